Background: an optimization exercise with open tools, aiming at small area, a short achievable clock period and few clock cycles. Do not read the settings as production practice.
The RTL was checked by simulation tests, not by an equivalence proof against the original design.
The runs stand in the order in which they began. Some may have run side by side, so a run need not build on the results above it, and the first need not be the original design.
Some runs may be left out. An edit can pass the tests and still lose a function that they never use.
Power and IR drop assume default switching activity.

`design/flow/run.sh`:
```
#!/bin/bash
# synth_recipe.tcl (not shown) runs the flow's synth.tcl, then flattens the netlist and writes it again
# the make line also repeats each setting of config.mk as NAME=value (left out here)
make -C /OpenROAD-flow-scripts/flow DESIGN_CONFIG=/design/flow/config.mk WORK_HOME=/design/flow/orfs CLKGATE_MAP_FILE= SYNTH_SCRIPT=/design/flow/synth_recipe.tcl finish
```
`design/flow/constraint.sdc`:
```
create_clock -name core_clock -period 8.0 [get_ports {clk}]
set_input_delay 1.6000 -clock core_clock [delete_from_list [all_inputs] [get_ports {clk}]]
set_output_delay 1.6000 -clock core_clock [all_outputs]
set_load 0.01 [all_outputs]
```
`design/flow/config.mk`:
```
export PLATFORM = sky130hd
export DESIGN_NAME = KANADE32
export DESIGN_NICKNAME = KANADE32
export VERILOG_FILES = /design/flow/design.v
export SDC_FILE = /design/flow/constraint.sdc
export NUM_CORES = 4
export LEC_CHECK = 0
export CAP_MARGIN = 20
export CORE_MARGIN = 2
export CORE_UTILIZATION = 40
export SLEW_MARGIN = 20
```
`design/flow/design.v`:
```
module REGFILE(
    input clk,
    input reset_n,
    input we,
    input [4:0] waddr,
    input [31:0] wdata,
    input [4:0] raddr0,
    input [4:0] raddr1,
    output [31:0] rdata0,
    output [31:0] rdata1
);
reg [31:1] valid;
wire [31:0] rword [0:31];
wire [31:0] vbits = {valid, 1'b0};
assign rword[0] = 32'h0;
genvar i;
generate
    for (i = 1; i < 32; i = i + 1) begin : g_r
        reg [31:0] q;
        always @(posedge clk) begin
            if (we && waddr == i)
                q <= wdata;
        end
        assign rword[i] = q;
    end
endgenerate
always @(posedge clk) begin
    if (!reset_n)
        valid <= 31'h0;
    else if (we && waddr != 5'd0)
        valid[waddr] <= 1'b1;
end
assign rdata0 = rword[raddr0] & {32{vbits[raddr0]}};
assign rdata1 = rword[raddr1] & {32{vbits[raddr1]}};
endmodule
module KANADE32(
    input reset_n,
    input clk,
    output [29:0] mem_addr,
    output [31:0] mem_wdata,
    output mem_we,
    input [31:0] mem_rdata
);
reg [31:0] fpc;         
reg        d_valid;     
reg        e_valid;
reg [31:0] e_a, e_b;    
reg        e_fa, e_fb;  
reg        e_la, e_lb;  
reg [15:0] e_imm;
reg [31:0] e_tgt;       
reg [4:0]  e_dst;
reg        e_we;        
reg        e_use_imm;
reg        e_sub;
reg [2:0]  e_rsel;      
reg        e_load, e_store;
reg        e_br, e_jmp, e_jr;
reg [1:0]  e_cond;      
reg [31:0] w_res;
reg [4:0]  w_dst;
reg        w_we;
reg        w_load;
localparam R_SUM = 3'd0, R_AND = 3'd1, R_OR = 3'd2, R_XOR = 3'd3,
           R_NOR = 3'd4, R_SLT = 3'd5, R_SLTU = 3'd6;
wire [31:0] ins = mem_rdata;
wire [5:0] op = ins[31:26];
wire [4:0] rs = ins[25:21];
wire [4:0] rt = ins[20:16];
wire [4:0] rd = ins[15:11];
wire [5:0] fn = ins[5:0];
reg        d_we, d_use_imm, d_sub, d_load, d_store, d_br, d_jmp, d_jr, d_jal;
reg        d_use_rs, d_use_rt;
reg [2:0]  d_rsel;
reg [4:0]  d_dst;
always @* begin
    d_we = 1'b0; d_use_imm = 1'b0; d_sub = 1'b0; d_load = 1'b0; d_store = 1'b0;
    d_br = 1'b0; d_jmp = 1'b0; d_jr = 1'b0; d_jal = 1'b0;
    d_use_rs = 1'b1; d_use_rt = 1'b0;
    d_rsel = R_SUM; d_dst = rt;
    case (op)
        6'h00: begin
            d_dst = rd;
            d_use_rt = 1'b1;
            case (fn)
                6'h20, 6'h21: begin d_we = 1'b1; end
                6'h22, 6'h23: begin d_we = 1'b1; d_sub = 1'b1; end
                6'h24: begin d_we = 1'b1; d_rsel = R_AND; end
                6'h25: begin d_we = 1'b1; d_rsel = R_OR; end
                6'h26: begin d_we = 1'b1; d_rsel = R_XOR; end
                6'h27: begin d_we = 1'b1; d_rsel = R_NOR; end
                6'h2A: begin d_we = 1'b1; d_sub = 1'b1; d_rsel = R_SLT; end
                6'h2B: begin d_we = 1'b1; d_sub = 1'b1; d_rsel = R_SLTU; end
                6'h08: begin d_jr = 1'b1; d_use_rt = 1'b0; end
                default: ;
            endcase
        end
        6'h01: begin d_br = 1'b1; d_sub = 1'b1; d_use_rt = 1'b1; end
        6'h02: begin d_jmp = 1'b1; d_use_rs = 1'b0; end
        6'h03: begin d_jmp = 1'b1; d_jal = 1'b1; d_use_rs = 1'b0; d_we = 1'b1;
                     d_dst = 5'd31; d_rsel = R_OR; end
        6'h04, 6'h05: begin d_br = 1'b1; d_use_rt = 1'b1; end
        6'h06: begin d_br = 1'b1; d_sub = 1'b1; d_use_rt = 1'b1; end
        6'h08, 6'h09: begin d_we = 1'b1; d_use_imm = 1'b1; end
        6'h0A: begin d_we = 1'b1; d_use_imm = 1'b1; d_sub = 1'b1; d_rsel = R_SLT; end
        6'h0B: begin d_we = 1'b1; d_use_imm = 1'b1; d_sub = 1'b1; d_rsel = R_SLTU; end
        6'h0C: begin d_we = 1'b1; d_use_imm = 1'b1; d_rsel = R_AND; end
        6'h0D: begin d_we = 1'b1; d_use_imm = 1'b1; d_rsel = R_OR; end
        6'h0E: begin d_we = 1'b1; d_use_imm = 1'b1; d_rsel = R_XOR; end
        6'h23: begin d_we = 1'b1; d_use_imm = 1'b1; d_load = 1'b1; end
        6'h2B: begin d_use_imm = 1'b1; d_store = 1'b1; d_use_rt = 1'b1; end
        default: ;
    endcase
end
wire [31:0] rf_a, rf_b;
wire [31:0] rdata_w = w_load ? mem_rdata : w_res;
REGFILE rf(
    .clk(clk),
    .reset_n(reset_n),
    .we(w_we),
    .waddr(w_dst),
    .wdata(rdata_w),
    .raddr0(rs),
    .raddr1(rt),
    .rdata0(rf_a),
    .rdata1(rf_b)
);
wire byp_a = w_we && (w_dst == rs);
wire byp_b = w_we && (w_dst == rt);
wire [31:0] d_a = d_jal ? fpc : (byp_a ? w_res : rf_a);
wire [31:0] d_b = d_jal ? 32'h0 : (byp_b ? w_res : rf_b);
wire hit_a = e_valid && e_we && (e_dst == rs) && d_use_rs;
wire hit_b = e_valid && e_we && (e_dst == rt) && d_use_rt;
wire [31:0] d_boff = {{14{ins[15]}}, ins[15:0], 2'b00};
wire [31:0] d_tgt = d_br ? (fpc + d_boff)
                  : {(d_jal ? 4'b0000 : fpc[31:28]), ins[25:0], 2'b00};
wire e_stall = e_la | e_lb;
wire e_go = e_valid & ~e_stall;
wire [31:0] A = e_fa ? w_res : e_a;
wire [31:0] B = e_fb ? w_res : e_b;
wire [31:0] imm32 = {{16{e_imm[15]}}, e_imm};
wire [31:0] B2 = e_use_imm ? imm32 : B;
wire [31:0] B2x = e_sub ? ~B2 : B2;
wire [32:0] sum33 = {1'b0, A} + {1'b0, B2x} + {32'h0, e_sub};
wire [31:0] sum = sum33[31:0];
wire ltu = ~sum33[32];
wire lts = (A[31] ^ B2[31]) ? A[31] : sum[31];
wire eq = (A == B);
reg [31:0] result;
always @* begin
    case (e_rsel)
        R_AND: result = A & B2;
        R_OR: result = A | B2;
        R_XOR: result = A ^ B2;
        R_NOR: result = ~(A | B2);
        R_SLT: result = {31'h0, lts};
        R_SLTU: result = {31'h0, ltu};
        default: result = sum;
    endcase
end
reg cond;
always @* begin
    case (e_cond)
        2'd0: cond = eq;
        2'd1: cond = ~eq;
        2'd2: cond = lts;
        default: cond = lts | eq;
    endcase
end
wire e_mem = e_go & (e_load | e_store);
wire redirect = e_go & (e_jmp | e_jr | (e_br & cond));
wire [31:0] tgt = e_jr ? A : e_tgt;
wire [31:0] nfa = redirect ? tgt : fpc;
assign mem_addr = e_mem ? sum[31:2] : nfa[31:2];
assign mem_we = e_go & e_store;
assign mem_wdata = B;
always @(posedge clk) begin
    if (!reset_n) begin
        fpc <= 32'h0;
        d_valid <= 1'b0;
        e_valid <= 1'b0;
        e_la <= 1'b0;
        e_lb <= 1'b0;
        w_we <= 1'b0;
        w_load <= 1'b0;
    end else begin
        if (!e_mem) fpc <= nfa + 32'd4;
        d_valid <= ~e_mem;
        if (e_stall) begin
            if (e_la) e_a <= mem_rdata;
            if (e_lb) e_b <= mem_rdata;
            e_la <= 1'b0;
            e_lb <= 1'b0;
        end else begin
            e_valid <= d_valid & ~redirect;
            e_a <= d_a;
            e_b <= d_b;
            e_fa <= hit_a & ~e_load;
            e_fb <= hit_b & ~e_load;
            e_la <= d_valid & ~redirect & hit_a & e_load;
            e_lb <= d_valid & ~redirect & hit_b & e_load;
            e_imm <= ins[15:0];
            e_tgt <= d_tgt;
            e_dst <= d_dst;
            e_we <= d_we & (d_dst != 5'd0);
            e_use_imm <= d_use_imm;
            e_sub <= d_sub;
            e_rsel <= d_rsel;
            e_load <= d_load;
            e_store <= d_store;
            e_br <= d_br;
            e_jmp <= d_jmp;
            e_jr <= d_jr;
            e_cond <= (op == 6'h04) ? 2'd0 : (op == 6'h05) ? 2'd1 :
                      (op == 6'h01) ? 2'd2 : 2'd3;
        end
        w_res <= result;
        w_dst <= e_dst;
        w_we <= e_go & e_we;
        w_load <= e_go & e_load;
    end
end
endmodule
```
==> key figures, run 1 <==
Detailed routing
  – ANT nets after route: 0
  – 1st-iter DRT viols: around 12000
  – Routed WL: 299000 um
  – Via Count: 54000
  – Vias per inst: 7.35
  – Drt wl/cell: 40.7 um
  – DRC: 0
  – DR pass1 iterations: 11

Synth
  – Area share of the largest cell type after synthesis: 0.562
  – Post-Synth Simple-Gate Area: 0.0919
  – Synth Area in XOR/XNOR: 0.0255
  – Number of synthesized flops with an enable pin: 1161
  – Most used DFF post-synth: edfxtp_1
  – Synthesized Nets: 5262
  – Post-synthesis compound-gate area fraction: 0.201
  – Commonest cells in the netlist: edfxtp_1, nor2_1, a221oi_1
  – Async set-reset flop share out of synthesis: 0
  – Register bit count reported by yosys: 1230
  – Register area share after synthesis: 0.584
  – Post-synthesis mux area share: 0.0388
  – Largest family of logic cells by synthesized area: compound AO/OA/AOI/OAI gates
  – Cells after synthesis: about 5100
  – Netlist cell types: 83
  – Synth Cell Area: 62100 um2
  – Syn Area/Cell: 12.2 um2
  – Adder-cell share of the synthesized area: 0.0283
  – Area leader, netlist: edfxtp_1
  – Top post-synthesis cells by area: edfxtp_1, a221oi_1, a22o_1
  – YS warnings: 2
  – Most common cell in the netlist: edfxtp_1

Cells and area
  – Finished Layout Cells: 7348
  – Area Growth Syn to Fin: 15.1%
  – Post-route cell area: 71500 um2
  – Nets: 5366
  – Fraction of layout cells with a size suffix above 1: 0.128

Timing
  – Final period util: 0.980
  – Fmax achieved: 128 MHz
  – Post-route setup TNS: 0 ps
  – Final min period: 7840 ps
  – Final Skew: 45.1 ps
  – RSZ-0062 raised after global routing: no
  – Final Hold Vio Count: 0
  – Fin. max-slew vios: 0
  – Slew Limit Headroom: 0.130
  – Worst Max-Slew Pin Slew: 1300 ps
  – WHS: 477 ps
  – # setup viols final: 0
  – Final worst slack: 162 ps

Floorplan
  – Site Rows: 144
  – Die height: 398 um
  – Die W: 398 um
  – Die area: 158000 um2
  – Area of the core: 154000 um2
  – Initial Util: 0.403
  – # IOs: 97

Global route
  – Number of global-route vias before repair: 50000
  – Antenna violations before repair: 21
  – Largest net degree at the start of global routing: between 70 and 80
  – GRT Residual Overflow: 0
  – First-pass GRT wire length: 404000 um
  – GRT Overall Usage: 0.366

Place
  – Routability congestion estimate: 0.972
  – Placed Instance Area: 66900 um2
  – Placed Instances: 7093
  – Hpwl dp: 181000 um
  – Post-place setup slack: slightly below 700 ps
  – PortBufs: 96

Job
  – # Max-Cap Violations: 0

Setup path
  – Kind of critical path: flop to primary output
  – Critical-path maximum fanout: 8
  – Crit path DAT: about 6200 ps
  – Crit path capture type: primary output
  – Critical Path RT: 6400 ps
  – Crit start category: flop

Clock network
  – Max Buffers Root-to-Sink: 3
  – Root buf cell: clkbuf_16
  – Clock Pin Slew Worst Setup and Hold Paths: 60 ps
  – Worst skew pair latency: 810 ps
  – Cts bufs inserted: 134
  – Depth of the CTS H-tree: 4
  – CTS tree: yes
  – Clock sink count: 1230

Pwr
  – Leak: 24.1 nW
  – Pwr per Cell Area: 229 nW/um2
  – VDD IR max: 0.000228 V

Run status
  – Status: finished clean

Hold path
  – Worst min path class: flop to flop
[path summary, 6_finish.rpt]
kind	startpoint	to	slack [ps]	cells past startpoint
max	e_fb$_DFFE_PP_	mem_addr[28]	160	16
min	fpc[1]$_SDFFE_PN0P_	fpc[1]$_SDFFE_PN0P_	480	2
max reg2reg	e_fb$_DFFE_PP_	fpc[30]$_SDFFE_PN0N_	1070	26
min reg2reg	fpc[1]$_SDFFE_PN0P_	fpc[1]$_SDFFE_PN0P_	480	2
[final cells by class]
| class | instances | area, um2 |
|---|---|---|
| Antenna cell | 12 | 30.0 |
| Clock buffer | 161 | 3520 |
| Clock inverter | 74 | 922 |
| Fill cell | 13700 | 82600 |
| Inverter | 116 | 435 |
| Multi-Input combinational cell | 3378 | 24800 |
| Sequential cell | 1230 | 36200 |
| Tap cell | 2044 | 2560 |
| Timing Repair Buffer | 333 | 2980 |
[critical path, cell delays in order (launching register included)]
cell,delay [ps]
edfxtp_1,350
buf_4,190
mux2_2,380
mux2i_1,290
xnor2_1,170
fa_1,470
a21o_1,230
a211o_1,290
a211oi_1,360
o21ai_0,250
a21oi_1,360
o311ai_0,330
o31ai_1,380
o21ai_0,210
xnor2_1,220
mux2i_1,330
clkdlybuf4s50_1,610
[registers in the layout, indices dropped and copies added (netlist names), 2 cells and up]
register / flops
e_tgt: 32
e_imm: 16
e_dst: 5
w_dst: 5
e_cond: 2
fpc: 32
e_b: 32
w_res: 32
e_a: 32
rf.valid: 31
rf.g_r.q: 992
e_rsel: 3
[timing repair]
action	4_1_cts	5_1_grt
setup buffers	7	0
endpoints found under the hold margin	0	0
hold buffers	0	0
endpoints found under the setup margin	3	0
gates resized for setup	0	0
[cells by family (layout without fill, tap and decap cells)]
| kind of cell | count (synthesis) | in the layout |
|---|---|---|
| other cells | 0 | 12 |
| fa+ha+maj | 139 | 139 |
| simple gates | 1189 | 1189 |
| mux | 207 | 207 |
| flops | 1230 | 1230 |
| buf+inv | 481 | 684 |
| compound gates | 1662 | 1662 |
| xor+xnor | 181 | 181 |
[per-layer routing]
metal	part of all wire	global-route usage	vias up	wire, um
met5	0.00096	0.000908	-	286
met4	0.077	0.217	16	23000
met3	0.17	0.163	1475	50200
met2	0.41	0.524	5665	123000
met1	0.34	0.455	26100	103000
li1	-	-	20700	-
[placed cells by master, fill, tap and decap left out, types with 173 or more instances in the layout]
master       n
a21oi_1    173
a221oi_1   324
a22o_1     313
a22oi_1    275
buf_4      218
edfxtp_1  1161
nand2_1    253
nand3_1    196
nor2_1     242
o21ai_0    228
[report_power, final]
| part | internal, mW | switching (mW) | total, mW | leakage [nW] |
|---|---|---|---|---|
| Clock | 3.73 | 2.75 | 6.48 | 2.13 |
| Combinational | 0.750 | 1.66 | 2.41 | 10.7 |
| Sequential | 7.32 | 0.157 | 7.47 | 11.2 |
[metrics by stage]
stage | util | total power, mW
2_1_floorplan | - | 8.85
4_1_cts | 0.463 | 16.2
3_5_place_dp | 0.434 | 9.88
5_1_grt | 0.464 | 16.7
3_3_place_gp | 0.434 | 9.87
6_report | 0.464 | 16.4
Testbench counts, summed over its fixed seeds: cycles 124,364.
==> run 2: changes to the inputs <==
==> design/flow/design.v (replaced) <==
module ADD32(
    input [31:0] a,
    input [31:0] b,
    input cin,
    output [31:0] s,
    output cout
);
wire [31:0] p0 = a ^ b;
wire [31:0] g0 = (a & b) | {31'h0, p0[0] & cin};
wire [31:0] g [0:5];
wire [31:0] p [0:5];
assign g[0] = g0;
assign p[0] = {p0[31:1], 1'b0};
genvar l, i;
generate
    for (l = 0; l < 5; l = l + 1) begin : g_lvl
        for (i = 0; i < 32; i = i + 1) begin : g_bit
            if (i & (1 << l)) begin : g_op
                localparam integer J = ((i >> l) << l) - 1;
                assign g[l+1][i] = g[l][i] | (p[l][i] & g[l][J]);
                assign p[l+1][i] = p[l][i] & p[l][J];
            end else begin : g_pass
                assign g[l+1][i] = g[l][i];
                assign p[l+1][i] = p[l][i];
            end
        end
    end
endgenerate
wire [32:0] c = {g[5], cin};
assign s = p0 ^ c[31:0];
assign cout = c[32];
endmodule
module INC30(
    input [29:0] x,
    output [29:0] y
);
wire [29:0] a [0:5];
assign a[0] = x;
genvar l, i;
generate
    for (l = 0; l < 5; l = l + 1) begin : g_lvl
        for (i = 0; i < 30; i = i + 1) begin : g_bit
            if (i & (1 << l)) begin : g_op
                localparam integer J = ((i >> l) << l) - 1;
                assign a[l+1][i] = a[l][i] & a[l][J];
            end else begin : g_pass
                assign a[l+1][i] = a[l][i];
            end
        end
    end
endgenerate
assign y = x ^ {a[5][28:0], 1'b1};
endmodule
module CMP32(
    input [31:0] a,
    input [31:0] b,
    output lt,
    output eq
);
wire [31:0] nb = ~b;
wire [31:0] p0 = a ^ nb;
wire [31:0] g0 = (a & nb) | {31'h0, p0[0]};
wire [31:0] g [0:5];
wire [31:0] p [0:5];
assign g[0] = g0;
assign p[0] = {p0[31:1], 1'b0};
genvar l, i;
generate
    for (l = 0; l < 5; l = l + 1) begin : g_lvl
        for (i = 0; i < 32; i = i + 1) begin : g_bit
            if (i & (1 << l)) begin : g_op
                localparam integer J = ((i >> l) << l) - 1;
                assign g[l+1][i] = g[l][i] | (p[l][i] & g[l][J]);
                assign p[l+1][i] = p[l][i] & p[l][J];
            end else begin : g_pass
                assign g[l+1][i] = g[l][i];
                assign p[l+1][i] = p[l][i];
            end
        end
    end
endgenerate
assign lt = (a[31] ^ b[31]) ? a[31] : ~g[5][30];
assign eq = &p0;
endmodule
module REGFILE(
    input clk,
    input reset_n,
    input we,
    input [4:0] waddr,
    input [31:0] wdata,
    input [4:0] raddr0,
    input [4:0] raddr1,
    output [31:0] rdata0,
    output [31:0] rdata1
);
reg [31:1] valid;
wire [31:0] rword [0:31];
wire [31:0] vbits = {valid, 1'b0};
assign rword[0] = 32'h0;
genvar i;
generate
    for (i = 1; i < 32; i = i + 1) begin : g_r
        reg [31:0] q;
        always @(posedge clk) begin
            if (we && waddr == i)
                q <= wdata;
        end
        assign rword[i] = q;
    end
endgenerate
always @(posedge clk) begin
    if (!reset_n)
        valid <= 31'h0;
    else if (we && waddr != 5'd0)
        valid[waddr] <= 1'b1;
end
assign rdata0 = rword[raddr0] & {32{vbits[raddr0]}};
assign rdata1 = rword[raddr1] & {32{vbits[raddr1]}};
endmodule
module KANADE32(
    input reset_n,
    input clk,
    output [29:0] mem_addr,
    output [31:0] mem_wdata,
    output mem_we,
    input [31:0] mem_rdata
);
reg [29:0] ar;
reg        we;
reg        m_fetch;     
reg [1:0]  flo;         
assign mem_addr = ar;
assign mem_we = we;
assign mem_wdata = w1_res;    
reg        d_valid;     
reg [31:0] dpc4;        
reg        e_valid;
reg [31:0] e_a, e_b;
reg        e_a1, e_b1;   
reg [31:0] e_alt;       
reg [4:0]  e_dst;
reg        e_we;
reg        e_use_imm, e_sub;
reg [2:0]  e_rsel;
reg        e_load, e_store;
reg        e_br, e_pred, e_force, e_jr;
reg [1:0]  e_cond;      
reg [31:0] w1_res, w2_res;
reg [4:0]  w1_dst, w2_dst;
reg        w1_we, w2_we;
reg        w1_load, w2_load;
localparam R_SUM = 3'd0, R_AND = 3'd1, R_OR = 3'd2, R_XOR = 3'd3,
           R_NOR = 3'd4, R_SLT = 3'd5, R_SLTU = 3'd6, R_B = 3'd7;
wire [31:0] ins = mem_rdata;
wire [5:0] op = ins[31:26];
wire [4:0] rs = ins[25:21];
wire [4:0] rt = ins[20:16];
wire [4:0] rd = ins[15:11];
wire [5:0] fn = ins[5:0];
reg        d_we, d_use_imm, d_sub, d_load, d_store, d_br, d_jmp, d_jr, d_jal;
reg        d_use_rs, d_use_rt;
reg [2:0]  d_rsel;
reg [4:0]  d_dst;
always @* begin
    d_we = 1'b0; d_use_imm = 1'b0; d_sub = 1'b0; d_load = 1'b0; d_store = 1'b0;
    d_br = 1'b0; d_jmp = 1'b0; d_jr = 1'b0; d_jal = 1'b0;
    d_use_rs = 1'b1; d_use_rt = 1'b0;
    d_rsel = R_SUM; d_dst = rt;
    case (op)
        6'h00: begin
            d_dst = rd;
            d_use_rt = 1'b1;
            case (fn)
                6'h20, 6'h21: begin d_we = 1'b1; end
                6'h22, 6'h23: begin d_we = 1'b1; d_sub = 1'b1; end
                6'h24: begin d_we = 1'b1; d_rsel = R_AND; end
                6'h25: begin d_we = 1'b1; d_rsel = R_OR; end
                6'h26: begin d_we = 1'b1; d_rsel = R_XOR; end
                6'h27: begin d_we = 1'b1; d_rsel = R_NOR; end
                6'h2A: begin d_we = 1'b1; d_sub = 1'b1; d_rsel = R_SLT; end
                6'h2B: begin d_we = 1'b1; d_sub = 1'b1; d_rsel = R_SLTU; end
                6'h08: begin d_jr = 1'b1; d_use_rt = 1'b0; end
                default: ;
            endcase
        end
        6'h01: begin d_br = 1'b1; d_sub = 1'b1; d_use_rt = 1'b1; end
        6'h02: begin d_jmp = 1'b1; d_use_rs = 1'b0; end
        6'h03: begin d_jmp = 1'b1; d_jal = 1'b1; d_use_rs = 1'b0; d_we = 1'b1;
                     d_dst = 5'd31; d_rsel = R_OR; end
        6'h04, 6'h05: begin d_br = 1'b1; d_use_rt = 1'b1; end
        6'h06: begin d_br = 1'b1; d_sub = 1'b1; d_use_rt = 1'b1; end
        6'h08, 6'h09: begin d_we = 1'b1; d_use_imm = 1'b1; end
        6'h0A: begin d_we = 1'b1; d_use_imm = 1'b1; d_sub = 1'b1; d_rsel = R_SLT; end
        6'h0B: begin d_we = 1'b1; d_use_imm = 1'b1; d_sub = 1'b1; d_rsel = R_SLTU; end
        6'h0C: begin d_we = 1'b1; d_use_imm = 1'b1; d_rsel = R_AND; end
        6'h0D: begin d_we = 1'b1; d_use_imm = 1'b1; d_rsel = R_OR; end
        6'h0E: begin d_we = 1'b1; d_use_imm = 1'b1; d_rsel = R_XOR; end
        6'h23: begin d_we = 1'b1; d_use_imm = 1'b1; d_load = 1'b1; end
        6'h2B: begin d_use_imm = 1'b1; d_store = 1'b1; d_use_rt = 1'b1; d_rsel = R_B; end
        default: ;
    endcase
end
wire [31:0] w2_data = w2_load ? mem_rdata : w2_res;
wire [31:0] rf_a, rf_b;
REGFILE rf(
    .clk(clk),
    .reset_n(reset_n),
    .we(w2_we),
    .waddr(w2_dst),
    .wdata(w2_data),
    .raddr0(rs),
    .raddr1(rt),
    .rdata0(rf_a),
    .rdata1(rf_b)
);
wire [29:0] dpc_w;
INC30 dec_d(.x(~dpc4[31:2]), .y(dpc_w));
wire [31:0] dpc = {~dpc_w, dpc4[1:0]};
wire m1_a = w1_we && (w1_dst == rs);
wire m1_b = w1_we && (w1_dst == rt);
wire m2_a = w2_we && (w2_dst == rs);
wire m2_b = w2_we && (w2_dst == rt);
wire [31:0] d_a = d_jal ? dpc4 : m1_a ? w1_res : m2_a ? w2_res : rf_a;
wire [31:0] d_b = d_jal ? 32'h0 : m1_b ? w1_res : m2_b ? w2_res : rf_b;
wire a1 = d_use_rs && e_valid && e_we && (e_dst == rs);
wire b1 = d_use_rt && e_valid && e_we && (e_dst == rt);
wire hz = (a1 | b1) & e_load |
          (d_use_rs && m1_a && w1_load) | (d_use_rt && m1_b && w1_load);
wire [31:0] d_boff = {{14{ins[15]}}, ins[15:0], 2'b00};
wire [31:0] d_btgt;
ADD32 add_d(.a(dpc4), .b(d_boff), .cin(1'b0), .s(d_btgt), .cout());
wire [31:0] d_jtgt = {(d_jal ? 4'b0000 : dpc4[31:28]), ins[25:0], 2'b00};
wire d_back = d_br & ins[15];           
wire d_redir_want = d_jmp | d_back;
wire [31:0] d_tgt = d_jmp ? d_jtgt : d_btgt;
wire e_go = e_valid;
wire [31:0] A = e_a1 ? w1_res : e_a;
wire [31:0] B = e_b1 ? w1_res : e_b;
wire [31:0] imm32 = {{16{e_alt[15]}}, e_alt[15:0]};
wire [31:0] B2 = e_use_imm ? imm32 : B;
wire [31:0] B2x = e_sub ? ~B2 : B2;
wire [31:0] sum;
wire cout;
ADD32 add_e(.a(A), .b(B2x), .cin(e_sub), .s(sum), .cout(cout));
wire ltu = ~cout;
wire lts = (A[31] ^ B2[31]) ? A[31] : sum[31];
wire blt, eq;
CMP32 cmp_e(.a(A), .b(B), .lt(blt), .eq(eq));
reg [31:0] result;
always @* begin
    case (e_rsel)
        R_AND: result = A & B2;
        R_OR: result = A | B2;
        R_XOR: result = A ^ B2;
        R_NOR: result = ~(A | B2);
        R_SLT: result = {31'h0, lts};
        R_SLTU: result = {31'h0, ltu};
        R_B: result = B;                  
        default: result = sum;
    endcase
end
reg cond;
always @* begin
    case (e_cond)
        2'd0: cond = eq;
        2'd1: cond = ~eq;
        2'd2: cond = blt;
        default: cond = blt | eq;
    endcase
end
wire e_mem = e_go & (e_load | e_store);
wire e_redir = e_go & (e_force | e_jr | (e_br & (cond ^ e_pred)));
wire [31:0] e_tgt = e_jr ? A : e_alt;
wire drop = d_valid & hz & ~e_redir;
wire [29:0] ar4;
INC30 inc_f(.x(ar), .y(ar4));
wire [29:0] seq = m_fetch ? ar4 : dpc4[31:2];
reg rpend;
wire d_redir_ok = d_valid & d_redir_want & ~e_mem & ~hz;
wire d_redir = d_redir_ok & ~e_redir;
wire d_taken = d_back & d_redir_ok;     
always @(posedge clk) begin
    if (!reset_n) begin
        ar <= 30'h0;
        flo <= 2'h0;
        m_fetch <= 1'b1;
        we <= 1'b0;
        d_valid <= 1'b0;
        e_valid <= 1'b0;
        rpend <= 1'b0;
        w1_we <= 1'b0; w1_load <= 1'b0;
        w2_we <= 1'b0; w2_load <= 1'b0;
    end else begin
        we <= 1'b0;
        if (e_redir) begin
            ar <= e_tgt[31:2]; flo <= e_tgt[1:0];
            m_fetch <= 1'b1;
        end else if (e_mem) begin
            ar <= sum[31:2];
            we <= e_store;
            m_fetch <= 1'b0;
        end else begin
            m_fetch <= 1'b1;
            if (drop | rpend) begin
                ar <= dpc[31:2]; flo <= dpc[1:0];
            end else if (d_redir) begin
                ar <= d_tgt[31:2]; flo <= d_tgt[1:0];
            end else begin
                ar <= seq;
            end
        end
        d_valid <= m_fetch & ~e_redir & ~drop & ~d_redir;
        rpend <= (drop | rpend) & e_mem;
        e_valid <= d_valid & ~e_redir & ~drop;
        w1_we <= e_go & e_we;
        w1_load <= e_go & e_load;
        w2_we <= w1_we;
        w2_load <= w1_load;
    end
end
always @(posedge clk) begin
    if (m_fetch & ~drop) dpc4 <= {ar4, flo};
    e_a <= d_a;
    e_b <= d_b;
    e_a1 <= a1;
    e_b1 <= b1;
    e_alt <= d_use_imm ? {16'h0, ins[15:0]} : d_taken ? dpc4 : d_tgt;
    e_dst <= d_dst;
    e_we <= d_we & (d_dst != 5'd0);
    e_use_imm <= d_use_imm;
    e_sub <= d_sub;
    e_rsel <= d_rsel;
    e_load <= d_load;
    e_store <= d_store;
    e_br <= d_br;
    e_pred <= d_taken;
    e_force <= d_jmp & ~d_redir_ok;
    e_jr <= d_jr;
    e_cond <= (op == 6'h04) ? 2'd0 : (op == 6'h05) ? 2'd1 :
              (op == 6'h01) ? 2'd2 : 2'd3;
    w1_res <= result;
    w1_dst <= e_dst;
    w2_res <= w1_res;
    w2_dst <= w1_dst;
end
endmodule
--- a/design/flow/config.mk
+++ b/design/flow/config.mk
@@ -8,4 +8,5 @@
 export CAP_MARGIN = 20
 export CORE_MARGIN = 2
 export CORE_UTILIZATION = 40
+export SETUP_SLACK_MARGIN = 4.0
 export SLEW_MARGIN = 20
==> key figures, run 2 <==
Pwr
  – Power after layout: 17.0 mW (was 16.4 mW)
  – VDD IR max: 0.000156 V (was 0.000228 V)
  – Leak: 26.5 nW (was 24.1 nW)
  – Pwr per Cell Area: 224 nW/um2 (was 229 nW/um2)

Synth
  – Most used DFF post-synth: edfxtp_1 (unchanged)
  – YS warnings: 5 (was 2)
  – Number of synthesized flops with an enable pin: 1024 (was 1161)
  – Top post-synthesis cells by area: edfxtp_1, dfxtp_1, a221oi_1 (was edfxtp_1, a221oi_1, a22o_1)
  – Area leader, netlist: edfxtp_1 (unchanged)
  – Async set-reset flop share out of synthesis: 0 (unchanged)
  – Most common cell in the netlist: edfxtp_1 (unchanged)
  – Area share of the largest cell type after synthesis: 0.497 (was 0.562)
  – Syn Area/Cell: 12.1 um2 (was 12.2 um2)
  – Register area share after synthesis: 0.582 (was 0.584)
  – Synthesized Nets: 5316 (was 5262)
  – Netlist cell types: 87 (was 83)
  – Commonest cells in the netlist: edfxtp_1, a221oi_1, a22o_1 (was edfxtp_1, nor2_1, a221oi_1)
  – Cells after synthesis: 5098 (was 5089)
  – Synth Cell Area: 61900 um2 (was 62100 um2)
  – Register bit count reported by yosys: 1287 (was 1230)

Place
  – PortBufs: 96 (unchanged)
  – Routability congestion estimate: 0.974 (was 0.972)
  – Placed Instance Area: 66200 um2 (was 66900 um2)
  – Hpwl dp: 178000 um (was 181000 um)
  – Post-place setup slack: 1740 ps (was 679 ps)

Setup path
  – Crit Reg-Reg Startpoint: e_a1$_DFF_P_ (was e_fb$_DFFE_PP_)
  – Crit path cell chain: buf_12 > buf_12 > mux2i_4 > inv_2 > ha_1 > nand4_1 > nor4_4 > nand4_1 > mux2i_2 > o22ai_4 > mux2i_4 > nor2b_4 > buf_12 > buf_12 > buf_8 > and3_4 > buf_4 > a211oi_4 (was buf_4 > mux2_2 > mux2i_1 > xnor2_1 > fa_1 > a21o_1 > a211o_1 > a211oi_1 > o21ai_0 > a21oi_1 > o311ai_0 > o31ai_1 > o21ai_0 > xnor2_1 > mux2i_1 > clkdlybuf4s50_1)
  – Worst-case reg-to-reg path depth: 18 (was 26)
  – Critical-path maximum fanout: 7 (was 8)
  – Critical Path RT: 8690 ps (was 6400 ps)
  – Crit start category: flop (unchanged)
  – Kind of critical path: flop to flop (was flop to primary output)
  – Crit path capture type: flop (was primary output)
  – Reg2reg end: ar[12]$_SDFF_PN0_ (was fpc[30]$_SDFFE_PN0N_)
  – Crit path DAT: 4910 ps (was 6240 ps)
  – Most used cell, CP: buf_12
  – Worst path slowest cell: dfxtp_4 (was clkdlybuf4s50_1)
  – Top delay family on crit path: simple AND/OR/NAND/NOR gates (was compound AO/OA/AOI/OAI gates)
  – Worst path bufs/invs: 7 (was 2)
  – Slowest cell delay on critical path: 430 ps (was 610 ps)
  – R2R Setup Slk: 3770 ps (was 1070 ps)

Clock network
  – Hold-fix buffers at CTS: 0 (unchanged)
  – Max Buffers Root-to-Sink: 3 (unchanged)
  – Clock Pin Slew Worst Setup and Hold Paths: 60 ps (about the same)
  – Clock sink count: 1287 (was 1230)
  – CTS tree: yes (unchanged)
  – Root buf cell: clkbuf_16 (unchanged)
  – Depth of the CTS H-tree: 4 (unchanged)
  – Cts bufs inserted: 139 (was 134)
  – Worst skew pair latency: 810 ps (about the same)

Floorplan
  – Site Rows: 144 (unchanged)
  – Die height: 397 um (was 398 um)
  – Area of the core: 154000 um2 (about the same)
  – Die W: 397 um (was 398 um)
  – Die area: 158000 um2 (about the same)
  – # IOs: 97 (unchanged)
  – Initial Util: 0.402 (was 0.403)

Global route
  – GRT Overall Usage: 0.381 (was 0.366)
  – First-pass GRT wire length: 419000 um (was 404000 um)
  – Largest net degree at the start of global routing: 70 (was 78)
  – Antenna violations before repair: 14 (was 21)
  – Number of global-route vias before repair: 51900 (was 50000)
  – GRT Residual Overflow: 0 (unchanged)

Run status
  – Status: finished clean (unchanged)

Detailed routing
  – Vias per inst: 7.38 (was 7.35)
  – Drt wl/cell: 41.1 um (was 40.7 um)
  – ANT nets after route: 0 (unchanged)
  – 1st-iter DRT viols: 12300 (about the same)
  – DR pass1 iterations: 11 (unchanged)
  – Routed WL: 312000 um (was 299000 um)
  – DRC: 0 (unchanged)
  – Via Count: 56000 (was 54000)

Cells and area
  – Max reg flops: 992 (unchanged)
  – Most common cell after layout, fill and taps aside: edfxtp_1 (unchanged)
  – Area Growth Syn to Fin: 22.5% (was 15.1%)
  – Biggest register: rf.g_r.q (unchanged)
  – Post-route cell area: 75800 um2 (was 71500 um2)
  – Fraction of layout cells with a size suffix above 1: 0.217 (was 0.128)
  – Seq. cell area: 36000 um2 (was 36200 um2)
  – Fillers: 13400 (was 13700)
  – Most frequent cells in the layout: edfxtp_1, a221oi_1, a22o_1, buf_4, dfxtp_1 (was edfxtp_1, a221oi_1, a22o_1, a22oi_1, nand2_1)
  – Nets: 5640 (was 5366)
  – Multi-input logic area: 26800 um2 (was 24800 um2)

Timing
  – Fin. max-slew vios: 0 (unchanged)
  – # setup viols final: 0 (unchanged)
  – Post-route setup TNS: 0 ps (unchanged)
  – Worst Max-Slew Pin Slew: 1230 ps (was 1300 ps)
  – Final min period: 4230 ps (was 7840 ps)
  – Final Hold Vio Count: 0 (unchanged)
  – WHS: 388 ps (was 477 ps)
  – Final worst slack: 3770 ps (was 162 ps)
  – Slew Limit Headroom: 0.181 (was 0.130)
  – Fmax achieved: 237 MHz (was 128 MHz)
  – RSZ-0062 raised after global routing: yes (was no)
  – Final Skew: 24.7 ps (was 45.1 ps)
  – Final period util: 0.528 (was 0.980)

Hold path
  – Worst Hold Path EP: w1_dst[0]$_DFF_P_ (was fpc[1]$_SDFFE_PN0P_)
  – Worst min path class: flop to flop (unchanged)
  – Hold Startpoint: e_dst[0]$_DFF_P_ (was fpc[1]$_SDFFE_PN0P_)
  – Min-Delay Path Depth: 0 (was 2)

Job
  – # Max-Cap Violations: 0 (unchanged)
==> run 2: cell families after synthesis <==
| family | count (synthesis) | share of synthesized area |
|---|---|---|
| fa+ha+maj | 184 | 0.0383 |
| compound gates | 1734 | 0.211 |
| buf+inv | 495 | 0.0306 |
| flops | 1287 | 0.582 |
| simple gates | 1083 | 0.0858 |
| mux | 163 | 0.0305 |
| xor+xnor | 152 | 0.0215 |
==> run 2: layout make-up <==
| class | instances | area share |
|---|---|---|
| diodes | 6 | 0.000198 |
| clock buffers | 176 | 0.0494 |
| clock inverters | 78 | 0.00907 |
| inverters | 123 | 0.00624 |
| multi-input cells | 3320 | 0.354 |
| flip-flops and latches | 1287 | 0.476 |
| well taps | 2044 | 0.0338 |
| repair buffers | 551 | 0.0714 |
==> run 2: per-layer routing <==
metal  vias up  routed length, um  GRT usage  part of all wire
li1      21200                  -          -                 -
met1     26900             103000      0.454              0.33
met2      5979             127000      0.546              0.41
met3      1872              50700      0.158              0.16
met4        18              31100      0.288              0.10
met5         -                249    0.00575           0.00080
==> run 2: timing repair <==
action	CTS	global route
endpoints found under the hold margin	0	0
resized for setup	512	174
pin swaps	86	75
cloned	7	6
setup buffers	164	85
endpoints found under the setup margin	192	143
==> run 2: worst max path at each step <==
| stage | start | to | slack [ps] | cells after the start |
|---|---|---|---|---|
| after floorplan | mem_rdata[0] | ar[29]$_SDFF_PN0_ | 3670 | 14 |
| after global placement | e_a1$_DFF_P_ | ar[22]$_SDFF_PN0_ | 1770 | 16 |
| after detailed placement | e_a1$_DFF_P_ | ar[29]$_SDFF_PN0_ | 1740 | 16 |
| after CTS | e_a1$_DFF_P_ | ar[12]$_SDFF_PN0_ | 3860 | 18 |
| after global routing | e_a1$_DFF_P_ | dpc4[24]$_DFFE_PP_ | 3700 | 16 |
| final | e_a1$_DFF_P_ | ar[12]$_SDFF_PN0_ | 3770 | 18 |
==> run 2: stage by stage <==
stage          cells   util
2_1_floorplan   5098      -
5_1_grt         7579  0.492
4_1_cts         7488  0.484
3_5_place_dp    7063  0.430
3_3_place_gp    7062  0.430
6_report        7585  0.492
==> run 2: power breakdown <==
part | switching, mW | total (mW) | internal, mW
Combinational | 1.63 | 2.44 | 0.804
Sequential | 0.333 | 8.12 | 7.79
Clock | 2.84 | 6.41 | 3.56
Testbench counts for the RTL of run 2, summed over its fixed seeds: cycles 135,445.
==> run 3: changes to the inputs <==
--- a/design/flow/design.v
+++ b/design/flow/design.v
@@ -144,6 +144,7 @@
 reg [2:0]  e_rsel;
 reg        e_load, e_store;
 reg        e_br, e_pred, e_force, e_jr;
+reg        e_k1;        
 reg [1:0]  e_cond;      
 reg [31:0] w1_res, w2_res;
 reg [4:0]  w1_dst, w2_dst;
@@ -199,6 +200,7 @@
         6'h2B: begin d_use_imm = 1'b1; d_store = 1'b1; d_use_rt = 1'b1; d_rsel = R_B; end
         default: ;
     endcase
+    if (ins[15:0] == 16'h0) d_br = 1'b0;
 end
 wire [31:0] w2_data = w2_load ? mem_rdata : w2_res;
 wire [31:0] rf_a, rf_b;
@@ -269,15 +271,19 @@
     endcase
 end
 wire e_mem = e_go & (e_load | e_store);
-wire e_redir = e_go & (e_force | e_jr | (e_br & (cond ^ e_pred)));
+wire k1ok = e_k1 & ~e_pred & (d_valid | m_fetch);
+wire e_skip = e_go & e_br & cond & k1ok;
+wire e_redir = e_go & (e_force | e_jr | (e_br & (cond ^ e_pred) & ~k1ok));
+wire sqd = e_redir | (e_skip & d_valid);       
+wire sqf = e_redir | (e_skip & ~d_valid);      
 wire [31:0] e_tgt = e_jr ? A : e_alt;
-wire drop = d_valid & hz & ~e_redir;
+wire drop = d_valid & hz & ~sqd;
 wire [29:0] ar4;
 INC30 inc_f(.x(ar), .y(ar4));
 wire [29:0] seq = m_fetch ? ar4 : dpc4[31:2];
 reg rpend;
 wire d_redir_ok = d_valid & d_redir_want & ~e_mem & ~hz;
-wire d_redir = d_redir_ok & ~e_redir;
+wire d_redir = d_redir_ok & ~sqd;
 wire d_taken = d_back & d_redir_ok;     
 always @(posedge clk) begin
     if (!reset_n) begin
@@ -309,9 +315,9 @@
                 ar <= seq;
             end
         end
-        d_valid <= m_fetch & ~e_redir & ~drop & ~d_redir;
+        d_valid <= m_fetch & ~sqf & ~drop & ~d_redir;
         rpend <= (drop | rpend) & e_mem;
-        e_valid <= d_valid & ~e_redir & ~drop;
+        e_valid <= d_valid & ~sqd & ~drop;
         w1_we <= e_go & e_we;
         w1_load <= e_go & e_load;
         w2_we <= w1_we;
@@ -336,6 +342,7 @@
     e_pred <= d_taken;
     e_force <= d_jmp & ~d_redir_ok;
     e_jr <= d_jr;
+    e_k1 <= (ins[15:0] == 16'h1);
     e_cond <= (op == 6'h04) ? 2'd0 : (op == 6'h05) ? 2'd1 :
               (op == 6'h01) ? 2'd2 : 2'd3;
     w1_res <= result;
==> key figures, run 3 <==
Cells and area
  – Biggest register: rf.g_r.q (unchanged)
  – Area Growth Syn to Fin: 24.0% (was 22.5%)
  – Most frequent cells in the layout: edfxtp_1, a22oi_1, buf_4, nand2_1, nor2_1 (was edfxtp_1, a221oi_1, a22o_1, buf_4, dfxtp_1)
  – Post-route cell area: 77400 um2 (was 75800 um2)
  – Most common cell after layout, fill and taps aside: edfxtp_1 (unchanged)
  – Max reg flops: 992 (unchanged)
  – Nets: 5901 (was 5640)
  – Final core utilization: 0.501 (was 0.492)
  – Fraction of layout cells with a size suffix above 1: 0.221 (was 0.217)

Timing
  – Slew Limit Headroom: 0.225 (was 0.181)
  – Post-route setup TNS: 0 ps (unchanged)
  – # setup viols final: 0 (unchanged)
  – Final Skew: 74.1 ps (was 24.7 ps)
  – Final worst slack: 3610 ps (was 3770 ps)
  – Worst Max-Slew Pin Slew: 1160 ps (was 1230 ps)
  – Fmax achieved: 228 MHz (was 237 MHz)
  – Final period util: 0.549 (was 0.528)
  – Fin. max-slew vios: 0 (unchanged)
  – Final Hold Vio Count: 0 (unchanged)
  – Final min period: 4390 ps (was 4230 ps)
  – RSZ-0062 raised after global routing: yes (unchanged)

Synth
  – Most common cell in the netlist: edfxtp_1 (unchanged)
  – YS warnings: 5 (unchanged)
  – Netlist cell types: 92 (was 87)
  – Async set-reset flop share out of synthesis: 0 (unchanged)
  – Register area share after synthesis: 0.577 (was 0.582)
  – Synthesized Nets: 5523 (was 5316)
  – Synth Cell Area: 62400 um2 (was 61900 um2)
  – Number of synthesized flops with an enable pin: 1024 (unchanged)
  – Area share of the largest cell type after synthesis: 0.493 (was 0.497)
  – Most used DFF post-synth: edfxtp_1 (unchanged)
  – Area leader, netlist: edfxtp_1 (unchanged)
  – Cells after synthesis: 5305 (was 5098)
  – Register bit count reported by yosys: 1288 (was 1287)
  – Commonest cells in the netlist: edfxtp_1, a22oi_1, nor2_1 (was edfxtp_1, a221oi_1, a22o_1)
  – Syn Area/Cell: 11.8 um2 (was 12.1 um2)
  – Top post-synthesis cells by area: edfxtp_1, dfxtp_1, a22oi_1 (was edfxtp_1, dfxtp_1, a221oi_1)

Place
  – Hpwl dp: 183000 um (was 178000 um)
  – PortBufs: 96 (unchanged)
  – Post-place setup slack: 1630 ps (was 1740 ps)
  – Placed Instance Area: 66900 um2 (was 66200 um2)
  – Routability congestion estimate: 1.01 (was 0.974)

Clock network
  – Worst skew pair latency: 840 ps (was 810 ps)
  – Root buf cell: clkbuf_16 (unchanged)
  – CTS tree: yes (unchanged)
  – Clock Pin Slew Worst Setup and Hold Paths: 60 ps (about the same)
  – Cts bufs inserted: 141 (was 139)
  – Max Buffers Root-to-Sink: 3 (unchanged)
  – Clock sink count: 1288 (was 1287)
  – Depth of the CTS H-tree: 4 (unchanged)

Floorplan
  – Die height: 399 um (was 397 um)
  – Die area: 159000 um2 (was 158000 um2)
  – Area of the core: 155000 um2 (was 154000 um2)
  – # IOs: 97 (unchanged)
  – Initial Util: 0.404 (was 0.402)
  – Site Rows: 144 (unchanged)
  – Die W: 399 um (was 397 um)

Detailed routing
  – Vias per inst: 7.36 (was 7.38)
  – Met1 wire length: 104000 um (was 103000 um)
  – 1st-iter DRT viols: 13500 (was 12300)
  – DRC: 0 (unchanged)
  – Routed WL: 319000 um (was 312000 um)
  – DR pass1 iterations: 14 (was 11)
  – Met3 routed WL: 54700 um (was 50700 um)
  – Metal2 WL: 128000 um (was 127000 um)
  – Highest Signal Layer: met5 (unchanged)
  – ANT nets after route: 0 (unchanged)
  – Via Count: 57800 (was 56000)
  – Drt wl/cell: 40.7 um (was 41.1 um)

Pwr
  – Sw Share: 0.291 (was 0.283)
  – Pwr per Cell Area: 220 nW/um2 (was 224 nW/um2)
  – Clock share of power: 0.379 (was 0.378)
  – Power after layout: 17.0 mW (about the same)
  – Pint: 12.1 mW (was 12.2 mW)
  – Comb pwr share: 0.146 (was 0.144)
  – Seq pwr share: 0.475 (was 0.479)
  – VDD IR max: 0.000224 V (was 0.000156 V)
  – Leak: 27.2 nW (was 26.5 nW)
  – Net switching power: 4.95 mW (was 4.81 mW)

Global route
  – First-pass GRT wire length: 427000 um (was 419000 um)
  – Number of global-route vias before repair: 53100 (was 51900)
  – GRT Overall Usage: 0.385 (was 0.381)
  – GRT Residual Overflow: 0 (unchanged)
  – Largest net degree at the start of global routing: 63 (was 70)
  – Antenna violations before repair: 20 (was 14)

Setup path
  – Crit path capture type: flop (unchanged)
  – Crit start category: flop (unchanged)
  – Critical Path RT: 8730 ps (was 8690 ps)
  – Critical-path maximum fanout: 8 (was 7)
  – Crit path DAT: 5120 ps (was 4910 ps)
  – Kind of critical path: flop to flop (unchanged)

Hold path
  – Worst min path class: flop to flop (unchanged)

Run status
  – Status: finished clean (unchanged)

Job
  – # Max-Cap Violations: 0 (unchanged)
==> run 3: cell count changes in the layout (fill, tap and decap cells not counted), moves of 30 or more <==
cell,previous run,this run
a22oi_1,157,567
a22o_1,375,147
a221oi_1,393,168
nand2_1,252,294
buf_4,353,391
nand3_1,114,149
nor2_4,51,84
o21ai_0,182,212
==> run 3: critical path: stages (launching register included) <==
cell and delay, ps:
dfxtp_4 450, buf_12 180, buf_16 180, mux2i_4 330, inv_2 100, ha_4 280
nand4_1 150, nor4_4 290, buf_4 180, nand4_1 180, mux2i_4 310, buf_6 170
a31oi_4 120, a2111oi_4 230, buf_6 200, buf_12 160, a211oi_2 90, a311oi_2 340
o221a_1 330
==> run 3: worst paths after layout <==
check / start / to / slack (ps) / cells after the start
setup / recovery: e_a1$_DFF_P_ / ar[11]$_SDFF_PN0_ / 3610 / 18
hold reg to reg: e_dst[1]$_DFF_P_ / w1_dst[1]$_DFF_P_ / 340 / 0
setup reg to reg: e_a1$_DFF_P_ / ar[11]$_SDFF_PN0_ / 3610 / 18
hold / removal: e_dst[1]$_DFF_P_ / w1_dst[1]$_DFF_P_ / 340 / 0
==> run 3: repair_timing <==
item	in CTS	in global routing
resized for setup	476	244
buffers inserted	229	71
hold buffers	0	0
endpoints found under the setup margin	222	199
cloned	14	4
pin swaps	103	103
hold endpoints to repair	0	0
==> run 3: routing by layer <==
metal	vias to the layer above	track usage
met2	6441	0.547
li1	21900	-
met1	27500	0.455
met3	2018	0.185
met4	32	0.270
met5	-	0.0173
==> run 3: cell type report <==
type | count | area [um2]
timing repair buffer | 613 | 6000
tap | 2044 | 2560
antenna | 8 | 20.0
clock buffer | 169 | 3700
timing repair inverter | 1 | 7.51
inverter | 131 | 518
multi-input combinational | 3507 | 27800
sequential | 1288 | 36100
clock inverter | 90 | 803
fill | 13300 | 77200
==> run 3: cells by family after synthesis <==
family                   count (synthesis)  synth area share
flip-flops                            1288             0.577
multiplexers                           191            0.0354
XOR/XNOR                               143            0.0201
buffers and inverters                  514            0.0322
AND/OR/NAND/NOR                       1253            0.0965
adder cells (fa/ha/maj)                184            0.0380
AO/OA/AOI/OAI                         1732             0.201
==> run 3: through the flow <==
stage                     hold WS [ps]  instances
after detailed placement           390       7266
after global routing               370       7845
after CTS                          358       7768
after global placement             391       7266
after floorplan                    373       5305
final                              345       7851
==> run 3: power groups by stage <==
| stage | Sequential [mW] | Combinational, mW | Clock, mW |
|---|---|---|---|
| finish | 8.09 | 2.50 | 6.46 |
| global route | 8.08 | 2.56 | 6.71 |
| CTS | 8.06 | 2.22 | 6.44 |
| detailed placement | 8.16 | 1.98 | 0 |
| global placement | 8.17 | 1.96 | 0 |
| floorplan | 8.02 | 1.12 | 0 |
Testbench counts for the RTL of run 3, summed over its fixed seeds: cycles 132,491.
==> run 4: changes to the inputs <==
--- a/design/flow/config.mk
+++ b/design/flow/config.mk
@@ -8,5 +8,6 @@
 export CAP_MARGIN = 20
 export CORE_MARGIN = 2
 export CORE_UTILIZATION = 40
+export CTS_BUF_LIST = sky130_fd_sc_hd__clkbuf_4 sky130_fd_sc_hd__clkbuf_8
 export SETUP_SLACK_MARGIN = 4.0
 export SLEW_MARGIN = 20
==> key figures, run 4 <==
Setup path
  – Worst path bufs/invs: 6 (was 7)
  – Critical Path RT: 8930 ps (was 8730 ps)
  – Critical-path maximum fanout: 7 (was 8)
  – Kind of critical path: flop to flop (unchanged)
  – Slowest cell delay on critical path: 400 ps (was 450 ps)
  – Crit start category: flop (unchanged)
  – Crit path capture type: flop (unchanged)
  – Crit path DAT: 5270 ps (was 5120 ps)
  – Worst path slowest cell: dfxtp_4 (unchanged)
  – Crit path cell chain: buf_12 > mux2i_4 > inv_2 > ha_1 > nand4_1 > buf_4 > nor4_4 > buf_4 > nand4_1 > mux2i_4 > and3_4 > a2111oi_4 > buf_6 > buf_12 > a211oi_4 > a311oi_2 > o221a_1 (was buf_12 > buf_16 > mux2i_4 > inv_2 > ha_4 > nand4_1 > nor4_4 > buf_4 > nand4_1 > mux2i_4 > buf_6 > a31oi_4 > a2111oi_4 > buf_6 > buf_12 > a211oi_2 > a311oi_2 > o221a_1)
  – Top delay family on crit path: compound AO/OA/AOI/OAI gates (was buffers and inverters)

Global route
  – GRT Residual Overflow: 0 (unchanged)
  – GRT Overall Usage: 0.382 (was 0.385)
  – Antenna violations before repair: 19 (was 20)
  – Number of global-route vias before repair: 53200 (was 53100)
  – Largest net degree at the start of global routing: 63 (unchanged)
  – First-pass GRT wire length: 424000 um (was 427000 um)

Detailed routing
  – Routed WL: 316000 um (was 319000 um)
  – Vias per inst: 7.29 (was 7.36)
  – 1st-iter DRT viols: 13900 (was 13500)
  – Met3 routed WL: 54000 um (was 54700 um)
  – ANT nets after route: 0 (unchanged)
  – Highest Signal Layer: met5 (unchanged)
  – Via Count: 57800 (about the same)
  – Drt wl/cell: 39.9 um (was 40.7 um)
  – DR pass1 iterations: 12 (was 14)
  – DRC: 0 (unchanged)
  – Met1 wire length: 104000 um (about the same)
  – Metal2 WL: 128000 um (about the same)

Cells and area
  – Most frequent cells in the layout: edfxtp_1, a22oi_1, buf_4, nand2_1, nor2_1 (unchanged)
  – Max reg flops: 992 (unchanged)
  – Most common cell after layout, fill and taps aside: edfxtp_1 (unchanged)
  – Finished Layout Cells: 7932 (was 7851)
  – Biggest register: rf.g_r.q (unchanged)
  – Area Growth Syn to Fin: 22.1% (was 24.0%)
  – Nets: 5911 (was 5901)
  – Fraction of layout cells with a size suffix above 1: 0.225 (was 0.221)

Hold path
  – Worst min path class: flop to flop (unchanged)

Synth
  – Syn Area/Cell: 11.8 um2 (unchanged)
  – Async set-reset flop share out of synthesis: 0 (unchanged)
  – Register bit count reported by yosys: 1288 (unchanged)
  – Register area share after synthesis: 0.577 (unchanged)
  – Synth Cell Area: 62400 um2 (unchanged)
  – Area leader, netlist: edfxtp_1 (unchanged)
  – Number of synthesized flops with an enable pin: 1024 (unchanged)
  – Commonest cells in the netlist: edfxtp_1, a22oi_1, nor2_1 (unchanged)
  – Most common cell in the netlist: edfxtp_1 (unchanged)
  – Area share of the largest cell type after synthesis: 0.493 (unchanged)
  – Synthesized Nets: 5523 (unchanged)
  – Netlist cell types: 92 (unchanged)
  – Cells after synthesis: 5305 (unchanged)
  – YS warnings: 5 (unchanged)
  – Top post-synthesis cells by area: edfxtp_1, dfxtp_1, a22oi_1 (unchanged)
  – Most used DFF post-synth: edfxtp_1 (unchanged)

Place
  – Placed Instances: 7266 (unchanged)
  – Routability congestion estimate: 1.01 (unchanged)
  – PortBufs: 96 (unchanged)
  – Hpwl dp: 183000 um (unchanged)

Run status
  – Status: finished clean (unchanged)

Pwr
  – Comb pwr share: 0.143 (was 0.146)
  – Net switching power: 4.91 mW (was 4.95 mW)
  – Clock share of power: 0.377 (was 0.379)
  – Pwr per Cell Area: 221 nW/um2 (was 220 nW/um2)
  – Seq pwr share: 0.480 (was 0.475)
  – Pint: 12.0 mW (was 12.1 mW)
  – VDD IR max: 0.000195 V (was 0.000224 V)
  – Leak: 26.9 nW (was 27.2 nW)
  – Sw Share: 0.291 (about the same)

Timing
  – # setup viols final: 0 (unchanged)
  – Final Skew: 64.4 ps (was 74.1 ps)
  – Post-route setup TNS: 0 ps (unchanged)
  – Fmax achieved: 231 MHz (was 228 MHz)
  – Worst Max-Slew Pin Slew: 1170 ps (was 1160 ps)
  – RSZ-0062 raised after global routing: yes (unchanged)
  – Slew Limit Headroom: 0.220 (was 0.225)
  – Final period util: 0.542 (was 0.549)
  – Final min period: 4340 ps (was 4390 ps)
  – Final Hold Vio Count: 0 (unchanged)
  – Fin. max-slew vios: 0 (unchanged)

Job
  – # Max-Cap Violations: 0 (unchanged)

Clock network
  – Depth of the CTS H-tree: 4 (unchanged)
  – Root buf cell: clkbuf_8 (was clkbuf_16)
  – CTS tree: yes (unchanged)
  – Cts bufs inserted: 210 (was 141)
  – Clock Pin Slew Worst Setup and Hold Paths: 60 ps (about the same)
  – Max Buffers Root-to-Sink: 3 (unchanged)
  – Clock sink count: 1288 (unchanged)
  – Hold-fix buffers at CTS: 0 (unchanged)
  – Worst skew pair latency: 1010 ps (was 840 ps)

Floorplan
  – Area of the core: 155000 um2 (unchanged)
  – Die area: 159000 um2 (unchanged)
  – Site Rows: 144 (unchanged)
  – # IOs: 97 (unchanged)
  – Die height: 399 um (unchanged)
  – Initial Util: 0.404 (unchanged)
  – Die W: 399 um (unchanged)
run 4: what timing repair did:
item                                    4_1_cts  5_1_grt
gates cloned                                 10        3
resized for setup                           324      238
endpoints found under the setup margin      222      197
setup buffers                               181       65
pin swaps                                    61       95
run 4: final timing paths:
path / start / endpoint / slack [ps] / cells past startpoint
setup / recovery: e_a1$_DFF_P_ / ar[11]$_SDFF_PN0_ / 3660 / 17
hold / removal: e_dst[1]$_DFF_P_ / w1_dst[1]$_DFF_P_ / 360 / 0
setup reg to reg: e_a1$_DFF_P_ / ar[11]$_SDFF_PN0_ / 3660 / 17
hold reg to reg: e_dst[1]$_DFF_P_ / w1_dst[1]$_DFF_P_ / 360 / 0
run 4: cell type report:
type	count	area (um2)
repair buffers	555	5250
multi-input cells	3506	27200
diodes	17	42.5
fillers	13500	78300
repair inverters	1	7.51
well taps	2044	2560
clock inverters	99	980
flip-flops and latches	1288	36100
inverters	131	519
clock buffers	291	3580
run 4: power by group through the flow:
stage	logic, mW	clock network (mW)	registers [mW]
2_1_floorplan	1.12	0	8.02
3_3_place_gp	1.96	0	8.17
3_5_place_dp	1.98	0	8.16
4_1_cts	2.15	6.34	8.06
5_1_grt	2.48	6.63	8.08
6_report	2.41	6.36	8.09
run 4: layer usage:
layer  global-route usage  vias to the layer above
met3                0.184                     1986
met5              0.00242                        -
met2                0.544                     6390
li1                     -                    21900
met1                0.453                    27500
met4                0.266                       29
run 4: metrics by stage:
stage | hold WS (ps) | worst slack [ps] | power, mW | utilization | area [um2]
2_1_floorplan | 373 | 3890 | 9.13 | - | 62600
3_3_place_gp | 391 | 1650 | 10.1 | 0.433 | 66900
3_5_place_dp | 390 | 1630 | 10.1 | 0.433 | 66900
4_1_cts | 380 | 3780 | 16.5 | 0.483 | 74700
5_1_grt | 384 | 3660 | 17.2 | 0.493 | 76200
6_report | 363 | 3660 | 16.9 | 0.493 | 76300
run 4: logic make-up after synthesis:
logic type / synth area share
buf+inv: 0.0322
mux: 0.0354
fa+ha+maj: 0.0380
flops: 0.577
compound gates: 0.201
simple gates: 0.0965
xor+xnor: 0.0201
==> run 5: changes to the inputs <==
--- a/design/flow/config.mk
+++ b/design/flow/config.mk
@@ -5,9 +5,10 @@
 export SDC_FILE = /design/flow/constraint.sdc
 export NUM_CORES = 4
 export LEC_CHECK = 0
-export CAP_MARGIN = 20
+export CAP_MARGIN = 10
 export CORE_MARGIN = 2
 export CORE_UTILIZATION = 40
 export CTS_BUF_LIST = sky130_fd_sc_hd__clkbuf_4 sky130_fd_sc_hd__clkbuf_8
+export PLACE_DENSITY = 0.66
 export SETUP_SLACK_MARGIN = 4.0
-export SLEW_MARGIN = 20
+export SLEW_MARGIN = 10
==> key figures, run 5 <==
Floorplan
  – Site Rows: 144 (unchanged)
  – Initial Util: 0.404 (unchanged)
  – Die area: 159000 um2 (unchanged)
  – # IOs: 97 (unchanged)
  – Die height: 399 um (unchanged)
  – Die W: 399 um (unchanged)
  – Area of the core: 155000 um2 (unchanged)

Global route
  – GRT Residual Overflow: 0 (unchanged)
  – Largest net degree at the start of global routing: 67 (was 63)
  – Antenna violations before repair: 17 (was 19)
  – First-pass GRT wire length: 432000 um (was 424000 um)
  – GRT Overall Usage: 0.390 (was 0.382)
  – Number of global-route vias before repair: 54100 (was 53200)

Detailed routing
  – ANT nets after route: 0 (unchanged)
  – DRC: 0 (unchanged)
  – DR pass1 iterations: 17 (was 12)
  – Drt wl/cell: 40.5 um (was 39.9 um)
  – Via Count: 58600 (was 57800)
  – 1st-iter DRT viols: 13800 (was 13900)
  – Routed WL: 322000 um (was 316000 um)
  – Vias per inst: 7.37 (was 7.29)

Synth
  – Number of synthesized flops with an enable pin: 1024 (unchanged)
  – Most common cell in the netlist: edfxtp_1 (unchanged)
  – Async set-reset flop share out of synthesis: 0 (unchanged)
  – Synthesized Nets: 5523 (unchanged)
  – Area leader, netlist: edfxtp_1 (unchanged)
  – Synth Area in XOR/XNOR: 0.0201 (unchanged)
  – Syn Area/Cell: 11.8 um2 (unchanged)
  – Post-synthesis mux area share: 0.0354 (unchanged)
  – Register bit count reported by yosys: 1288 (unchanged)
  – Netlist cell types: 92 (unchanged)
  – Largest family of logic cells by synthesized area: compound AO/OA/AOI/OAI gates (unchanged)
  – Most used DFF post-synth: edfxtp_1 (unchanged)
  – Adder-cell share of the synthesized area: 0.0380 (unchanged)
  – Post-Synth Simple-Gate Area: 0.0965 (unchanged)
  – Synth Cell Area: 62400 um2 (unchanged)
  – Cells after synthesis: 5305 (unchanged)
  – Register area share after synthesis: 0.577 (unchanged)
  – Area share of the largest cell type after synthesis: 0.493 (unchanged)
  – Commonest cells in the netlist: edfxtp_1, a22oi_1, nor2_1 (unchanged)
  – Top post-synthesis cells by area: edfxtp_1, dfxtp_1, a22oi_1 (unchanged)
  – Post-synthesis compound-gate area fraction: 0.201 (unchanged)
  – YS warnings: 5 (unchanged)

Setup path
  – Crit path DAT: 5140 ps (was 5270 ps)
  – Worst-case reg-to-reg path depth: 19 (was 17)
  – Crit start category: primary input (was flop)
  – Critical-path maximum fanout: 11 (was 7)
  – Critical Path RT: 8930 ps (about the same)
  – Kind of critical path: primary input to flop (was flop to flop)
  – Crit path capture type: flop (unchanged)

Clock network
  – CTS tree: yes (unchanged)
  – Clock Pin Slew Worst Setup and Hold Paths: 60 ps (about the same)
  – Clock sink count: 1288 (unchanged)
  – Root buf cell: clkbuf_8 (unchanged)
  – Max Buffers Root-to-Sink: 3 (unchanged)
  – Worst skew pair latency: 1030 ps (was 1010 ps)
  – Cts bufs inserted: 212 (was 210)
  – Hold-fix buffers at CTS: 0 (unchanged)
  – Depth of the CTS H-tree: 4 (unchanged)

Run status
  – Status: finished clean (unchanged)

Timing
  – Final min period: 4210 ps (was 4340 ps)
  – RSZ-0062 raised after global routing: yes (unchanged)
  – Fmax achieved: 238 MHz (was 231 MHz)
  – Worst Max-Slew Pin Slew: 1280 ps (was 1170 ps)
  – # setup viols final: 0 (unchanged)
  – Post-route setup TNS: 0 ps (unchanged)
  – Slew Limit Headroom: 0.141 (was 0.220)
  – Final period util: 0.526 (was 0.542)
  – Final Skew: 77.4 ps (was 64.4 ps)
  – Final worst slack: 3790 ps (was 3660 ps)
  – Fin. max-slew vios: 0 (unchanged)
  – Final Hold Vio Count: 0 (unchanged)

Place
  – PortBufs: 96 (unchanged)
  – Hpwl dp: 188000 um (was 183000 um)
  – Routability congestion estimate: 1.03 (was 1.01)
  – Post-place setup slack: 1840 ps (was 1630 ps)

Job
  – # Max-Cap Violations: 0 (unchanged)

Cells and area
  – Seq. cell area: 36100 um2 (about the same)
  – Area Growth Syn to Fin: 22.5% (was 22.1%)
  – Most frequent cells in the layout: edfxtp_1, a22oi_1, buf_4, nand2_1, nor2_1 (unchanged)
  – Multi-input logic area: 27300 um2 (was 27200 um2)
  – Nets: 5921 (was 5911)
  – Biggest register: rf.g_r.q (unchanged)
  – Fraction of layout cells with a size suffix above 1: 0.230 (was 0.225)
  – Fillers: 13400 (was 13500)
  – Most common cell after layout, fill and taps aside: edfxtp_1 (unchanged)
  – Max reg flops: 992 (unchanged)

Hold path
  – Worst min path class: flop to flop (unchanged)
  – Min-Delay Path Depth: 0 (unchanged)

Pwr
  – Leak: 27.0 nW (was 26.9 nW)
  – Pwr per Cell Area: 221 nW/um2 (about the same)
  – VDD IR max: 0.000198 V (was 0.000195 V)
-- run 5: layout make-up --
type	count	area share
Inverter	131	0.00676
Multi-Input combinational cell	3508	0.357
Timing Repair Buffer	561	0.0704
Tap cell	2044	0.0334
Antenna cell	16	0.000524
Clock buffer	304	0.0495
Timing Repair inverter	1	0.0000982
Sequential cell	1288	0.472
Clock inverter	95	0.0107
-- run 5: metrics by stage --
stage	total power [mW]	cell area [um2]	utilization	hold slack, ps	cells
finish	16.9	76500	0.495	397	7948
global route	17.2	76400	0.494	395	7936
CTS	16.6	74800	0.484	377	7857
detailed placement	10.2	67000	0.433	385	7273
global placement	10.2	67000	0.433	387	7272
floorplan	9.13	62600	-	373	5305
-- run 5: worst paths after layout --
path                             to  slack, ps              from
setup / recovery    e_a[26]$_DFF_P_       3790     mem_rdata[21]
hold / removal    w1_dst[3]$_DFF_P_        400  e_dst[3]$_DFF_P_
setup reg to reg  ar[24]$_SDFF_PN0_       3810      e_a1$_DFF_P_
hold reg to reg   w1_dst[3]$_DFF_P_        400  e_dst[3]$_DFF_P_
-- run 5: metal layers --
| layer | global-route usage | wire [um] | up-vias |
|---|---|---|---|
| met4 | 0.322 | 35000 | 20 |
| met2 | 0.541 | 127000 | 6644 |
| met3 | 0.166 | 55400 | 2104 |
| li1 | - | - | 22000 |
| met1 | 0.468 | 105000 | 27800 |
| met5 | 0.00787 | 233 | - |
-- run 5: critical path: stages --
cell and delay, ps:
clkdlybuf4s50_1 450, buf_12 180, nand2b_4 170, buf_12 170, nor2_4 600, buf_4 460, a22oi_1 120, nand2_1 120
nor3_1 70, a21oi_1 610, a21oi_1 110, a211oi_1 300, a21o_1 130
-- run 5: kinds of logic after synthesis --
logic type / count (synthesis)
buf+inv: 514
xor+xnor: 143
compound gates: 1732
flops: 1288
mux: 191
simple gates: 1253
fa+ha+maj: 184
-- run 5: repair_timing --
item / 4_1_cts / 5_1_grt
resized for setup: 374 / 211
endpoints found under the hold margin: 0 / 0
gates cloned: 11 / 5
endpoints found under the setup margin: 223 / 189
pin swaps: 88 / 88
setup buffers: 174 / 70
-- run 5: power breakdown --
| part | internal [mW] | switching [mW] | total (mW) |
|---|---|---|---|
| clock network | 3.42 | 2.91 | 6.33 |
| logic | 0.795 | 1.69 | 2.48 |
| registers | 7.76 | 0.357 | 8.12 |
==> run 6: changes to the inputs <==
==> design/flow/config.mk (replaced) <==
export PLATFORM = sky130hd
export DESIGN_NAME = KANADE32
export DESIGN_NICKNAME = KANADE32
export VERILOG_FILES = /design/flow/design.v
export SDC_FILE = /design/flow/constraint.sdc
export NUM_CORES = 4
export LEC_CHECK = 0
export CAP_MARGIN = 20
export CORE_MARGIN = 2
export CORE_UTILIZATION = 40
export CTS_BUF_LIST = sky130_fd_sc_hd__clkbuf_4 sky130_fd_sc_hd__clkbuf_8
export PLACE_DENSITY = 0.72
export SETUP_SLACK_MARGIN = 4.0
export SLEW_MARGIN = 20
==> key figures, run 6 <==
Synth
  – Area leader, netlist: edfxtp_1 (unchanged)
  – Register area share after synthesis: 0.577 (unchanged)
  – YS warnings: 5 (unchanged)
  – Synthesized Nets: 5523 (unchanged)
  – Register bit count reported by yosys: 1288 (unchanged)
  – Async set-reset flop share out of synthesis: 0 (unchanged)
  – Most used DFF post-synth: edfxtp_1 (unchanged)
  – Area share of the largest cell type after synthesis: 0.493 (unchanged)
  – Top post-synthesis cells by area: edfxtp_1, dfxtp_1, a22oi_1 (unchanged)
  – Syn Area/Cell: 11.8 um2 (unchanged)
  – Synth Cell Area: 62400 um2 (unchanged)
  – Number of synthesized flops with an enable pin: 1024 (unchanged)
  – Most common cell in the netlist: edfxtp_1 (unchanged)
  – Cells after synthesis: 5305 (unchanged)
  – Commonest cells in the netlist: edfxtp_1, a22oi_1, nor2_1 (unchanged)
  – Netlist cell types: 92 (unchanged)

Detailed routing
  – Vias per inst: 7.37 (about the same)
  – ANT nets after route: 0 (unchanged)
  – Via Count: 58400 (was 58600)
  – Drt wl/cell: 38.6 um (was 40.5 um)
  – 1st-iter DRT viols: 14900 (was 13800)
  – Routed WL: 306000 um (was 322000 um)
  – DRC: 0 (unchanged)
  – DR pass1 iterations: 14 (was 17)

Timing
  – Fmax achieved: 229 MHz (was 238 MHz)
  – RSZ-0062 raised after global routing: yes (unchanged)
  – Fin. max-slew vios: 0 (unchanged)
  – # setup viols final: 0 (unchanged)
  – Worst Max-Slew Pin Slew: 1170 ps (was 1280 ps)
  – Final Hold Vio Count: 0 (unchanged)
  – Post-route setup TNS: 0 ps (unchanged)
  – Final Skew: 93.9 ps (was 77.4 ps)
  – Final min period: 4360 ps (was 4210 ps)
  – Slew Limit Headroom: 0.220 (was 0.141)
  – Final period util: 0.545 (was 0.526)

Setup path
  – Most used cell, CP: buf_12
  – Crit path capture type: flop (unchanged)
  – Crit path cell chain: buf_12 > buf_12 > mux2i_4 > inv_1 > ha_1 > nand4_1 > a2111oi_0 > o31ai_2 > buf_6 > and3_4 > a2111oi_4 > buf_4 > buf_6 > buf_12 > a211oi_2 > a31oi_1 > a21oi_1 > o32ai_1 (was clkdlybuf4s50_1 > buf_12 > nand2b_4 > buf_12 > nor2_4 > buf_4 > a22oi_1 > nand2_1 > nor3_1 > a21oi_1 > a21oi_1 > a211oi_1 > a21o_1)
  – Crit path DAT: 5220 ps (was 5140 ps)
  – Kind of critical path: flop to flop (was primary input to flop)
  – Worst path slowest cell: a2111oi_0 (was a21oi_1)
  – Slowest cell delay on critical path: 600 ps (was 610 ps)
  – Crit start category: flop (was primary input)
  – Critical Path RT: 8860 ps (was 8930 ps)
  – Critical-path maximum fanout: 8 (was 11)

Floorplan
  – Die height: 399 um (unchanged)
  – # IOs: 97 (unchanged)
  – Area of the core: 155000 um2 (unchanged)
  – Die area: 159000 um2 (unchanged)
  – Initial Util: 0.404 (unchanged)
  – Site Rows: 144 (unchanged)
  – Die W: 399 um (unchanged)

Pwr
  – Leak: 26.6 nW (was 27.0 nW)
  – VDD IR max: 0.000185 V (was 0.000198 V)
  – Power after layout: 16.4 mW (was 16.9 mW)
  – Pwr per Cell Area: 217 nW/um2 (was 221 nW/um2)

Cells and area
  – Fillers: 13300 (was 13400)
  – Biggest register: rf.g_r.q (unchanged)
  – Max reg flops: 992 (unchanged)
  – Most common cell after layout, fill and taps aside: edfxtp_1 (unchanged)
  – Fraction of layout cells with a size suffix above 1: 0.218 (was 0.230)
  – Most frequent cells in the layout: edfxtp_1, a22oi_1, buf_4, nand2_1, nor2_1 (unchanged)
  – Nets: 5907 (was 5921)
  – Area Growth Syn to Fin: 21.0% (was 22.5%)

Place
  – Hpwl dp: 178000 um (was 188000 um)
  – Routability congestion estimate: 1.04 (was 1.03)
  – PortBufs: 96 (unchanged)

Job
  – # Max-Cap Violations: 0 (unchanged)

Clock network
  – Clock sink count: 1288 (unchanged)
  – Clock Pin Slew Worst Setup and Hold Paths: 70 ps (was 60 ps)
  – Depth of the CTS H-tree: 4 (unchanged)
  – Worst skew pair latency: 1020 ps (was 1030 ps)
  – Root buf cell: clkbuf_8 (unchanged)
  – Max Buffers Root-to-Sink: 3 (unchanged)
  – CTS tree: yes (unchanged)
  – Cts bufs inserted: 201 (was 212)

Global route
  – Largest net degree at the start of global routing: 75 (was 67)
  – GRT Residual Overflow: 0 (unchanged)
  – Number of global-route vias before repair: 53500 (was 54100)
  – GRT Overall Usage: 0.368 (was 0.390)
  – Antenna violations before repair: 19 (was 17)
  – First-pass GRT wire length: 412000 um (was 432000 um)

Run status
  – Status: finished clean (unchanged)

Hold path
  – Worst min path class: flop to flop (unchanged)
-- run 6: cell families (layout without fill, tap and decap cells) --
logic type	after synthesis	count (layout)	synth area share
AO/OA/AOI/OAI	1732	1733	0.201
flip-flops	1288	1288	0.577
AND/OR/NAND/NOR	1253	1257	0.0965
buffers and inverters	514	1068	0.0322
multiplexers	191	191	0.0354
adder cells (fa/ha/maj)	184	184	0.0380
XOR/XNOR	143	143	0.0201
other	0	20	0
-- run 6: per-stage QoR --
step                      cells  instance area (um2)  hold slack, ps   util  setup WS, ps
after floorplan            5305                62600             373      -          3890
final                      7928                75600             390  0.489          3640
after CTS                  7791                73700             395  0.476          3790
after detailed placement   7259                66800             385  0.432          1620
after global placement     7259                66800             389  0.432          1660
after global routing       7916                75500             398  0.489          3560
-- run 6: final cells by class --
class                           count  area, um2  area share
Sequential cell                  1288      36100       0.477
Multi-Input combinational cell   3508      27100       0.358
Timing Repair Buffer              558       5170      0.0684
Clock buffer                      274       3400      0.0449
Tap cell                         2044       2560      0.0338
Clock inverter                    104        752     0.00995
Inverter                          131        514     0.00680
Antenna cell                       20       50.0    0.000662
Timing Repair inverter              1       7.51   0.0000993
-- run 6: what timing repair did --
item | in CTS | in global routing
pin swaps | 90 | 73
endpoints found under the hold margin | 0 | 0
gates cloned | 9 | 1
setup buffers | 145 | 116
endpoints found under the setup margin | 224 | 198
resized for setup | 339 | 184
hold buffers | 0 | 0
-- run 6: final timing paths --
path	slack, ps	endpoint	startpoint	cells past startpoint
setup / recovery	3640	ar[4]$_SDFF_PN0_	e_a1$_DFF_P_	18
hold reg to reg	390	w1_dst[4]$_DFF_P_	e_dst[4]$_DFF_P_	0
hold / removal	390	w1_dst[4]$_DFF_P_	e_dst[4]$_DFF_P_	0
setup reg to reg	3640	ar[4]$_SDFF_PN0_	e_a1$_DFF_P_	18
-- run 6: power breakdown --
group          switching, mW  internal (mW)  leakage [nW]
clock                   2.85           2.99          2.21
combinational           1.64          0.783          12.9
sequential             0.346           7.76          11.6
total                   4.84           11.5          26.6
-- run 6: critical path: cells and delay by family (launching register included) --
family          cells  cell delay, ps
fa+ha+maj           1             310
buf+inv             7            1060
flops               1             370
mux                 1             440
simple gates        2             390
compound gates      7            1640
-- run 6: per-layer routing --
layer	up-vias	global-route usage	routed length [um]
met5	-	0.0118	747
met4	32	0.291	33200
met1	27400	0.428	96900
met3	2288	0.187	55800
li1	21900	-	-
met2	6832	0.507	119000

[afterwards: timing with drivers on the ports]
How much do the figures lean on ideal ports? The routed layouts below were timed once more, with nothing changed but the port constraints.
Step 1 sets driving cells, clkbuf_16 on the clock port and buf_2 on the other inputs (assumed; they add their load-dependent delay and slew).
Step 2 also shifts input and output timing later by t, the mid clock arrival at the registers, as if the neighbouring blocks saw the same clock.
Three values: ideal, step 1, step 2; two values: the first two.
run | t (ns) | setup WS [ns] | cell pins on the clock port's net
run 1 | 0.861 | 0.162 / 0.084 / 0.946 | 1
run 2 | 0.873 | 3.774 / 3.774 / 3.026 | 1
run 3 | 0.889 | 3.606 / 3.606 / 2.812 | 1
run 4 | 1.071 | 3.663 / 3.663 / 2.882 | 1
run 5 | 1.062 | 3.793 / 3.809 / 2.796 | 1
run 6 | 1.060 | 3.636 / 3.592 / 2.531 | 1
After both steps setup and hold are still met in every run listed. The setup slack of run 6, which loses most, moves by -0.044 ns with the drivers and by -1.105 ns with both steps.
